What follows belongs to an exercise in optimizing a design on an open flow for small area; a production flow would make more cautious choices.
In this exercise RTL edits were held to simulation tests only and were not proved equivalent to the original.
Order is by start time. A run may have started before the one above it ended, and the first run may already hold edits.
The series may have gaps, and a smaller design here may also do less where the tests do not look.
In runs 6 and 8 to 11 the design's own scripts or RTL, not TritonCTS, make the clock network.
The flow treats the clock pin as an ideal source. Dropping or thinning the clock tree relies on that and would not hold on a real chip.

==> flow/design.v <==
module bcd2disp (bcd_in, disp_out);
    input [3:0] bcd_in;
    output reg [6:0] disp_out;
    always @(*) begin
        case (bcd_in)
           4'd0 : disp_out = 7'b1000000;
           4'd1 : disp_out = 7'b1111001;
           4'd2 : disp_out = 7'b0100100;
           4'd3 : disp_out = 7'b0110000;
           4'd4 : disp_out = 7'b0011001;
           4'd5 : disp_out = 7'b0010010;
           4'd6 : disp_out = 7'b0000010;
           4'd7 : disp_out = 7'b1111000;
           4'd8 : disp_out = 7'b0000000;
           4'd9 : disp_out = 7'b0010000;
           default: disp_out =  7'b1000000;
        endcase
    end
endmodule
module trim_gen (CLOCK_50,START,RST,ENCLK,DOUT,LEDR,HEX0,HEX1,HEX2,HEX3);
    input CLOCK_50, RST, START;
    output reg DOUT;
    output [17:0] LEDR;
    output ENCLK;
    output [6:0] HEX0, HEX1, HEX2, HEX3;
    localparam S_IDLE = 5'd0;
    localparam S_LOAD = 5'd1;
    localparam S_SH1  = 5'd2;    
    localparam S_SH13 = 5'd14;
    localparam S_IN1  = 5'd15;
    localparam S_IN2  = 5'd16;
    localparam S_IN3  = 5'd17;
    reg [2:0] cnt;           
    reg [4:0] s;
    reg [11:0] mirror;       
    reg cy;                  
    reg [3:0] d0, d1, d2;    
    reg [2:0] d3;
    wire rise = (cnt == 3'd3);
    wire fall = (cnt == 3'd7);
    wire shift = (s >= S_SH1) && (s <= S_SH13);
    wire full = d3[2] & d1[3] & d1[0] & d0[2] & d0[0];
    always @(posedge CLOCK_50 or posedge RST)
        if (RST) cnt <= 3'd0;
        else cnt <= cnt + 3'd1;
    always @(posedge CLOCK_50 or posedge RST)
        if (RST) s <= S_IDLE;
        else if (fall) begin
            case (s)
                S_IDLE: if (START) s <= S_LOAD;
                S_SH13: s <= full ? S_IDLE : S_IN1;
                S_IN3:  s <= S_LOAD;
                default: s <= s + 5'd1;
            endcase
        end
    always @(posedge CLOCK_50 or posedge RST)
        if (RST) begin
            DOUT <= 1'b0;
            cy <= 1'b0;
            mirror <= 12'd0;
            d0 <= 4'd0; d1 <= 4'd0; d2 <= 4'd0; d3 <= 3'd0;
        end else if (rise) begin
            if (shift) begin
                mirror <= {DOUT, mirror[11:1]};
                cy <= cy & mirror[0];
                if (s != S_SH13) DOUT <= mirror[0] ^ cy;
            end else if (s == S_IN2) begin
                DOUT <= 1'b0;
                cy <= 1'b1;
                if (d0[3] & d0[0]) begin
                    d0 <= 4'd0;
                    if (d1[3] & d1[0]) begin
                        d1 <= 4'd0;
                        if (d2[3] & d2[0]) begin
                            d2 <= 4'd0;
                            d3 <= d3 + 3'd1;
                        end else d2 <= d2 + 4'd1;
                    end else d1 <= d1 + 4'd1;
                end else d0 <= d0 + 4'd1;
            end
        end
    assign ENCLK = shift & cnt[2];
    assign LEDR = {6'd0, mirror};
    bcd2disp X0(.bcd_in(d0), .disp_out(HEX0));
    bcd2disp X1(.bcd_in(d1), .disp_out(HEX1));
    bcd2disp X2(.bcd_in(d2), .disp_out(HEX2));
    bcd2disp X3(.bcd_in({1'b0, d3}), .disp_out(HEX3));
endmodule
==> flow/run.sh <==
#!/bin/bash
# synth_recipe.tcl (not shown) runs the flow's synth.tcl, then flattens the netlist and writes it again
# the make line also repeats each setting of config.mk as NAME=value (left out here)
make -C /OpenROAD-flow-scripts/flow DESIGN_CONFIG=/design/flow/config.mk WORK_HOME=/design/flow/orfs CLKGATE_MAP_FILE= SYNTH_SCRIPT=/design/flow/synth_recipe.tcl finish
==> flow/config.mk <==
export PLATFORM = sky130hd
export DESIGN_NAME = trim_gen
export DESIGN_NICKNAME = trim_gen
export VERILOG_FILES = /design/flow/design.v
export SDC_FILE = /design/flow/constraint.sdc
export NUM_CORES = 4
export LEC_CHECK = 0
export CAP_MARGIN = 20
export CORE_MARGIN = 2
export CORE_UTILIZATION = 40
export SLEW_MARGIN = 20
==> flow/constraint.sdc <==
create_clock -name core_clock -period 15.0 [get_ports {CLOCK_50}]
set_input_delay 3.0000 -clock core_clock [delete_from_list [all_inputs] [get_ports {CLOCK_50}]]
set_output_delay 3.0000 -clock core_clock [all_outputs]
set_load 0.01 [all_outputs]
==> metrics.yaml, run 1 <==
critical_path:
  startpoint_type: "flip-flop"
  worstPathCellList: "inv_1 -> ha_1 -> nor4_1 -> nor4_1 -> clkdlybuf4s50_1"
  crit_path_end_kind: "output pin"
  crit_required_ns: 12.00
  r2r_start: "s[0]"
  crit_fanout: 7
  worstPathArrival_ns: 2.09
  cpMaxStageDelayCell: "clkdlybuf4s50_1"
  critPathKind: "flip-flop to output pin"
  max_stage_delay_ns: 0.49
  reg2reg_depth: 6
  cp_common_cell: "nor4_1"
  reg2reg_slack_ns: 12.63
  timing.rr.end: "d3[1]"
clock_tree:
  clock-sinks: 37
  clk_pin_slew_worst_paths_ns: 0.07
  cts.htree.levels: 2
  cts_buffer_depth: 2
  cts_inserted_buffers: 5
  cts_hold_buffers: 0
  cts-root-buf: "clkbuf_8"
  cts_tree: "built"
  cts_resized: 0
  postCtsSetupRepairBufs: 0
  clkLatencyLatePin_ns: 0.29
global_route:
  overflow: 0
  grt_first_pass_wirelength_microns: 7480
  antenna_found_initial: 0
  first_global_vias: 1664
  grt_max_degree: 38
  track_usage_pct: 14.5
floorplan:
  die_y_microns: 81.5
  rows: 28
  die_w_microns: 81.5
  ios: 51
  core_sq_mm: 0.00585
  fp.dieArea_sq_mm: 0.00664
  start_util_pct: 41.0
cells_and_area:
  n_antenna_cell: 0
  areaGrowthSynthToFinish_pct: 25.4
  final_common_cell: "clkdlybuf4s50_1"
  final_cell_mix: "clkdlybuf4s50_1 (44), dfrtp_1 (37), ha_1 (25), inv_1 (21), nor2_1 (21)"
  nets: 317
  final_layout_size_suffix_gt1_share_pct: 11.0
  fillers: 543
sta:
  hold_viol: 0
  final.setup.tns_ns: 0
  post-route-period-util_pct: 33.9
  fin_skew_ns: 0.00697
  max_freq_ghz: 0.197
  finalSetupViolCount: 0
  fin_crit_ns: 5.09
  worst_pin_slew_ns: 0.758
  drv_slew: 0
  rsz0062_at_grt: "no"
  relSlewSlack_pct: 49.0
synth:
  yosys_most_used_dff: "dfrtp_1"
  async_flop_share_pct: 100
  ys_seq_area_share_pct: 38.6
  syn-cell-area_sq_mm: 0.00240
  ys_ff_latch: 37
  syn-instance-count: 247
  yosysUniqueCellTypes: 44
  syn_area_per_cell_sq_um: 9.72
  yosys_warnings: 2
  synth_edf_count: 0
min_path:
  whs_path_depth: 1
  hold_start: "cnt[0]"
  hold_path_end: "cnt[0]"
  min-delay-path-class: "flip-flop to flip-flop"
outcome:
  status: "timing/DRC/antenna clean"
routing:
  num_vias: 1800
  avgRoutedWirePerCell_microns: 11.9
  drt_pass1_iterations: 4
  drcViolationCount: 0
  ant_nets: 0
  viasPerCell: 4.93
  drt_iter0_drc: 50
  wl_microns: 4340
place:
  gp_congestion: 0.803
  port_buffers: 44
  post-dp-hpwl_microns: 3140
job:
  maxCapViolCount: 0
through the flow:
step	utilization [%]	instances	worst slack [ns]	hold slack (ns)	instance area, sq um
3_3_place_gp	49.2	357	10.27	0.421	2880
6_report	51.5	365	9.91	0.432	3010
2_1_floorplan	-	252	10.72	0.401	2420
4_1_cts	51.5	365	9.89	0.433	3010
5_1_grt	51.5	365	9.76	0.448	3010
3_5_place_dp	49.2	357	10.23	0.422	2880
area by class of cell:
type	instances	area [sq um]	area share, %
inverter	21	78.8	2.62
tap	75	93.8	3.12
sequential	37	926	30.7
timing repair buffer	46	455	15.1
multi-input combinational	178	1320	44.0
clock buffer	5	68.8	2.29
clock inverter	3	65.1	2.16
routing by layer:
metal	wire length, microns	track usage, %	vias up
met5	0	0	-
met4	52	4.58	0
met3	205	4.51	7
met2	1910	22.3	35
met1	2180	19.5	836
li1	-	-	922
critical path: cells and delay by family, from the launching register on:
| kind | cells | cell delay, ns |
|---|---|---|
| buf+inv | 2 | 0.62 |
| simple gates | 2 | 0.52 |
| flops | 1 | 0.44 |
| fa+ha+maj | 1 | 0.21 |
flip-flops by register name, summed over array words and instances, names as in the netlist:
register / count
DOUT: 1
cnt: 3
d3: 3
d1: 4
s: 5
d2: 4
d0: 4
cy: 1
mirror: 12
synthesized netlist by cell type (2+ instances only):
cell	n	share of area, %
dfrtp_1	37	39
ha_1	25	13
inv_1	21	3.3
nor2_1	21	3.3
a21oi_1	18	3.8
nand2_1	16	2.5
mux2_2	15	7.0
o21ai_0	12	2.5
clkbuf_1	8	1.3
xnor2_1	8	2.9
nand3_1	7	1.5
buf_4	6	1.9
nand2b_1	6	1.6
mux2i_1	4	1.7
nor3b_1	4	1.3
o22ai_1	4	1.0
nand4b_1	3	1.1
and2_1	2	0.52
nand4_1	2	0.52
nor4_1	2	0.52
o22a_1	2	0.73
o31ai_1	2	0.63
worst max-delay path by stage:
stage / startpoint / end / slack (ns)
CTS: s[0] / ENCLK / 9.89
finish: s[0] / ENCLK / 9.91
global placement: d2[0] / HEX2[3] / 10.27
floorplan: d2[0] / HEX2[3] / 10.72
detailed placement: s[0] / ENCLK / 10.23
global route: s[0] / ENCLK / 9.76
logic make-up after synthesis:
group,after synthesis,share of synthesized area (%)
AND/OR/NAND/NOR,73,17.1
AO/OA/AOI/OAI,46,11.8
flip-flops,37,38.6
buffers and inverters,37,7.09
adder cells (fa/ha/maj),25,13.0
multiplexers,20,9.33
XOR/XNOR,8,2.92
other,1,0.156
Power of run 1 is not shown: the default activity estimate is doubtful for this run.
==> inputs of run 2 (changes only) <==
==> flow/flow/run.sh (new file) <==
#!/bin/bash
# The standard ORFS flow (standard.sh) with:
#  - an area-oriented ABC script for synthesis (flow/abc.script), no adder cells
#  - sky130_fd_sc_hd__buf_1 as the port buffer
#  - a clock tree without dummy loads, built from small clock buffers
set -e
here=$(pwd)
rm -rf "$here/scripts_local"
cp -r "$FLOW_HOME/scripts" "$here/scripts_local"
cp "$here/flow/abc.script" "$here/scripts_local/abc_speed.script"
cp "$here/flow/abc.script" "$here/scripts_local/abc_area.script"
export SCRIPTS_DIR="$here/scripts_local"
export ADDER_MAP_FILE=
export BUFFER_PORTS_ARGS="-buffer_cell sky130_fd_sc_hd__buf_1"
export CTS_ARGS="-sink_clustering_enable -repair_clock_nets -dont_use_dummy_load -buf_list {sky130_fd_sc_hd__clkbuf_4 sky130_fd_sc_hd__clkbuf_8}"
bash standard.sh > standard.log 2>&1
==> flow/flow/abc.script (new file) <==
strash
&get -n
&deepsyn -J 200 -T 300
&put
dch -f
amap
topo
==> flow/standard.sh (new file) <==
#!/bin/bash
# synth_recipe.tcl (not shown) runs the flow's synth.tcl, then flattens the netlist and writes it again
# the make line also repeats each setting of config.mk as NAME=value (left out here)
make -C /OpenROAD-flow-scripts/flow DESIGN_CONFIG=/design/flow/config.mk WORK_HOME=/design/flow/orfs CLKGATE_MAP_FILE= SYNTH_SCRIPT=/design/flow/synth_recipe.tcl "${@:-finish}"
removed: flow/run.sh
==> metrics.yaml, run 2 <==
outcome:
  status: "timing/DRC/antenna clean"
cells_and_area:
  n_antenna_cell: 0
  regMostFlops: "mirror"
  final_cell_mix: "buf_1 (44), dfrtp_1 (37), nor2_1 (36), clkinv_1 (31), a21oi_1 (18)"
  areaGrowthSynthToFinish_pct: 16.4
  largest_register_ffs: 12
  final_common_cell: "buf_1"
  design_area_sq_mm: 0.00204
  nets: 257
  final_layout_size_suffix_gt1_share_pct: 2.78
  largestRegisters: "mirror (12), s (5)"
global_route:
  antenna_found_initial: 0
  grt_max_degree: 38
  overflow: 0
  grt_first_pass_wirelength_microns: 6040
  track_usage_pct: 15.1
  first_global_vias: 1383
  grt-busiest-layer: "met2"
  gr-usage-met3_pct: 4.62
  gr-usage-met1_pct: 20.7
  grtUsageMet2_pct: 23.5
critical_path:
  reg2reg_slack_ns: 12.22
  crit_path_end_kind: "output pin"
  reg2reg_depth: 13
  cpMaxStageDelayCell: "o32ai_1"
  timing.rr.end: "d3[2]"
  crit_required_ns: 12.00
  startpoint_type: "flip-flop"
  critPathBufInv: 3
  critPathKind: "flip-flop to output pin"
  max_stage_delay_ns: 0.39
  worstPathCellList: "clkinv_1 -> o32ai_1 -> nand2_1 -> o21ai_0 -> clkinv_1 -> o21ai_0 -> buf_1"
  crit_fanout: 5
  worstPathArrival_ns: 1.96
  r2r_start: "s[1]"
  critPathTopFamily: "compound AO/OA/AOI/OAI gates"
routing:
  ant_nets: 0
  wl_microns: 3380
  drt_iter0_drc: 50
  drcViolationCount: 0
  num_vias: 1514
  viasPerCell: 4.98
  drt_pass1_iterations: 4
  avgRoutedWirePerCell_microns: 11.1
floorplan:
  die_y_microns: 70.2
  core_sq_mm: 0.00429
  ios: 51
  rows: 24
  die_w_microns: 70.2
  fp.dieArea_sq_mm: 0.00492
  start_util_pct: 40.8
synth:
  syn-cell-area_sq_mm: 0.00175
  yosys_most_used_dff: "dfrtp_1"
  yosys.area.top_type: "dfrtp_1"
  ys_ff_latch: 37
  ys_top_cells_by_area: "dfrtp_1 (53%), nor2_1 (7.7%), clkinv_1 (6.6%)"
  yosys_warnings: 2
  synth_edf_count: 0
  synth_top_family_by_area: "compound AO/OA/AOI/OAI gates"
  synth_common_cells: "dfrtp_1 (37), nor2_1 (36), clkinv_1 (31)"
  synth-compound-area-share_pct: 20.1
  yosysUniqueCellTypes: 22
  syn_area_per_cell_sq_um: 8.67
  synth_most_common_cell: "dfrtp_1"
  synth_fa_ha_area_share_pct: 0
  yosys.area_share.xor_xnor_pct: 0
  synth_top_cell_area_share_pct: 52.9
  synthMuxAreaShare_pct: 0
  syn-instance-count: 202
  async_flop_share_pct: 100
  ys_seq_area_share_pct: 52.9
  synthSimpleGateAreaFrac_pct: 17.6
sta:
  final.setup.tns_ns: 0
  fin_ws_ns: 10.04
  rsz0062_at_grt: "no"
  finalSetupViolCount: 0
  max_freq_ghz: 0.202
  hold_viol: 0
  drv_slew: 0
  fin_crit_ns: 4.96
  fin_skew_ns: 0.0119
  post-route-period-util_pct: 33.1
place:
  gp_congestion: 0.851
  placed_area_sq_mm: 0.00197
  port_buffers: 44
  post-dp-hpwl_microns: 2580
  dp_slack_ns: 10.32
clock_tree:
  clock-sinks: 37
  clk_pin_slew_worst_paths_ns: 0.06
  cts_buffer_depth: 2
  cts_resized: 0
  clkLatencyLatePin_ns: 0.28
  cts-root-buf: "clkbuf_8"
  cts_tree: "built"
  postCtsSetupRepairBufs: 0
  cts.htree.levels: 2
  cts_inserted_buffers: 5
  cts_hold_buffers: 0
min_path:
  min-delay-path-class: "flip-flop to flip-flop"
  whs_path_depth: 1
  hold_start: "cnt[0]"
  hold_path_end: "cnt[0]"
job:
  maxCapViolCount: 0
-- run 2: cell type report --
class                   instances  area, sq um
fillers                       448         2260
repair buffers                 46          180
flip-flops and latches         37          926
multi-input cells             133          682
inverters                      31          116
clock buffers                   5         68.8
well taps                      52         65.1
-- run 2: worst max-delay path by stage --
stage / slack, ns / endpoint / startpoint / cells after the start
floorplan: 10.13 / HEX2[5] / d2[2] / 6
global placement: 10.40 / HEX0[1] / d0[2] / 8
detailed placement: 10.32 / HEX2[5] / d2[2] / 7
CTS: 10.02 / HEX2[5] / d2[2] / 7
global route: 9.80 / HEX2[5] / d2[2] / 7
finish: 10.04 / HEX2[5] / d2[2] / 7
-- run 2: cell families (layout without fill, tap and decap cells) --
group,Yosys count,in the layout
and+or+nand+nor,73,73
AOI/OAI and AO/OA,54,54
DFF,37,37
buffers and inverters,37,82
other,1,6
-- run 2: metrics by stage --
stage	cells	hold WS (ns)	util, %
global route	304	0.504	47.5
floorplan	207	0.443	-
finish	304	0.469	47.5
detailed placement	299	0.460	45.9
global placement	299	0.459	45.9
CTS	304	0.474	47.5
-- run 2: routing by layer --
layer  wire length [microns]  vias up
li1                        -      790
met1                    1700      681
met2                    1470       39
met3                     168        4
met4                      38        0
met5                       0        -
Power of run 2 is not shown: the default activity estimate is doubtful for this run.
==> inputs of run 3 (changes only) <==
--- a/flow/flow/run.sh
+++ b/flow/flow/run.sh
@@ -13,4 +13,5 @@
 export ADDER_MAP_FILE=
 export BUFFER_PORTS_ARGS="-buffer_cell sky130_fd_sc_hd__buf_1"
-export CTS_ARGS="-sink_clustering_enable -repair_clock_nets -dont_use_dummy_load -buf_list {sky130_fd_sc_hd__clkbuf_4 sky130_fd_sc_hd__clkbuf_8}"
+export CTS_ARGS="-sink_clustering_enable -sink_clustering_size 40 -sink_clustering_max_diameter 300 -repair_clock_nets -dont_use_dummy_load -buf_list {sky130_fd_sc_hd__clkbuf_8}"
+export SKIP_REPAIR_TIE_FANOUT=1
 bash standard.sh > standard.log 2>&1
==> metrics.yaml, run 3 <==
outcome:
  status: "timing/DRC/antenna clean"
cells_and_area:
  largest_register_ffs: 12
  areaGrowthSynthToFinish_pct: 15.4
  largestRegisters: "mirror (12), s (5)"
  fillers: 447
  n_antenna_cell: 0
  final_common_cell: "buf_1"
  final_cell_mix: "buf_1 (44), dfrtp_1 (37), nor2_1 (36), clkinv_1 (31), a21oi_1 (18)"
  regMostFlops: "mirror"
  nets: 252
  final_layout_size_suffix_gt1_share_pct: 2.83
routing:
  ant_nets: 0
  drcViolationCount: 0
  wl_microns: 3380
  drt_iter0_drc: 65
  viasPerCell: 5.02
  drt_pass1_iterations: 4
  num_vias: 1501
  avgRoutedWirePerCell_microns: 11.3
global_route:
  first_global_vias: 1430
  overflow: 0
  antenna_found_initial: 0
  grt_first_pass_wirelength_microns: 5950
  grt_max_degree: 38
  track_usage_pct: 15.1
synth:
  syn-cell-area_sq_mm: 0.00175
  yosys_warnings: 2
  async_flop_share_pct: 100
  ys_seq_area_share_pct: 52.9
  yosys.area.top_type: "dfrtp_1"
  yosysUniqueCellTypes: 22
  synth_edf_count: 0
  synth_top_cell_area_share_pct: 52.9
  yosys_most_used_dff: "dfrtp_1"
  synth_common_cells: "dfrtp_1 (37), nor2_1 (36), clkinv_1 (31)"
  ys_top_cells_by_area: "dfrtp_1 (53%), nor2_1 (7.7%), clkinv_1 (6.6%)"
  ys_ff_latch: 37
  syn-instance-count: 202
  syn_area_per_cell_sq_um: 8.67
  synth_most_common_cell: "dfrtp_1"
critical_path:
  critPathTopFamily: "compound AO/OA/AOI/OAI gates"
  startpoint_type: "flip-flop"
  max_stage_delay_ns: 0.35
  crit_path_end_kind: "output pin"
  crit_required_ns: 12.00
  worstPathArrival_ns: 1.89
  critPathKind: "flip-flop to output pin"
  critPathBufInv: 3
  cpMaxStageDelayCell: "o32ai_1"
  crit_fanout: 5
  worstPathCellList: "clkinv_1 -> o32ai_1 -> nand2_1 -> o21ai_0 -> clkinv_1 -> o21ai_0 -> buf_1"
place:
  port_buffers: 44
  post-dp-hpwl_microns: 2590
  gp_congestion: 0.828
clock_tree:
  cts_resized: 0
  cts_hold_buffers: 0
  cts-root-buf: "clkbuf_8"
  cts.htree.levels: 2
  clkLatencyLatePin_ns: 0.29
  clock-sinks: 37
  cts_inserted_buffers: 5
  cts_tree: "built"
  postCtsSetupRepairBufs: 0
  cts_buffer_depth: 2
  clk_pin_slew_worst_paths_ns: 0.06
sta:
  post-route-period-util_pct: 32.6
  max_freq_ghz: 0.204
  finalSetupViolCount: 0
  fin_skew_ns: 0.0207
  holdWs_ns: 0.470
  fin_crit_ns: 4.89
  final.setup.tns_ns: 0
  rsz0062_at_grt: "no"
  drv_slew: 0
  hold_viol: 0
floorplan:
  rows: 24
  core_sq_mm: 0.00429
  die_w_microns: 70.2
  start_util_pct: 40.8
  fp.dieArea_sq_mm: 0.00492
  die_y_microns: 70.2
  ios: 51
min_path:
  min-delay-path-class: "flip-flop to flip-flop"
job:
  maxCapViolCount: 0
## run 3: per-stage QoR
stage | std cells | utilization [%] | instance area (sq um) | worst slack (ns)
2_1_floorplan | 202 | - | 1750 | 10.13
3_3_place_gp | 294 | 45.4 | 1950 | 10.43
3_5_place_dp | 294 | 45.4 | 1950 | 10.42
4_1_cts | 299 | 47.0 | 2020 | 10.10
5_1_grt | 299 | 47.0 | 2020 | 9.88
6_report | 299 | 47.0 | 2020 | 10.11
## run 3: kinds of logic (layout without fill, tap and decap cells)
family	count (synthesis)	in the layout	synth area share (%)
AO/OA/AOI/OAI	54	54	20.1
flip-flops	37	37	52.9
other	1	1	0.214
buffers and inverters	37	82	9.22
AND/OR/NAND/NOR	73	73	17.6
## run 3: final timing paths
check                           startpoint   endpoint  slack [ns]  depth (start not counted)
min in group asynchronous              RST  mirror[0]        2.78                          3
worst min-delay path                cnt[0]     cnt[0]        0.47                          1
worst min register to register      cnt[0]     cnt[0]        0.47                          1
worst max-delay path                 d2[2]    HEX2[5]       10.11                          7
worst max register to register        s[4]      d3[2]       12.19                         14
max in group asynchronous              RST      d0[1]       11.89                          3
## run 3: per-layer routing
layer / vias to the layer above / global-route usage, % / part of all wire (%)
li1: 775 / - / -
met1: 690 / 18.6 / 47
met2: 31 / 24.2 / 46
met3: 5 / 4.04 / 5.1
met4: 0 / 7.69 / 1.5
met5: - / 0 / 0
## run 3: final cells by class
cell class | instances | area (sq um) | share of cell area [%]
well taps | 52 | 65.1 | 3.22
multi-input cells | 128 | 663 | 32.8
inverters | 31 | 116 | 5.76
repair buffers | 46 | 180 | 8.92
flip-flops and latches | 37 | 926 | 45.8
clock buffers | 5 | 68.8 | 3.41
## run 3: worst reg2reg max path: cells and delay by family, from the launching register on
kind                   cells  cell delay (ns)
DFF                        1             0.38
and+or+nand+nor           11             1.95
buffers and inverters      2             0.29
AOI/OAI and AO/OA          1             0.12
Power of run 3 is not shown: the default activity estimate is doubtful for this run.
==> inputs of run 4 (changes only) <==
--- a/flow/flow/run.sh
+++ b/flow/flow/run.sh
@@ -13,5 +13,5 @@
 export ADDER_MAP_FILE=
 export BUFFER_PORTS_ARGS="-buffer_cell sky130_fd_sc_hd__buf_1"
-export CTS_ARGS="-sink_clustering_enable -sink_clustering_size 40 -sink_clustering_max_diameter 300 -repair_clock_nets -dont_use_dummy_load -buf_list {sky130_fd_sc_hd__clkbuf_8}"
+export CTS_ARGS="-sink_clustering_enable -sink_clustering_size 40 -sink_clustering_max_diameter 300 -repair_clock_nets -dont_use_dummy_load -buf_list {sky130_fd_sc_hd__clkbuf_4 sky130_fd_sc_hd__clkbuf_8 sky130_fd_sc_hd__clkbuf_16}"
 export SKIP_REPAIR_TIE_FANOUT=1
 bash standard.sh > standard.log 2>&1
==> metrics.yaml, run 4 <==
min_path:
  hold_path_end: "cnt[0]"
  hold_start: "cnt[0]"
  whs_path_depth: 1
  min-delay-path-class: "flip-flop to flip-flop"
cells_and_area:
  final_common_cell: "buf_1"
  regMostFlops: "mirror"
  design_area_sq_mm: 0.00202
  n_antenna_cell: 0
  final_cell_mix: "buf_1 (44), dfrtp_1 (37), nor2_1 (36), clkinv_1 (31), a21oi_1 (18)"
  nets: 252
  areaGrowthSynthToFinish_pct: 15.4
  largestRegisters: "mirror (12), s (5)"
  largest_register_ffs: 12
  final_layout_size_suffix_gt1_share_pct: 2.83
place:
  gp_congestion: 0.828
  post-dp-hpwl_microns: 2590
  placed_area_sq_mm: 0.00195
  port_buffers: 44
synth:
  yosysUniqueCellTypes: 22
  syn-instance-count: 202
  ys_top_cells_by_area: "dfrtp_1 (53%), nor2_1 (7.7%), clkinv_1 (6.6%)"
  syn-cell-area_sq_mm: 0.00175
  yosys_warnings: 2
  ys_seq_area_share_pct: 52.9
  yosys_most_used_dff: "dfrtp_1"
  synth_top_cell_area_share_pct: 52.9
  async_flop_share_pct: 100
  synth_most_common_cell: "dfrtp_1"
  synth_common_cells: "dfrtp_1 (37), nor2_1 (36), clkinv_1 (31)"
  ys_ff_latch: 37
  syn_area_per_cell_sq_um: 8.67
  synth_edf_count: 0
  yosys.area.top_type: "dfrtp_1"
routing:
  wl_met2_microns: 1570
  ant_nets: 0
  drcViolationCount: 0
  dr_wl_met3_microns: 171
  avgRoutedWirePerCell_microns: 11.3
  drt-met1-wl_microns: 1590
  drt_iter0_drc: 65
  top_layer: "met4"
  viasPerCell: 5.02
  wl_microns: 3380
  drt_pass1_iterations: 4
  num_vias: 1501
clock_tree:
  cts_tree: "built"
  cts_hold_buffers: 0
  clkLatencyLatePin_ns: 0.29
  postCtsSetupRepairBufs: 0
  cts_buffer_depth: 2
  clk_pin_slew_worst_paths_ns: 0.06
  cts.htree.levels: 2
  cts-root-buf: "clkbuf_8"
  cts_resized: 0
  cts_inserted_buffers: 5
  clock-sinks: 37
floorplan:
  ios: 51
  rows: 24
  die_y_microns: 70.2
  die_w_microns: 70.2
  fp.dieArea_sq_mm: 0.00492
  core_sq_mm: 0.00429
  start_util_pct: 40.8
sta:
  hold_viol: 0
  fin_skew_ns: 0.0207
  finalSetupViolCount: 0
  final.setup.tns_ns: 0
  post-route-period-util_pct: 32.6
  fin_crit_ns: 4.89
  drv_slew: 0
  max_freq_ghz: 0.204
  rsz0062_at_grt: "no"
critical_path:
  worstPathArrival_ns: 1.89
  critPathKind: "flip-flop to output pin"
  crit_fanout: 5
  timing.rr.end: "d3[2]"
  crit_required_ns: 12.00
  reg2reg_slack_ns: 12.19
  startpoint_type: "flip-flop"
  r2r_start: "s[4]"
  crit_path_end_kind: "output pin"
  reg2reg_depth: 14
outcome:
  status: "timing/DRC/antenna clean"
global_route:
  grt_max_degree: 38
  grt_first_pass_wirelength_microns: 5950
  overflow: 0
  antenna_found_initial: 0
  track_usage_pct: 15.1
  first_global_vias: 1430
job:
  maxCapViolCount: 0
[run 4: cell counts after synthesis]
Identical to the previous run, type by type.
[run 4: worst max-delay path, stage by stage, from the launching register on]
cell      delay (ns)
dfrtp_1         0.34
clkinv_1        0.13
o32ai_1         0.35
nand2_1         0.10
o21ai_0         0.29
clkinv_1        0.09
o21ai_0         0.14
buf_1           0.16
[run 4: how the worst max path moves through the flow]
stage / startpoint / to / slack [ns]
finish: d2[2] / HEX2[5] / 10.11
global placement: d2[2] / HEX2[5] / 10.43
CTS: d2[2] / HEX2[5] / 10.10
detailed placement: d2[2] / HEX2[5] / 10.42
floorplan: d2[2] / HEX2[5] / 10.13
global route: d2[2] / HEX2[5] / 9.88
[run 4: metal layers]
layer | GRT usage, % | up-vias
li1 | - | 775
met1 | 18.6 | 690
met2 | 24.2 | 31
met3 | 4.04 | 5
met4 | 7.69 | 0
met5 | 0 | -
[run 4: final cells by class]
cell class | instances | area (sq um)
fillers | 447 | 2270
flip-flops and latches | 37 | 926
multi-input cells | 128 | 663
repair buffers | 46 | 180
inverters | 31 | 116
clock buffers | 5 | 68.8
well taps | 52 | 65.1
[run 4: kinds of logic (layout without fill, tap and decap cells)]
kind of cell | Yosys count | in the layout | synth area share (%)
other | 1 | 1 | 0.214
AO/OA/AOI/OAI | 54 | 54 | 20.1
buffers and inverters | 37 | 82 | 9.22
AND/OR/NAND/NOR | 73 | 73 | 17.6
flip-flops | 37 | 37 | 52.9
[run 4: through the flow]
step	worst slack, ns	std cells	hold WS (ns)	util [%]
floorplan	10.13	202	0.443	-
global placement	10.43	294	0.459	45.4
detailed placement	10.42	294	0.461	45.4
CTS	10.10	299	0.475	47.0
global route	9.88	299	0.487	47.0
finish	10.11	299	0.470	47.0
Power of run 4 is not shown: the default activity estimate is doubtful for this run.
==> inputs of run 5 (changes only) <==
==> flow/design.v (replaced) <==
module digit_cell (input en, input [3:0] q, output reg [3:0] nq, output reg co, output reg [6:0] seg);
    always @(*) begin
        case ({en, q})
            5'b00000: begin nq = 4'b0000; co = 1'b0; seg = 7'b1000000; end
            5'b00001: begin nq = 4'b0001; co = 1'b0; seg = 7'b0000010; end
            5'b00010: begin nq = 4'b1010; co = 1'b0; seg = 7'b0010000; end
            5'b00011: begin nq = 4'b0011; co = 1'b0; seg = 7'b0010000; end
            5'b00100: begin nq = 4'b0100; co = 1'b0; seg = 7'b1000000; end
            5'b00101: begin nq = 4'b0101; co = 1'b0; seg = 7'b0000000; end
            5'b00110: begin nq = 4'b1110; co = 1'b0; seg = 7'b0100100; end
            5'b00111: begin nq = 4'b0111; co = 1'b0; seg = 7'b0100100; end
            5'b01000: begin nq = 4'b1000; co = 1'b0; seg = 7'b1111000; end
            5'b01001: begin nq = 4'b1001; co = 1'b0; seg = 7'b0011010; end
            5'b01010: begin nq = 4'b1010; co = 1'b0; seg = 7'b0110000; end
            5'b01011: begin nq = 4'b1011; co = 1'b0; seg = 7'b0010010; end
            5'b01100: begin nq = 4'b1100; co = 1'b0; seg = 7'b1111001; end
            5'b01101: begin nq = 4'b1101; co = 1'b0; seg = 7'b0011001; end
            5'b01110: begin nq = 4'b1110; co = 1'b0; seg = 7'b0100100; end
            5'b01111: begin nq = 4'b1111; co = 1'b0; seg = 7'b0100100; end
            5'b10000: begin nq = 4'b1100; co = 1'b0; seg = 7'b1000000; end
            5'b10001: begin nq = 4'b1000; co = 1'b0; seg = 7'b0000010; end
            5'b10010: begin nq = 4'b1100; co = 1'b1; seg = 7'b0010000; end
            5'b10011: begin nq = 4'b0000; co = 1'b1; seg = 7'b0010000; end
            5'b10100: begin nq = 4'b0111; co = 1'b0; seg = 7'b1000000; end
            5'b10101: begin nq = 4'b0011; co = 1'b0; seg = 7'b0000000; end
            5'b10110: begin nq = 4'b1110; co = 1'b1; seg = 7'b0100100; end
            5'b10111: begin nq = 4'b0010; co = 1'b1; seg = 7'b0100100; end
            5'b11000: begin nq = 4'b0101; co = 1'b0; seg = 7'b1111000; end
            5'b11001: begin nq = 4'b0001; co = 1'b0; seg = 7'b0011010; end
            5'b11010: begin nq = 4'b1101; co = 1'b0; seg = 7'b0110000; end
            5'b11011: begin nq = 4'b0001; co = 1'b0; seg = 7'b0010010; end
            5'b11100: begin nq = 4'b1111; co = 1'b0; seg = 7'b1111001; end
            5'b11101: begin nq = 4'b1011; co = 1'b0; seg = 7'b0011001; end
            5'b11110: begin nq = 4'b1110; co = 1'b0; seg = 7'b0100100; end
            5'b11111: begin nq = 4'b1010; co = 1'b0; seg = 7'b0100100; end
            default: begin nq = 4'b0; co = 1'b0; seg = 7'b0; end
        endcase
    end
endmodule
module digit3_cell (input en, input [2:0] q, output reg [2:0] nq, output reg [6:0] seg);
    always @(*) begin
        case ({en, q})
            4'b0000: begin nq = 3'b000; seg = 7'b1000000; end
            4'b0001: begin nq = 3'b001; seg = 7'b1100000; end
            4'b0010: begin nq = 3'b010; seg = 7'b1011001; end
            4'b0011: begin nq = 3'b011; seg = 7'b1111001; end
            4'b0100: begin nq = 3'b100; seg = 7'b0110000; end
            4'b0101: begin nq = 3'b101; seg = 7'b0100100; end
            4'b0110: begin nq = 3'b110; seg = 7'b0011001; end
            4'b0111: begin nq = 3'b111; seg = 7'b0111101; end
            4'b1000: begin nq = 3'b011; seg = 7'b1000000; end
            4'b1001: begin nq = 3'b001; seg = 7'b1100000; end
            4'b1010: begin nq = 3'b111; seg = 7'b1011001; end
            4'b1011: begin nq = 3'b101; seg = 7'b1111001; end
            4'b1100: begin nq = 3'b110; seg = 7'b0110000; end
            4'b1101: begin nq = 3'b100; seg = 7'b0100100; end
            4'b1110: begin nq = 3'b110; seg = 7'b0011001; end
            4'b1111: begin nq = 3'b100; seg = 7'b0111101; end
            default: begin nq = 3'b0; seg = 7'b0; end
        endcase
    end
endmodule
module trim_gen (CLOCK_50,START,RST,ENCLK,DOUT,LEDR,HEX0,HEX1,HEX2,HEX3);
    input CLOCK_50, RST, START;
    output reg DOUT;
    output [17:0] LEDR;
    output ENCLK;
    output [6:0] HEX0, HEX1, HEX2, HEX3;
    localparam S_IDLE = 5'd0;
    localparam S_LOAD = 5'd1;
    localparam S_SH1  = 5'd2;    
    localparam S_SH13 = 5'd14;
    localparam S_IN1  = 5'd15;
    localparam S_IN2  = 5'd16;
    localparam S_IN3  = 5'd17;
    reg [2:0] cnt;           
    reg [4:0] s;
    reg [11:0] mirror;       
    reg cy;                  
    reg [3:0] d0, d1, d2;    
    reg [2:0] d3;
    wire [3:0] n0, n1, n2;
    wire [2:0] n3;
    wire c0, c1, c2;
    wire rise = (cnt == 3'd3);
    wire fall = (cnt == 3'd7);
    wire shift = (s >= S_SH1) && (s <= S_SH13);
    wire full = d0[0] & ~d0[2] & d1[1] & ~d1[3] & ~d3[0] & d3[1];
    always @(posedge CLOCK_50 or posedge RST)
        if (RST) cnt <= 3'd0;
        else cnt <= cnt + 3'd1;
    always @(posedge CLOCK_50 or posedge RST)
        if (RST) s <= S_IDLE;
        else if (fall) begin
            case (s)
                S_IDLE: if (START) s <= S_LOAD;
                S_SH13: s <= full ? S_IDLE : S_IN1;
                S_IN3:  s <= S_LOAD;
                default: s <= s + 5'd1;
            endcase
        end
    always @(posedge CLOCK_50 or posedge RST)
        if (RST) begin
            DOUT <= 1'b0;
            cy <= 1'b0;
            mirror <= 12'd0;
        end else if (rise) begin
            if (shift) begin
                mirror <= {DOUT, mirror[11:1]};
                cy <= cy & mirror[0];
                if (s != S_SH13) DOUT <= mirror[0] ^ cy;
            end else if (s == S_IN2) begin
                DOUT <= 1'b0;
                cy <= 1'b1;
            end
        end
    always @(posedge CLOCK_50 or posedge RST)
        if (RST) begin
            d0 <= 4'b0000; d1 <= 4'b0000; d2 <= 4'b0000; d3 <= 3'b000;
        end else begin
            d0 <= n0; d1 <= n1; d2 <= n2; d3 <= n3;
        end
    assign ENCLK = shift & cnt[2];
    assign LEDR = {6'd0, mirror};
    digit_cell  U0(.en(rise & (s == S_IN2)), .q(d0), .nq(n0), .co(c0), .seg(HEX0));
    digit_cell  U1(.en(c0), .q(d1), .nq(n1), .co(c1), .seg(HEX1));
    digit_cell  U2(.en(c1), .q(d2), .nq(n2), .co(c2), .seg(HEX2));
    digit3_cell U3(.en(c2), .q(d3), .nq(n3), .seg(HEX3));
endmodule
--- a/flow/flow/run.sh
+++ b/flow/flow/run.sh
@@ -13,5 +13,5 @@
 export ADDER_MAP_FILE=
 export BUFFER_PORTS_ARGS="-buffer_cell sky130_fd_sc_hd__buf_1"
-export CTS_ARGS="-sink_clustering_enable -sink_clustering_size 40 -sink_clustering_max_diameter 300 -repair_clock_nets -dont_use_dummy_load -buf_list {sky130_fd_sc_hd__clkbuf_4 sky130_fd_sc_hd__clkbuf_8 sky130_fd_sc_hd__clkbuf_16}"
+export CTS_ARGS="-sink_clustering_enable -sink_clustering_size 40 -sink_clustering_max_diameter 300 -repair_clock_nets -dont_use_dummy_load -buf_list {sky130_fd_sc_hd__clkbuf_8}"
 export SKIP_REPAIR_TIE_FANOUT=1
 bash standard.sh > standard.log 2>&1
==> metrics.yaml, run 5 <==
floorplan:
  fp.dieArea_sq_mm: 0.00469
  core_sq_mm: 0.00400
  start_util_pct: 41.6
  die_w_microns: 68.5
  rows: 23
  ios: 51
  die_y_microns: 68.5
clock_tree:
  cts_tree: "built"
  cts_hold_buffers: 0
  cts_inserted_buffers: 5
  cts-root-buf: "clkbuf_8"
  clkLatencyLatePin_ns: 0.28
  cts_resized: 0
  cts_buffer_depth: 2
  postCtsSetupRepairBufs: 0
  clock-sinks: 37
  clk_pin_slew_worst_paths_ns: 0.06
  cts.htree.levels: 2
sta:
  finalSetupViolCount: 0
  fin_ws_ns: 10.53
  drv_slew: 0
  post-route-period-util_pct: 29.8
  rsz0062_at_grt: "no"
  final.setup.tns_ns: 0
  fin_crit_ns: 4.47
  hold_viol: 0
  max_freq_ghz: 0.224
  fin_skew_ns: 0.00926
global_route:
  antenna_found_initial: 0
  overflow: 0
  grt_first_pass_wirelength_microns: 5050
  track_usage_pct: 15.2
  first_global_vias: 1087
  grt_max_degree: 38
synth:
  syn-cell-area_sq_mm: 0.00166
  ys_top_cells_by_area: "dfrtp_1 (56%), nor2_1 (7.0%), o22a_1 (6.8%)"
  synth_edf_count: 0
  synth_common_cells: "dfrtp_1 (37), nor2_1 (31), clkinv_1 (26)"
  yosys_most_used_dff: "dfrtp_1"
  synth_most_common_cell: "dfrtp_1"
  yosysUniqueCellTypes: 21
  synth_top_cell_area_share_pct: 55.7
  ys_ff_latch: 37
  yosys.area.top_type: "dfrtp_1"
  syn_area_per_cell_sq_um: 9.50
  yosys_warnings: 3
  async_flop_share_pct: 100
  ys_seq_area_share_pct: 55.7
  syn-instance-count: 175
cells_and_area:
  largestRegisters: "mirror (12), s (5)"
  nets: 221
  final_cell_mix: "buf_1 (43), dfrtp_1 (37), nor2_1 (31), clkinv_1 (26), o22a_1 (13)"
  areaGrowthSynthToFinish_pct: 14.4
  design_area_sq_mm: 0.00190
  regMostFlops: "mirror"
  final_layout_size_suffix_gt1_share_pct: 3.24
  largest_register_ffs: 12
  utilization_pct: 47.6
  fillers: 414
  final_common_cell: "buf_1"
  n_antenna_cell: 0
routing:
  drcViolationCount: 0
  num_vias: 1356
  ant_nets: 0
  drt_pass1_iterations: 4
  viasPerCell: 5.10
  drt_iter0_drc: 59
  wl_microns: 3200
  avgRoutedWirePerCell_microns: 12.0
critical_path:
  worstPathCellList: "nand3_1 -> clkinv_1 -> a21oi_1 -> nand2_1 -> nor2_1 -> buf_1"
  cpMaxStageDelayCell: "dfrtp_1"
  critPathBufInv: 2
  worstPathArrival_ns: 1.47
  max_stage_delay_ns: 0.42
  startpoint_type: "flip-flop"
  crit_fanout: 5
  critPathKind: "flip-flop to output pin"
  crit_path_end_kind: "output pin"
  crit_required_ns: 12.00
  critPathTopFamily: "flip-flops"
outcome:
  status: "timing/DRC/antenna clean"
place:
  port_buffers: 43
  dp_slack_ns: 10.83
  post-dp-hpwl_microns: 2320
  gp_congestion: 0.823
  placed_area_sq_mm: 0.00183
job:
  maxCapViolCount: 0
min_path:
  min-delay-path-class: "flip-flop to flip-flop"
-- run 5: path summary, 6_finish.rpt --
path	start	endpoint	slack, ns	cells past startpoint
min in group asynchronous	RST	d3[2]	2.78	3
worst min-delay path	d3[2]	d3[0]	0.47	1
worst max register to register	s[1]	d2[3]	12.41	8
worst min register to register	d3[2]	d3[0]	0.47	1
worst max-delay path	s[3]	ENCLK	10.53	6
max in group asynchronous	RST	s[4]	11.89	3
-- run 5: area by class of cell --
class | instances | area [sq um] | share of cell area, %
clock buffers | 5 | 68.8 | 3.62
inverters | 26 | 97.6 | 5.13
multi-input cells | 103 | 572 | 30.0
flip-flops and latches | 37 | 926 | 48.7
well taps | 50 | 62.6 | 3.29
repair buffers | 45 | 176 | 9.27
-- run 5: worst reg2reg max path: stages, from the launching register on --
cell	delay, ns
dfrtp_1	0.41
nor4_1	0.44
nand2_1	0.25
nor3_1	0.34
clkinv_1	0.23
nor2_1	0.29
clkinv_1	0.19
nor2_1	0.20
o221ai_1	0.13
-- run 5: metrics by stage --
step	cells	hold slack, ns
detailed placement	261	0.459
finish	266	0.465
global route	266	0.498
floorplan	175	0.442
CTS	266	0.471
global placement	261	0.460
-- run 5: cell families after synthesis --
kind of cell           after synthesis  synth area share, %
AOI/OAI and AO/OA                   48                 20.4
buffers and inverters               35                 9.93
DFF                                 37                 55.7
and+or+nand+nor                     54                 13.8
other                                1                0.226
-- run 5: routing by layer --
| layer | GRT usage [%] | wire length (microns) | vias up |
|---|---|---|---|
| met1 | 20.2 | 1600 | 617 |
| met5 | 0 | 0 | - |
| met3 | 5.43 | 216 | 6 |
| li1 | - | - | 689 |
| met4 | 8.25 | 68 | 0 |
| met2 | 21.5 | 1320 | 44 |
Power of run 5 is not shown: the default activity estimate is doubtful for this run.
==> inputs of run 6 (changes only) <==
==> flow/flow/run.sh (replaced) <==
#!/bin/bash
# The standard ORFS flow (standard.sh) with:
#  - an area-oriented ABC script for synthesis (flow/abc.script), no adder cells
#  - sky130_fd_sc_hd__buf_1 as the port buffer
#  - one tie cell for the constant outputs
#  - a one-level clock tree (flow/clock_buffer.tcl) in place of clock_tree_synthesis
set -e
here=$(pwd)
rm -rf "$here/scripts_local"
cp -r "$FLOW_HOME/scripts" "$here/scripts_local"
cp "$here/flow/abc.script" "$here/scripts_local/abc_speed.script"
cp "$here/flow/abc.script" "$here/scripts_local/abc_area.script"
sed -i 's#^log_cmd clock_tree_synthesis {\*}$cts_args#source $::env(CLOCK_BUFFER_TCL)#' "$here/scripts_local/cts.tcl"
grep -q CLOCK_BUFFER_TCL "$here/scripts_local/cts.tcl"
export SCRIPTS_DIR="$here/scripts_local"
export ADDER_MAP_FILE=
export BUFFER_PORTS_ARGS="-buffer_cell sky130_fd_sc_hd__buf_1"
export SKIP_REPAIR_TIE_FANOUT=1
export CLOCK_BUFFER_TCL="$here/flow/clock_buffer.tcl"
export CLOCK_BUFFER_CELL=sky130_fd_sc_hd__clkbuf_8
export CLOCK_BUFFER_COUNT=3
bash standard.sh > standard.log 2>&1
==> flow/flow/clock_buffer.tcl (new file) <==
# Replaces clock_tree_synthesis with a one-level clock tree: the register clock
# pins are split into CLOCK_BUFFER_COUNT groups by position (k-means), and each
# group gets one CLOCK_BUFFER_CELL at its centre, driven straight from the clock
# port. Every register is one buffer away from the port.
set block [ord::get_db_block]
set clk_src [get_name [lindex [get_property [lindex [all_clocks] 0] sources] 0]]
set clk_net [$block findNet $clk_src]
set k $::env(CLOCK_BUFFER_COUNT)
set pts {}
foreach it [$clk_net getITerms] {
  lassign [[$it getInst] getLocation] x y
  lappend pts [list $x $y [$it getInst] [$it getMTerm]]
}
set n [llength $pts]
# k-means, seeded with points spread along the sorted-by-x order
set sorted [lsort -integer -index 0 $pts]
set cent {}
for {set i 0} {$i < $k} {incr i} {
  set p [lindex $sorted [expr {int(($i + 0.5) * $n / $k)}]]
  lappend cent [list [lindex $p 0] [lindex $p 1]]
}
for {set iter 0} {$iter < 50} {incr iter} {
  set groups {}
  for {set i 0} {$i < $k} {incr i} { lappend groups {} }
  foreach p $pts {
    set best 0
    set bd 1e30
    for {set i 0} {$i < $k} {incr i} {
      lassign [lindex $cent $i] cx cy
      set d [expr {abs([lindex $p 0] - $cx) + abs([lindex $p 1] - $cy)}]
      if {$d < $bd} { set bd $d; set best $i }
    }
    lset groups $best [concat [lindex $groups $best] [list $p]]
  }
  set newcent {}
  for {set i 0} {$i < $k} {incr i} {
    set g [lindex $groups $i]
    if {[llength $g] == 0} { lappend newcent [lindex $cent $i]; continue }
    set sx 0; set sy 0
    foreach p $g { set sx [expr {$sx + [lindex $p 0]}]; set sy [expr {$sy + [lindex $p 1]}] }
    lappend newcent [list [expr {$sx / [llength $g]}] [expr {$sy / [llength $g]}]]
  }
  if {$newcent == $cent} break
  set cent $newcent
}
for {set i 0} {$i < $k} {incr i} {
  set g [lindex $groups $i]
  if {[llength $g] == 0} continue
  set pins {}
  foreach p $g {
    lappend pins [get_pins "[[lindex $p 2] getName]/[[lindex $p 3] getName]"]
  }
  lassign [lindex $cent $i] cx cy
  set x [ord::dbu_to_microns $cx]
  set y [ord::dbu_to_microns $cy]
  puts "Clock buffer $i: $::env(CLOCK_BUFFER_CELL) at ($x, $y) for [llength $g] registers"
  insert_buffer -buffer_cell $::env(CLOCK_BUFFER_CELL) -net $clk_src -load_pins $pins \
    -location [list $x $y] -buffer_name clkbuf_${i}_$clk_src -net_name clknet_${i}_$clk_src
}
foreach it [$clk_net getITerms] {
  foreach ot [[$it getInst] getITerms] {
    set net [$ot getNet]
    if { $net != "NULL" && [$ot isOutputSignal] } { $net setSigType CLOCK }
  }
}
set_propagated_clock [all_clocks]
==> metrics.yaml, run 6 <==
global_route:
  grt_first_pass_wirelength_microns: 4970
  antenna_found_initial: 0
  first_global_vias: 1077
  grt_max_degree: 38
  overflow: 0
  track_usage_pct: 13.2
critical_path:
  critPathBufInv: 2
  cpMaxStageDelayCell: "dfrtp_1"
  cp.depth: 6
  r2r_start: "s[1]"
  max_stage_delay_ns: 0.42
  worstPathCellList: "nand3_1 -> clkinv_1 -> a21oi_1 -> nand2_1 -> nor2_1 -> buf_1"
  timing.rr.end: "d2[3]"
  critPathTopFamily: "flip-flops"
  crit_start: "s[3]"
  worstPathArrival_ns: 1.33
  crit_fanout: 5
  reg2reg_depth: 8
  startpoint_type: "flip-flop"
  critPathKind: "flip-flop to output pin"
  reg2reg_slack_ns: 12.42
  crit_path_end_kind: "output pin"
  crit_required_ns: 12.00
sta:
  fin_crit_ns: 4.33
  max_freq_ghz: 0.231
  finalSetupViolCount: 0
  post-route-period-util_pct: 28.9
  fin_skew_ns: 0.0241
  hold_viol: 0
  drv_slew: 0
  final.setup.tns_ns: 0
  rsz0062_at_grt: "no"
floorplan:
  fp.dieArea_sq_mm: 0.00469
  rows: 23
  start_util_pct: 41.6
  die_y_microns: 68.5
  ios: 51
  core_sq_mm: 0.00400
  die_w_microns: 68.5
min_path:
  min-delay-path-class: "flip-flop to flip-flop"
  whs_path_depth: 1
  hold_start: "d3[2]"
  hold_path_end: "d3[0]"
routing:
  drt_pass1_iterations: 4
  wl_microns: 3140
  ant_nets: 0
  viasPerCell: 5.09
  num_vias: 1344
  drcViolationCount: 0
  drt_iter0_drc: 59
  avgRoutedWirePerCell_microns: 11.9
cells_and_area:
  regMostFlops: "mirror"
  largestRegisters: "mirror (12), s (5)"
  largest_register_ffs: 12
  n_antenna_cell: 0
  areaGrowthSynthToFinish_pct: 12.8
  final_cell_mix: "buf_1 (43), dfrtp_1 (37), nor2_1 (31), clkinv_1 (26), o22a_1 (13)"
  final_layout_size_suffix_gt1_share_pct: 2.34
  nets: 219
  final_common_cell: "buf_1"
clock_tree:
  clkLatencyLatePin_ns: 0.15
  postCtsSetupRepairBufs: 0
  cts_resized: 0
  clk_pin_slew_worst_paths_ns: 0.09
  cts_hold_buffers: 0
job:
  maxCapViolCount: 0
synth:
  ys_seq_area_share_pct: 55.7
  synth_top_cell_area_share_pct: 55.7
  syn-cell-area_sq_mm: 0.00166
  async_flop_share_pct: 100
  yosys_most_used_dff: "dfrtp_1"
  yosysUniqueCellTypes: 21
  ys_top_cells_by_area: "dfrtp_1 (56%), nor2_1 (7.0%), o22a_1 (6.8%)"
  yosys_warnings: 3
  syn-instance-count: 175
  yosys.area.top_type: "dfrtp_1"
  synth_edf_count: 0
  ys_ff_latch: 37
  syn_area_per_cell_sq_um: 9.50
  synth_common_cells: "dfrtp_1 (37), nor2_1 (31), clkinv_1 (26)"
  synth_most_common_cell: "dfrtp_1"
outcome:
  status: "timing/DRC/antenna clean"
place:
  port_buffers: 43
  gp_congestion: 0.823
  post-dp-hpwl_microns: 2320
-- run 6: worst max-delay path by stage --
stage / endpoint / slack (ns)
6_report: ENCLK / 10.67
3_3_place_gp: ENCLK / 10.86
3_5_place_dp: ENCLK / 10.83
5_1_grt: ENCLK / 10.54
4_1_cts: ENCLK / 10.67
2_1_floorplan: ENCLK / 10.99
-- run 6: final cells by class, clock buffers not listed --
type,instances,area (sq um)
fillers,418,2120
well taps,50,62.6
inverters,26,97.6
flip-flops and latches,37,926
multi-input cells,103,572
repair buffers,45,176
-- run 6: cell families after synthesis --
| kind of cell | synth area share [%] |
|---|---|
| AOI/OAI and AO/OA | 20.4 |
| buffers and inverters | 9.93 |
| other | 0.226 |
| and+or+nand+nor | 13.8 |
| DFF | 55.7 |
-- run 6: layer usage --
metal / GRT usage (%) / up-vias / wire, microns / share of wire, %
met5: 0 / - / 0 / 0
met4: 1.25 / 0 / 24 / 0.76
met3: 0.822 / 2 / 178 / 5.7
met2: 20.6 / 42 / 1340 / 43
met1: 20.9 / 617 / 1600 / 51
li1: - / 683 / - / -
-- run 6: through the flow --
stage / cell area (sq um) / hold WS [ns] / worst slack, ns / util, % / instances
5_1_grt: 1880 / 0.502 / 10.54 / 46.9 / 264
3_3_place_gp: 1830 / 0.460 / 10.86 / 45.9 / 261
6_report: 1880 / 0.469 / 10.67 / 46.9 / 264
3_5_place_dp: 1830 / 0.459 / 10.83 / 45.9 / 261
2_1_floorplan: 1660 / 0.442 / 10.99 / - / 175
4_1_cts: 1880 / 0.476 / 10.67 / 46.9 / 264
Power of run 6 is not shown: the default activity estimate is doubtful for this run.
==> inputs of run 7 (changes only) <==
--- a/flow/design.v
+++ b/flow/design.v
@@ -67,13 +67,5 @@
     output ENCLK;
     output [6:0] HEX0, HEX1, HEX2, HEX3;
-    localparam S_IDLE = 5'd0;
-    localparam S_LOAD = 5'd1;
-    localparam S_SH1  = 5'd2;    
-    localparam S_SH13 = 5'd14;
-    localparam S_IN1  = 5'd15;
-    localparam S_IN2  = 5'd16;
-    localparam S_IN3  = 5'd17;
-    reg [2:0] cnt;           
-    reg [4:0] s;
+    wire mshift, last, incr;
     reg [11:0] mirror;       
     reg cy;                  
@@ -83,21 +75,6 @@
     wire [2:0] n3;
     wire c0, c1, c2;
-    wire rise = (cnt == 3'd3);
-    wire fall = (cnt == 3'd7);
-    wire shift = (s >= S_SH1) && (s <= S_SH13);
     wire full = d0[0] & ~d0[2] & d1[1] & ~d1[3] & ~d3[0] & d3[1];
-    always @(posedge CLOCK_50 or posedge RST)
-        if (RST) cnt <= 3'd0;
-        else cnt <= cnt + 3'd1;
-    always @(posedge CLOCK_50 or posedge RST)
-        if (RST) s <= S_IDLE;
-        else if (fall) begin
-            case (s)
-                S_IDLE: if (START) s <= S_LOAD;
-                S_SH13: s <= full ? S_IDLE : S_IN1;
-                S_IN3:  s <= S_LOAD;
-                default: s <= s + 5'd1;
-            endcase
-        end
+    seq_ctl SEQ(.CLOCK_50(CLOCK_50), .RST(RST), .START(START), .full(full), .mshift(mshift), .last(last), .incr(incr), .ENCLK(ENCLK));
     always @(posedge CLOCK_50 or posedge RST)
         if (RST) begin
@@ -105,10 +82,10 @@
             cy <= 1'b0;
             mirror <= 12'd0;
-        end else if (rise) begin
-            if (shift) begin
+        end else begin
+            if (mshift) begin
                 mirror <= {DOUT, mirror[11:1]};
                 cy <= cy & mirror[0];
-                if (s != S_SH13) DOUT <= mirror[0] ^ cy;
-            end else if (s == S_IN2) begin
+                if (!last) DOUT <= mirror[0] ^ cy;
+            end else if (incr) begin
                 DOUT <= 1'b0;
                 cy <= 1'b1;
@@ -121,9 +98,32 @@
             d0 <= n0; d1 <= n1; d2 <= n2; d3 <= n3;
         end
-    assign ENCLK = shift & cnt[2];
     assign LEDR = {6'd0, mirror};
-    digit_cell  U0(.en(rise & (s == S_IN2)), .q(d0), .nq(n0), .co(c0), .seg(HEX0));
+    digit_cell  U0(.en(incr), .q(d0), .nq(n0), .co(c0), .seg(HEX0));
     digit_cell  U1(.en(c0), .q(d1), .nq(n1), .co(c1), .seg(HEX1));
     digit_cell  U2(.en(c1), .q(d2), .nq(n2), .co(c2), .seg(HEX2));
     digit3_cell U3(.en(c2), .q(d3), .nq(n3), .seg(HEX3));
 endmodule
+module seq_ctl(input CLOCK_50, input RST, input START, input full, output mshift, output last, output incr, output ENCLK);
+    reg [2:0] cnt; reg [4:0] s;
+    wire rise = (cnt == 3'd3);
+    wire fall = (cnt == 3'd7);
+    wire [31:0] shift_t = 32'b01111111111111000111111111111100;
+    wire [31:0] last_t = 32'b01000000000000000100000000000000;
+    wire [31:0] inc_t = 32'b01010101010101010000000000000000;
+    wire shift = shift_t[s];
+    assign last = last_t[s];
+    assign mshift = rise & shift;
+    assign incr = rise & inc_t[s];
+    wire [127:0] ns0_t = 128'b11111111111111110001010101010101111111111111111100010101010101001111111111111111010101010101010111111111111111110101010101010100;
+    wire [127:0] ns1_t = 128'b00000100010001000010011001100110000001000100010000100110011001100100010001000100011001100110011001000100010001000110011001100110;
+    wire [127:0] ns2_t = 128'b00111000011110000011100001111000001110000111100000111000011110000111100001111000011110000111100001111000011110000111100001111000;
+    wire [127:0] ns3_t = 128'b00111111100000000011111110000000001111111000000000111111100000000111111110000000011111111000000001111111100000000111111110000000;
+    wire [127:0] ns4_t = 128'b11010101010101011000000000000000110101010101010110000000000000001101010101010101100000000000000011010101010101011000000000000000;
+    wire [4:0] ns = {ns4_t[{full,START,s}],ns3_t[{full,START,s}],ns2_t[{full,START,s}],ns1_t[{full,START,s}],ns0_t[{full,START,s}]};
+    always @(posedge CLOCK_50 or posedge RST)
+        if (RST) cnt <= 3'd0; else cnt <= cnt + 3'd1;
+    always @(posedge CLOCK_50 or posedge RST)
+        if (RST) s <= 5'd0;
+        else if (fall) s <= ns;
+    assign ENCLK = shift & cnt[2];
+endmodule
--- a/flow/flow/run.sh
+++ b/flow/flow/run.sh
@@ -19,4 +19,4 @@
 export CLOCK_BUFFER_TCL="$here/flow/clock_buffer.tcl"
 export CLOCK_BUFFER_CELL=sky130_fd_sc_hd__clkbuf_8
-export CLOCK_BUFFER_COUNT=3
+export CLOCK_BUFFER_COUNT=2
 bash standard.sh > standard.log 2>&1
--- a/flow/config.mk
+++ b/flow/config.mk
@@ -8,4 +8,5 @@
 export CAP_MARGIN = 20
 export CORE_MARGIN = 2
-export CORE_UTILIZATION = 40
+export CORE_UTILIZATION = 85
+export PLACE_DENSITY = 0.92
 export SLEW_MARGIN = 20
==> metrics.yaml, run 7 <==
outcome:
  stop_stage: "global placement without I/O"
  status: "stopped before the end"
  error: "[ERROR GPL-0301] Utilization 102.835 % exceeds 100%."
synth:
  ys_ff_latch: 37
  yosysUniqueCellTypes: 22
  async_flop_share_pct: 100
  synth_top_cell_area_share_pct: 56.1
  yosys.area.top_type: "dfrtp_1"
  ys_seq_area_share_pct: 56.1
  syn_area_per_cell_sq_um: 9.38
  synth_edf_count: 0
  yosys_most_used_dff: "dfrtp_1"
  ys_top_cells_by_area: "dfrtp_1 (56%), nor2_1 (7.0%), clkinv_1 (6.6%)"
  synth_most_common_cell: "dfrtp_1"
  synth_common_cells: "dfrtp_1 (37), nor2_1 (31), clkinv_1 (29)"
  yosys_warnings: 4
  syn-cell-area_sq_mm: 0.00165
  syn-instance-count: 176
floorplan:
  die_w_microns: 48.1
  rows: 15
  die_y_microns: 48.1
  start_util_pct: 92.6
## run 7: logic make-up after synthesis
family / after synthesis / share of synthesized area, %
buf+inv: 38 / 10.7
compound gates: 46 / 19.2
simple gates: 54 / 13.8
flops: 37 / 56.1
other cells: 1 / 0.227
==> inputs of run 8 (changes only) <==
--- a/flow/flow/run.sh
+++ b/flow/flow/run.sh
@@ -19,4 +19,4 @@
 export CLOCK_BUFFER_TCL="$here/flow/clock_buffer.tcl"
 export CLOCK_BUFFER_CELL=sky130_fd_sc_hd__clkbuf_8
-export CLOCK_BUFFER_COUNT=2
+export CLOCK_BUFFER_COUNT=3
 bash standard.sh > standard.log 2>&1
--- a/flow/config.mk
+++ b/flow/config.mk
@@ -8,5 +8,4 @@
 export CAP_MARGIN = 20
 export CORE_MARGIN = 2
-export CORE_UTILIZATION = 85
-export PLACE_DENSITY = 0.92
+export CORE_UTILIZATION = 40
 export SLEW_MARGIN = 20
==> metrics.yaml, run 8 <==
floorplan:
  rows: 23
  fp.dieArea_sq_mm: 0.00466
  die_w_microns: 68.3
  die_y_microns: 68.3
  core_sq_mm: 0.00400
  start_util_pct: 41.3
  ios: 51
sta:
  drv_slew: 0
  worst_pin_slew_ns: 0.964
  fin_skew_ns: 0.0270
  post-route-period-util_pct: 27.9
  hold_viol: 0
  finalSetupViolCount: 0
  fin_crit_ns: 4.19
  holdWs_ns: 0.464
  final.setup.tns_ns: 0
  rsz0062_at_grt: "no"
  max_freq_ghz: 0.239
  relSlewSlack_pct: 35.5
cells_and_area:
  regMostFlops: "mirror"
  final_common_cell: "buf_1"
  fin_cells: 264
  areaGrowthSynthToFinish_pct: 12.4
  final_cell_mix: "buf_1 (43), dfrtp_1 (37), nor2_1 (31), clkinv_1 (29), o22a_1 (12)"
  utilization_pct: 46.4
  nets: 219
  final_layout_size_suffix_gt1_share_pct: 1.87
  largestRegisters: "mirror (12), SEQ.s (5)"
  fillers: 404
  largest_register_ffs: 12
  n_antenna_cell: 0
routing:
  viasPerCell: 5.12
  drt_iter0_drc: 92
  drt_pass1_iterations: 4
  ant_nets: 0
  avgRoutedWirePerCell_microns: 12.1
  wl_microns: 3180
  num_vias: 1351
  drcViolationCount: 0
critical_path:
  critPathKind: "flip-flop to output pin"
  startpoint_type: "flip-flop"
  reg2reg_depth: 6
  crit_fanout: 7
  timing.rr.end: "DOUT"
  crit_end: "HEX0[1]"
  worstPathArrival_ns: 1.19
  r2r_start: "SEQ.s[3]"
  reg2reg_slack_ns: 12.29
  crit_start: "d0[3]"
  crit_path_end_kind: "output pin"
  crit_required_ns: 12.00
synth:
  synth_most_common_cell: "dfrtp_1"
  ys_top_cells_by_area: "dfrtp_1 (56%), nor2_1 (7.0%), clkinv_1 (6.6%)"
  yosys_most_used_dff: "dfrtp_1"
  ys_seq_area_share_pct: 56.1
  yosys_warnings: 4
  yosys.area.top_type: "dfrtp_1"
  async_flop_share_pct: 100
  synth_top_cell_area_share_pct: 56.1
  syn-instance-count: 176
  ys_ff_latch: 37
  synth_edf_count: 0
  yosysUniqueCellTypes: 22
  synth_common_cells: "dfrtp_1 (37), nor2_1 (31), clkinv_1 (29)"
  syn_area_per_cell_sq_um: 9.38
  syn-cell-area_sq_mm: 0.00165
global_route:
  grt_first_pass_wirelength_microns: 5260
  track_usage_pct: 14.0
  grt_max_degree: 38
  antenna_found_initial: 0
  overflow: 0
  first_global_vias: 1138
clock_tree:
  postCtsSetupRepairBufs: 0
  cts_hold_buffers: 0
  cts_resized: 0
  clk_pin_slew_worst_paths_ns: 0.09
  clkLatencyLatePin_ns: 0.15
job:
  maxCapViolCount: 0
place:
  post-dp-hpwl_microns: 2300
  placed_cells: 261
  gp_congestion: 0.821
  port_buffers: 43
outcome:
  status: "timing/DRC/antenna clean"
min_path:
  min-delay-path-class: "flip-flop to flip-flop"
[run 8: cell counts after synthesis]
No cell type changed its count.
[run 8: layer usage]
layer	track usage [%]	vias to the layer above	part of all wire [%]
li1	-	687	-
met1	22.5	622	52
met2	21.0	37	42
met3	1.15	5	5.5
met4	1.50	0	1.3
met5	0	-	0
[run 8: through the flow]
| stage | cell area (sq um) | setup WS (ns) |
|---|---|---|
| after detailed placement | 1820 | 11.01 |
| after global routing | 1860 | 10.68 |
| after floorplan | 1650 | 11.09 |
| final | 1860 | 10.81 |
| after global placement | 1820 | 10.98 |
| after CTS | 1860 | 10.82 |
[run 8: logic make-up (layout without fill, tap and decap cells)]
| family | count (synthesis) | after routing | synth area share (%) |
|---|---|---|---|
| AND/OR/NAND/NOR | 54 | 54 | 13.8 |
| AO/OA/AOI/OAI | 46 | 46 | 19.2 |
| buffers and inverters | 38 | 76 | 10.7 |
| flip-flops | 37 | 37 | 56.1 |
| other | 1 | 1 | 0.227 |
[run 8: layout make-up, clock buffers not listed]
cell class	instances	area [sq um]	area share (%)
inverter	29	109	5.86
multi-input combinational	101	549	29.6
sequential	37	926	49.9
tap	50	62.6	3.37
timing repair buffer	44	169	9.10
[run 8: how the worst min path moves through the flow]
stage,start,end,depth (start not counted)
6_report,d3[2],d3[0],1
5_1_grt,SEQ.cnt[0],SEQ.cnt[0],1
4_1_cts,d3[2],d3[0],1
3_5_place_dp,d3[2],d3[0],1
3_3_place_gp,d3[2],d3[0],1
2_1_floorplan,d3[2],d3[0],1
[run 8: critical path: stages (launching register included)]
cell and delay (ns):
dfrtp_1 0.39, clkinv_1 0.19, a211oi_1 0.28, buf_1 0.18
Power of run 8 is not shown: the default activity estimate is doubtful for this run.
==> inputs of run 9 (changes only) <==
--- a/flow/flow/run.sh
+++ b/flow/flow/run.sh
@@ -19,4 +19,4 @@
 export CLOCK_BUFFER_TCL="$here/flow/clock_buffer.tcl"
 export CLOCK_BUFFER_CELL=sky130_fd_sc_hd__clkbuf_8
-export CLOCK_BUFFER_COUNT=3
+export CLOCK_BUFFER_COUNT=2
 bash standard.sh > standard.log 2>&1
--- a/flow/config.mk
+++ b/flow/config.mk
@@ -8,4 +8,4 @@
 export CAP_MARGIN = 20
 export CORE_MARGIN = 2
-export CORE_UTILIZATION = 40
+export CORE_UTILIZATION = 50
 export SLEW_MARGIN = 20
==> metrics.yaml, run 9 <==
clock_tree:
  postCtsSetupRepairBufs: 0
  clk_pin_slew_worst_paths_ns: 0.10
  cts_hold_buffers: 0
  cts_resized: 0
  clkLatencyLatePin_ns: 0.17
sta:
  rsz0062_at_grt: "no"
  fin_skew_ns: 0.00925
  hold_viol: 0
  fin_crit_ns: 4.19
  relSlewSlack_pct: 42.4
  drv_slew: 0
  max_freq_ghz: 0.238
  final.setup.tns_ns: 0
  post-route-period-util_pct: 28.0
  worst_pin_slew_ns: 0.861
  finalSetupViolCount: 0
cells_and_area:
  final_layout_size_suffix_gt1_share_pct: 1.41
  fillers: 293
  final_cell_mix: "buf_1 (43), dfrtp_1 (37), nor2_1 (31), clkinv_1 (29), o22a_1 (12)"
  regMostFlops: "mirror"
  nets: 218
  areaGrowthSynthToFinish_pct: 11.1
  largest_register_ffs: 12
  largestRegisters: "mirror (12), SEQ.s (5)"
  regArea_sq_um: 926
  multi_input_area_sq_um: 549
  n_antenna_cell: 0
  final_common_cell: "buf_1"
global_route:
  overflow: 0
  first_global_vias: 1145
  grt_first_pass_wirelength_microns: 4900
  antenna_found_initial: 0
  track_usage_pct: 16.6
  grt_max_degree: 38
critical_path:
  crit_required_ns: 12.00
  critPathKind: "flip-flop to output pin"
  crit_fanout: 6
  startpoint_type: "flip-flop"
  reg2reg_depth: 6
  crit_path_end_kind: "output pin"
  worstPathArrival_ns: 1.19
synth:
  ys_seq_area_share_pct: 56.1
  yosys_most_used_dff: "dfrtp_1"
  yosys_warnings: 4
  yosysUniqueCellTypes: 22
  async_flop_share_pct: 100
  syn-cell-area_sq_mm: 0.00165
  synth_common_cells: "dfrtp_1 (37), nor2_1 (31), clkinv_1 (29)"
  ys_top_cells_by_area: "dfrtp_1 (56%), nor2_1 (7.0%), clkinv_1 (6.6%)"
  syn_area_per_cell_sq_um: 9.38
  synth_top_cell_area_share_pct: 56.1
  synth_most_common_cell: "dfrtp_1"
  syn-instance-count: 176
  ys_ff_latch: 37
  yosys.area.top_type: "dfrtp_1"
  synth_edf_count: 0
place:
  post-dp-hpwl_microns: 2330
  port_buffers: 43
  gp_congestion: 0.823
min_path:
  min-delay-path-class: "flip-flop to flip-flop"
  whs_path_depth: 1
floorplan:
  die_y_microns: 61.5
  fp.dieArea_sq_mm: 0.00378
  start_util_pct: 53.2
  die_w_microns: 61.5
  ios: 51
  core_sq_mm: 0.00310
  rows: 20
routing:
  drt_pass1_iterations: 5
  wl_microns: 3120
  num_vias: 1349
  avgRoutedWirePerCell_microns: 12.2
  drt_iter0_drc: 46
  drcViolationCount: 0
  ant_nets: 0
  viasPerCell: 5.25
outcome:
  status: "timing/DRC/antenna clean"
job:
  maxCapViolCount: 0
## run 9: final timing paths
kind | start | endpoint | slack (ns)
worst max register to register | SEQ.s[3] | DOUT | 12.48
min in group asynchronous | RST | SEQ.s[3] | 2.88
max in group asynchronous | RST | d2[1] | 11.80
worst max-delay path | d1[1] | HEX1[4] | 10.81
worst min-delay path | d3[2] | d3[0] | 0.48
worst min register to register | d3[2] | d3[0] | 0.48
## run 9: logic make-up (layout without fill, tap and decap cells)
logic type / Yosys count / in the layout / synth area share (%)
AND/OR/NAND/NOR: 54 / 54 / 13.8
AO/OA/AOI/OAI: 46 / 46 / 19.2
buffers and inverters: 38 / 75 / 10.7
flip-flops: 37 / 37 / 56.1
other: 1 / 1 / 0.227
## run 9: layer usage
metal | part of all wire, % | up-vias | GRT usage, %
met4 | 1.3 | 0 | 2.43
met2 | 46 | 44 | 29.6
met5 | 0 | - | 0
met3 | 5.5 | 4 | 1.68
li1 | - | 683 | -
met1 | 47 | 618 | 22.6
## run 9: cell type report, clock buffers not listed
| type | instances | area share, % |
|---|---|---|
| Inverter | 29 | 5.93 |
| Multi-Input combinational cell | 101 | 29.9 |
| Sequential cell | 37 | 50.4 |
| Tap cell | 44 | 3.00 |
| Timing Repair Buffer | 44 | 9.20 |
## run 9: metrics by stage
stage	std cells	setup slack [ns]	area [sq um]	utilization, %	hold WS, ns
2_1_floorplan	176	11.09	1650	-	0.442
3_3_place_gp	255	11.02	1810	58.3	0.454
3_5_place_dp	255	11.03	1810	58.3	0.462
4_1_cts	257	10.81	1840	59.2	0.485
5_1_grt	257	10.68	1840	59.2	0.511
6_report	257	10.81	1840	59.2	0.483
## run 9: critical path, cell delays in order (launching register included)
cell,delay (ns)
dfrtp_1,0.43
clkinv_1,0.19
nor2_1,0.22
a21oi_1,0.06
buf_1,0.14
Power of run 9 is not shown: the default activity estimate is doubtful for this run.
==> inputs of run 10 (changes only) <==
--- a/flow/flow/run.sh
+++ b/flow/flow/run.sh
@@ -20,3 +20,5 @@
 export CLOCK_BUFFER_CELL=sky130_fd_sc_hd__clkbuf_8
 export CLOCK_BUFFER_COUNT=2
+export GPL_TIMING_DRIVEN=0
+export PRE_GLOBAL_PLACE_TCL="$here/flow/pre_global_place.tcl"
 bash standard.sh > standard.log 2>&1
==> flow/flow/pre_global_place.tcl (new file) <==
remove_buffers
==> metrics.yaml, run 10 <==
synth:
  yosys_most_used_dff: "dfrtp_1"
  synth_fa_ha_area_share_pct: 0
  ys_ff_latch: 37
  synthMuxAreaShare_pct: 0
  synth_top_family_by_area: "compound AO/OA/AOI/OAI gates"
  synth_top_cell_area_share_pct: 56.1
  ys_seq_area_share_pct: 56.1
  syn_area_per_cell_sq_um: 9.38
  synth_common_cells: "dfrtp_1 (37), nor2_1 (31), clkinv_1 (29)"
  synthSimpleGateAreaFrac_pct: 13.8
  yosys.area_share.xor_xnor_pct: 0
  synth-compound-area-share_pct: 19.2
  synth_edf_count: 0
  ys_top_cells_by_area: "dfrtp_1 (56%), nor2_1 (7.0%), clkinv_1 (6.6%)"
  syn-cell-area_sq_mm: 0.00165
  yosys.area.top_type: "dfrtp_1"
  yosys_warnings: 4
  synth_most_common_cell: "dfrtp_1"
  syn-instance-count: 176
  yosysUniqueCellTypes: 22
  async_flop_share_pct: 100
clock_tree:
  cts_hold_buffers: 0
  clkLatencyLatePin_ns: 0.17
  clk_pin_slew_worst_paths_ns: 0.10
  postCtsSetupRepairBufs: 0
  cts_resized: 0
sta:
  fin_crit_ns: 4.20
  hold_viol: 0
  worst_pin_slew_ns: 0.884
  relSlewSlack_pct: 40.8
  post-route-period-util_pct: 28.0
  max_freq_ghz: 0.238
  drv_slew: 0
  finalSetupViolCount: 0
  final.setup.tns_ns: 0
  rsz0062_at_grt: "no"
  fin_skew_ns: 0.00977
global_route:
  grt_first_pass_wirelength_microns: 5370
  overflow: 0
  grt_max_degree: 38
  antenna_found_initial: 0
  track_usage_pct: 18.1
  first_global_vias: 1254
critical_path:
  crit_fanout: 7
  reg2reg_depth: 7
  crit_path_end_kind: "output pin"
  worstPathArrival_ns: 1.20
  worstPathCellList: "clkinv_1 -> nor2_1 -> a21oi_1 -> buf_1"
  critPathKind: "flip-flop to output pin"
  startpoint_type: "flip-flop"
  cpMaxStageDelayCell: "dfrtp_1"
  r2r_start: "SEQ.s[3]"
  timing.rr.end: "DOUT"
  crit_required_ns: 12.00
  max_stage_delay_ns: 0.43
  reg2reg_slack_ns: 12.43
cells_and_area:
  regMostFlops: "mirror"
  multi_input_area_sq_um: 549
  n_antenna_cell: 0
  final_cell_mix: "buf_1 (43), dfrtp_1 (37), nor2_1 (31), clkinv_1 (28), o22a_1 (12)"
  areaGrowthSynthToFinish_pct: 10.8
  nets: 217
  final_layout_size_suffix_gt1_share_pct: 1.42
  fillers: 326
  largest_register_ffs: 12
  final_common_cell: "buf_1"
  regArea_sq_um: 926
  largestRegisters: "mirror (12), SEQ.s (5)"
floorplan:
  die_w_microns: 61.5
  rows: 20
  fp.dieArea_sq_mm: 0.00378
  start_util_pct: 53.2
  core_sq_mm: 0.00310
  die_y_microns: 61.5
  ios: 51
routing:
  avgRoutedWirePerCell_microns: 13.2
  drt_pass1_iterations: 4
  drt_iter0_drc: 81
  ant_nets: 0
  wl_microns: 3390
  viasPerCell: 5.34
  num_vias: 1368
  drcViolationCount: 0
min_path:
  hold_path_end: "SEQ.cnt[0]"
  min-delay-path-class: "flip-flop to flip-flop"
  hold_start: "SEQ.cnt[0]"
  whs_path_depth: 1
outcome:
  status: "timing/DRC/antenna clean"
place:
  gp_congestion: 0.773
  port_buffers: 43
  post-dp-hpwl_microns: 2480
job:
  maxCapViolCount: 0
==> run 10: cell counts after synthesis <==
No cell type changed its count.
==> run 10: worst max-delay path, delay by kind of cell (launching register included) <==
family | cells | cell delay [ns]
buf+inv | 2 | 0.34
simple gates | 1 | 0.21
compound gates | 1 | 0.06
flops | 1 | 0.43
==> run 10: kinds of logic after synthesis <==
logic type             count (synthesis)
other                                  1
and+or+nand+nor                       54
DFF                                   37
AOI/OAI and AO/OA                     46
buffers and inverters                 38
==> run 10: layout make-up, clock buffers not listed <==
class / count / share of cell area [%]
Timing Repair Buffer: 43 / 8.82
Sequential cell: 37 / 50.6
Tap cell: 44 / 3.01
Inverter: 29 / 6.02
Multi-Input combinational cell: 101 / 30.0
==> run 10: how the worst max path moves through the flow <==
stage / depth (start not counted) / startpoint / endpoint / slack, ns
2_1_floorplan: 3 / d0[1] / HEX0[4] / 11.09
3_3_place_gp: 4 / SEQ.s[2] / ENCLK / 11.02
3_5_place_dp: 4 / d0[1] / HEX0[4] / 11.00
4_1_cts: 4 / d0[1] / HEX0[4] / 10.79
5_1_grt: 4 / SEQ.s[2] / ENCLK / 10.65
6_report: 4 / d0[1] / HEX0[4] / 10.80
==> run 10: stage by stage <==
step / hold WS, ns / instances / util, % / setup WS [ns] / area, sq um
after floorplan: 0.442 / 176 / - / 11.09 / 1650
after global placement: 0.454 / 254 / 58.0 / 11.02 / 1800
after detailed placement: 0.461 / 254 / 58.1 / 11.00 / 1800
after CTS: 0.482 / 256 / 59.0 / 10.79 / 1830
after global routing: 0.510 / 256 / 59.0 / 10.65 / 1830
final: 0.477 / 256 / 59.0 / 10.80 / 1830
==> run 10: per-layer routing <==
metal  wire, microns  up-vias  track usage [%]
met5               0        -                0
met4              21        0             1.82
met3             171        2             1.89
met2            1650       34             32.4
met1            1540      658             24.7
li1                -      674                -
Power of run 10 is not shown: the default activity estimate is doubtful for this run.
==> inputs of run 11 (changes only) <==
--- a/flow/flow/run.sh
+++ b/flow/flow/run.sh
@@ -4,4 +4,6 @@
 #  - sky130_fd_sc_hd__buf_1 as the port buffer
 #  - one tie cell for the constant outputs
+#  - port buffering without the timing-driven placement repair (flow/pre_global_place.tcl
+#    removes the synthesis buffers first, as timing-driven placement would)
 #  - a one-level clock tree (flow/clock_buffer.tcl) in place of clock_tree_synthesis
 set -e
==> metrics.yaml, run 11 <==
outcome:
  status: "timing/DRC/antenna clean"
global_route:
  overflow: 0
  track_usage_pct: 18.1
  first_global_vias: 1254
  grt_first_pass_wirelength_microns: 5370
  antenna_found_initial: 0
  grt_max_degree: 38
floorplan:
  rows: 20
  die_w_microns: 61.5
  ios: 51
  start_util_pct: 53.2
  core_sq_mm: 0.00310
  fp.dieArea_sq_mm: 0.00378
  die_y_microns: 61.5
critical_path:
  reg2reg_slack_ns: 12.43
  crit_start: "d0[1]"
  crit_end: "HEX0[4]"
  critPathKind: "flip-flop to output pin"
  reg2reg_depth: 7
  crit_required_ns: 12.00
  timing.rr.end: "DOUT"
  worstPathArrival_ns: 1.20
  r2r_start: "SEQ.s[3]"
  crit_fanout: 7
  startpoint_type: "flip-flop"
  crit_path_end_kind: "output pin"
cells_and_area:
  largest_register_ffs: 12
  regArea_sq_um: 926
  nets: 217
  final_common_cell: "buf_1"
  largestRegisters: "mirror (12), SEQ.s (5)"
  areaGrowthSynthToFinish_pct: 10.8
  multi_input_area_sq_um: 549
  n_antenna_cell: 0
  final_cell_mix: "buf_1 (43), dfrtp_1 (37), nor2_1 (31), clkinv_1 (28), o22a_1 (12)"
  final_layout_size_suffix_gt1_share_pct: 1.42
  regMostFlops: "mirror"
  fillers: 326
routing:
  num_vias: 1368
  drt_iter0_drc: 81
  ant_nets: 0
  drt_pass1_iterations: 4
  wl_microns: 3390
  drcViolationCount: 0
  avgRoutedWirePerCell_microns: 13.2
  viasPerCell: 5.34
job:
  maxCapViolCount: 0
synth:
  yosysUniqueCellTypes: 22
  ys_seq_area_share_pct: 56.1
  syn-cell-area_sq_mm: 0.00165
  synth_top_cell_area_share_pct: 56.1
  syn_area_per_cell_sq_um: 9.38
  synth_common_cells: "dfrtp_1 (37), nor2_1 (31), clkinv_1 (29)"
  async_flop_share_pct: 100
  ys_ff_latch: 37
  ys_top_cells_by_area: "dfrtp_1 (56%), nor2_1 (7.0%), clkinv_1 (6.6%)"
  synth_edf_count: 0
  yosys.area.top_type: "dfrtp_1"
  yosys_warnings: 4
  yosys_most_used_dff: "dfrtp_1"
  syn-instance-count: 176
  synth_most_common_cell: "dfrtp_1"
min_path:
  min-delay-path-class: "flip-flop to flip-flop"
place:
  post-dp-hpwl_microns: 2480
  gp_congestion: 0.773
  port_buffers: 43
sta:
  max_freq_ghz: 0.238
  finalSetupViolCount: 0
  worst_pin_slew_ns: 0.884
  post-route-period-util_pct: 28.0
  drv_slew: 0
  hold_viol: 0
  rsz0062_at_grt: "no"
  final.setup.tns_ns: 0
  fin_skew_ns: 0.00977
  relSlewSlack_pct: 40.8
  fin_crit_ns: 4.20
clock_tree:
  clk_pin_slew_worst_paths_ns: 0.10
  postCtsSetupRepairBufs: 0
  clkLatencyLatePin_ns: 0.17
  cts_hold_buffers: 0
  cts_resized: 0
-- run 11: logic make-up (layout without fill, tap and decap cells) --
| group | Yosys count | after routing | share of synthesized area [%] |
|---|---|---|---|
| flip-flops | 37 | 37 | 56.1 |
| buffers and inverters | 38 | 74 | 10.7 |
| other | 1 | 1 | 0.227 |
| AO/OA/AOI/OAI | 46 | 46 | 19.2 |
| AND/OR/NAND/NOR | 54 | 54 | 13.8 |
-- run 11: how the worst min path moves through the flow --
| stage | start | to | slack [ns] | cells past startpoint |
|---|---|---|---|---|
| floorplan | d3[2] | d3[0] | 0.44 | 1 |
| global placement | d3[2] | d3[0] | 0.45 | 1 |
| detailed placement | SEQ.cnt[0] | SEQ.cnt[0] | 0.46 | 1 |
| CTS | d3[2] | d3[0] | 0.48 | 1 |
| global route | SEQ.cnt[0] | SEQ.cnt[0] | 0.51 | 1 |
| finish | SEQ.cnt[0] | SEQ.cnt[0] | 0.48 | 1 |
-- run 11: stage by stage --
stage	cell area, sq um	cells	util, %	setup WS [ns]	hold WS [ns]
final	1830	256	59.0	10.80	0.477
after global routing	1830	256	59.0	10.65	0.510
after CTS	1830	256	59.0	10.79	0.482
after detailed placement	1800	254	58.1	11.00	0.461
after global placement	1800	254	58.0	11.02	0.454
after floorplan	1650	176	-	11.09	0.442
-- run 11: layer usage --
layer / GRT usage [%] / wire length, microns / up-vias
met1: 24.7 / 1540 / 658
met5: 0 / 0 / -
met4: 1.82 / 21 / 0
li1: - / - / 674
met2: 32.4 / 1650 / 34
met3: 1.89 / 171 / 2
-- run 11: final cells by class, clock buffers not listed --
cell class	instances	share of cell area, %
Sequential cell	37	50.6
Multi-Input combinational cell	101	30.0
Timing Repair Buffer	43	8.82
Inverter	29	6.02
Tap cell	44	3.01
-- run 11: worst max-delay path: stages, from the launching register on --
cell and delay (ns):
dfrtp_1 0.43, clkinv_1 0.21, nor2_1 0.21, a21oi_1 0.06
buf_1 0.13
Power of run 11 is not shown: the default activity estimate is doubtful for this run.

[separate check: timing with driven ports]
How much do the figures lean on ideal ports? The routed layouts below were timed once more, with nothing changed but the port constraints. Step 1 (the two cells are an assumption about what drives the block):
set clk [get_ports {CLOCK_50}]
set_driving_cell -lib_cell sky130_fd_sc_hd__clkbuf_16 $clk
set_driving_cell -lib_cell sky130_fd_sc_hd__buf_2 [delete_from_list [all_inputs] $clk]
Step 2 moves the port delays by t, midway between the first and last clock arrival at a register: inputs arrive t later, outputs are due t later. That takes back most of the time a late clock gives input paths. Slacks: ideal / step 1 / step 2; pairs: ideal / step 1.
| run | t (ns) | setup WS [ns] | worst setup path at the end | latest minus earliest clock arrival (ns) |
|---|---|---|---|---|
| run 1 | 0.314 | 9.911 / 9.886 / 10.199 | register to output | 0.007 / 0.007 |
| run 2 | 0.302 | 10.038 / 10.014 / 10.317 | register to output | 0.013 / 0.013 |
| run 3 | 0.303 | 10.108 / 10.083 / 10.387 | register to output | 0.021 / 0.021 |
| run 4 | 0.303 | 10.108 / 10.083 / 10.387 | register to output | 0.021 / 0.021 |
| run 5 | 0.303 | 10.531 / 10.503 / 10.807 | register to output | 0.009 / 0.009 |
| run 6 | 0.179 | 10.669 / 10.629 / 10.808 | register to output | 0.024 / 0.024 |
| run 8 | 0.182 | 10.810 / 10.765 / 10.948 | register to output | 0.027 / 0.027 |
| run 9 | 0.194 | 10.806 / 10.773 / 10.967 | register to output | 0.009 / 0.009 |
| run 10 | 0.195 | 10.797 / 10.765 / 10.960 | register to output | 0.009 / 0.010 |
| run 11 | 0.195 | 10.797 / 10.765 / 10.960 | register to output | 0.009 / 0.010 |
After both steps setup and hold are still met in every run listed.
